Context: an optimization exercise on an open-source flow, tuned for small area and few clock cycles. The choices shown serve that exercise and are no tape-out recipe.
Only simulation tests tie the RTL to the original design; equivalence was not proved.
Order is by start time. A run may have started before the one above it ended, and the first run may already hold edits.
Not every run is shown, and edits may drop behaviour that the tests do not exercise.
No activity file was given, so power comes from the tool's default toggle rates.

==> design/flow/design.v <==
`timescale 1ns / 1ps
`timescale 1ns / 1ps
 `timescale 1ns / 1ps
module ExploreMIPS(
    input   wire            clk,
    input   wire            rst,
    output  wire            W_instr_ram_ena,
    output  wire [3:0]      W_instr_ram_wea,
    output  wire [31:0]     W_instr_ram_w_data,
    output  wire [31:0]     W_instr_ram_addr,          
    input   wire [31:0]     W_instr_ram_r_data,        
    output  wire            W_data_ram_ena,
    output  wire [3:0]      W_data_ram_wea,            
    output  wire [31:0]     W_data_ram_w_data,         
    output  wire [31:0]     W_data_ram_addr,           
    input   wire [31:0]     W_data_ram_r_data,         
    output  wire [31:0]     W_debug_wb_pc,
    output  wire [ 3:0]     W_debug_wb_rf_wen,
    output  wire [ 4:0]     W_debug_wb_rf_wnum,
    output  wire [31:0]     W_debug_wb_rf_wdata
    );
    assign W_instr_ram_ena = ~rst;
    assign W_instr_ram_wea = 4'h0;
    assign W_instr_ram_w_data = 32'h0000_0000;
    assign W_data_ram_ena = 1'b1;
    wire [5:0]  W_op, W_func;
    wire        W_w_dst_sel;
    wire        W_w_reg_ena;
    wire        W_rt_sel;
    wire [3:0]  W_alu_sel;
    wire        W_w_mem_ena;
    wire        W_wb_sel;
    wire        W_ID_EX_mem_r;
    wire [1:0]  W_branch_sel;
    wire [1:0]  W_j_sel;
    Controller controller(
        W_op,
        W_func,
        W_w_dst_sel,
        W_w_reg_ena,
        W_branch_sel,
        W_j_sel,
        W_rt_sel,
        W_alu_sel,
        W_w_mem_ena,
        W_wb_sel
    );
    wire        PC_stall;
    wire        IF_ID_stall;
    wire        ID_EX_flush;
    wire        IF_ID_flush;
    wire [1:0]  W_EX_forwardA;
    wire [1:0]  W_EX_forwardB;
    wire [1:0]  W_ID_forwardA;
    wire [1:0]  W_ID_forwardB;
    wire [4:0]  W_ID_rs, W_ID_rt;
    wire        W_ID_mem_r;
    wire        W_ID_branch_op;
    wire        W_ID_j_op;
    wire [4:0]  W_ID_EX_rt, W_ID_EX_rs, W_ID_EX_rd;
    wire        W_EX_MEM_w_reg_ena;
    wire        W_ID_EX_w_reg_ena;
    wire [4:0]  W_EX_MEM_rd;
    wire        W_MEM_WB_w_reg_ena;
    wire [4:0]  W_MEM_WB_rd;
    wire        W_EX_MEM_mem_r;
    wire [4:0]  W_EX_MEM_rs, W_EX_MEM_rt;
    DataPath datapath(
        clk, rst,
        W_w_dst_sel,
        W_w_reg_ena,
        W_branch_sel,
        W_j_sel,
        W_rt_sel,
        W_alu_sel,
        W_w_mem_ena,
        W_wb_sel,
        PC_stall,
        IF_ID_stall,
        IF_ID_flush,
        ID_EX_flush,
        W_EX_forwardA,
        W_EX_forwardB,
        W_ID_forwardA,
        W_ID_forwardB,
        W_op,
        W_func,
        W_ID_rs,
        W_ID_rt,
        W_ID_branch_op,
        W_ID_j_op,
        W_ID_EX_mem_r,
        W_EX_MEM_mem_r,
        W_ID_EX_rt,
        W_ID_EX_rs,
        W_ID_EX_rd,
        W_EX_MEM_rt,
        W_EX_MEM_rs,
        W_ID_EX_w_reg_ena,
        W_EX_MEM_w_reg_ena,
        W_EX_MEM_rd,
        W_MEM_WB_w_reg_ena,
        W_MEM_WB_rd,
        W_instr_ram_addr,
        W_instr_ram_r_data,
        W_data_ram_wea,
        W_data_ram_w_data,
        W_data_ram_addr,
        W_data_ram_r_data,
        W_debug_wb_pc,
        W_debug_wb_rf_wen,
        W_debug_wb_rf_wnum,
        W_debug_wb_rf_wdata
    );
    Hazard hazard(
        W_ID_rs,
        W_ID_rt,
        W_ID_branch_op,
        W_ID_j_op,
        W_ID_EX_mem_r,
        W_EX_MEM_mem_r,
        W_ID_EX_rt,
        W_ID_EX_rs,
        W_ID_EX_rd,
        W_EX_MEM_rt,
        W_EX_MEM_rs,
        W_ID_EX_w_reg_ena,
        W_EX_MEM_w_reg_ena,
        W_EX_MEM_rd,
        W_MEM_WB_w_reg_ena,
        W_MEM_WB_rd,
        PC_stall,
        IF_ID_stall,
        IF_ID_flush,
        ID_EX_flush,
        W_EX_forwardA,
        W_EX_forwardB,
        W_ID_forwardA,
        W_ID_forwardB
    );
endmodule
`timescale 1ns / 1ps
 `timescale 1ns / 1ps
module Controller(
    input   wire [5:0]  W_op,
    input   wire [5:0]  W_func,
    output  reg         R_w_dst_sel,
    output  reg         R_w_reg_ena,
    output  reg  [1:0]  R_branch_sel,
    output  reg  [1:0]  R_j_sel,
    output  reg         R_rt_sel,
    output  reg  [3:0]  R_alu_sel,
    output  reg         R_w_mem_ena,
    output  reg         R_wb_sel
    );
    always @(*) begin
        case(W_op)
            6'b000_000: begin
                case (W_func)
                    6'b100_000: begin
                        R_w_dst_sel =   1'b0;
                        R_w_reg_ena =   1'b1;
                        R_branch_sel=   2'b00;
                        R_j_sel     =   2'b00;
                        R_rt_sel    =   1'b0;
                        R_alu_sel   =   4'h0;
                        R_w_mem_ena =   1'b0;
                        R_wb_sel    =   1'b0;
                    end
                    6'b100_010: begin
                        R_w_dst_sel =   1'b0;
                        R_w_reg_ena =   1'b1;
                        R_branch_sel=   2'b00;
                        R_j_sel     =   2'b00;
                        R_rt_sel    =   1'b0;
                        R_alu_sel   =   4'h1;
                        R_w_mem_ena =   1'b0;
                        R_wb_sel    =   1'b0;
                    end
                    6'b100_100: begin
                        R_w_dst_sel =   1'b0;
                        R_w_reg_ena =   1'b1;
                        R_branch_sel=   2'b00;
                        R_j_sel     =   2'b00;
                        R_rt_sel    =   1'b0;
                        R_alu_sel   =   4'h2;
                        R_w_mem_ena =   1'b0;
                        R_wb_sel    =   1'b0;
                    end 
                    6'b100_101: begin
                        R_w_dst_sel =   1'b0;
                        R_w_reg_ena =   1'b1;
                        R_branch_sel=   2'b00;
                        R_j_sel     =   2'b00;
                        R_rt_sel    =   1'b0;
                        R_alu_sel   =   4'h3;
                        R_w_mem_ena =   1'b0;
                        R_wb_sel    =   1'b0;
                    end
                    6'b101_010: begin
                        R_w_dst_sel =   1'b0;
                        R_w_reg_ena =   1'b1;
                        R_branch_sel=   2'b00;
                        R_j_sel     =   2'b00;
                        R_rt_sel    =   1'b0;
                        R_alu_sel   =   4'h4;
                        R_w_mem_ena =   1'b0;
                        R_wb_sel    =   1'b0;
                    end
                    default: begin
                        R_w_dst_sel =   1'b0;
                        R_w_reg_ena =   1'b0;
                        R_branch_sel=   2'b00;
                        R_j_sel     =   2'b00;
                        R_rt_sel    =   1'b0;
                        R_alu_sel   =   4'h0;
                        R_w_mem_ena =   1'b0;
                        R_wb_sel    =   1'b0;
                    end 
                endcase
            end
            6'b001_000: begin
                R_w_dst_sel =   1'b1;
                R_w_reg_ena =   1'b1;
                R_branch_sel=   2'b00;
                R_j_sel     =   2'b00;
                R_rt_sel    =   1'b1;
                R_alu_sel   =   4'h0;
                R_w_mem_ena =   1'b0;
                R_wb_sel    =   1'b0;
            end
            6'b100_011: begin
                R_w_dst_sel =   1'b1;
                R_w_reg_ena =   1'b1;
                R_branch_sel=   2'b00;
                R_j_sel     =   2'b00;
                R_rt_sel    =   1'b1;
                R_alu_sel   =   4'h0;
                R_w_mem_ena =   1'b0;
                R_wb_sel    =   1'b1;
            end
            6'b101_011: begin
                R_w_dst_sel =   1'b0;
                R_w_reg_ena =   1'b0;
                R_branch_sel=   2'b00;
                R_j_sel     =   2'b00;
                R_rt_sel    =   1'b1;
                R_alu_sel   =   4'h0;
                R_w_mem_ena =   1'b1;
                R_wb_sel    =   1'b0;
            end
            6'b000_100: begin
                R_w_dst_sel =   1'b0;
                R_w_reg_ena =   1'b0;
                R_branch_sel=   2'b01;
                R_j_sel     =   2'b00;
                R_rt_sel    =   1'b0;
                R_alu_sel   =   4'h0;
                R_w_mem_ena =   1'b0;
                R_wb_sel    =   1'b0;
            end
            6'b000_010: begin
                R_w_dst_sel =   1'b0;
                R_w_reg_ena =   1'b0;
                R_branch_sel=   2'b00;
                R_j_sel     =   2'b01;
                R_rt_sel    =   1'b0;
                R_alu_sel   =   4'h0;
                R_w_mem_ena =   1'b0;
                R_wb_sel    =   1'b0;
            end
            default: begin
                R_w_dst_sel =   1'b0;
                R_w_reg_ena =   1'b0;
                R_branch_sel=   2'b00;
                R_j_sel     =   2'b00;
                R_rt_sel    =   1'b0;
                R_alu_sel   =   4'h0;
                R_w_mem_ena =   1'b0;
                R_wb_sel    =   1'b0;
            end
        endcase
    end
endmodule
`timescale 1ns / 1ps
 `timescale 1ns / 1ps
module DataPath(
    input   wire clk,
    input   wire rst,
    input   wire            W_w_dst_sel,
    input   wire            W_w_reg_ena,
    input   wire [1:0]      W_branch_sel,
    input   wire [1:0]      W_j_sel,
    input   wire            W_rt_sel,
    input   wire [3:0]      W_alu_sel,
    input   wire            W_w_mem_ena,
    input   wire            W_wb_sel,
    input   wire            PC_stall,
    input   wire            IF_ID_stall,
    input   wire            IF_ID_flush,
    input   wire            ID_EX_flush,
    input   wire [1:0]      W_EX_forwardA,
    input   wire [1:0]      W_EX_forwardB,
    input   wire [1:0]      W_ID_forwardA,
    input   wire [1:0]      W_ID_forwardB,
    output  wire [5:0]      W_op,
    output  wire [5:0]      W_func,
    output  wire [4:0]      W_ID_rs,
    output  wire [4:0]      W_ID_rt,
    output  wire            W_ID_branch_op,
    output  wire            W_ID_j_op,
    output  wire            W_ID_EX_mem_r,
    output  wire            W_EX_MEM_mem_r,
    output  wire [4:0]      W_ID_EX_rt,
    output  wire [4:0]      W_ID_EX_rs,
    output  wire [4:0]      W_ID_EX_rd,
    output  wire [4:0]      W_EX_MEM_rt,
    output  wire [4:0]      W_EX_MEM_rs,
    output  wire            W_ID_EX_w_reg_ena,
    output  wire            W_EX_MEM_w_reg_ena,
    output  wire [4:0]      W_EX_MEM_rd,
    output  wire            W_MEM_WB_w_reg_ena,
    output  wire [4:0]      W_MEM_WB_rd,
    output  wire [31:0]     W_instr_ram_addr,
    input   wire [31:0]     W_instr_ram_r_data,
    output  wire [3:0]      W_data_ram_wea,
    output  wire [31:0]     W_data_ram_w_data,
    output  wire [31:0]     W_data_ram_addr,
    input   wire [31:0]     W_data_ram_r_data,
    output  wire [31:0]     W_debug_wb_pc,
    output  wire [ 3:0]     W_debug_wb_rf_wen,
    output  wire [ 4:0]     W_debug_wb_rf_wnum,
    output  wire [31:0]     W_debug_wb_rf_wdata
    );
    wire    ID_EX_stall;
    wire    EX_MEM_stall;
    wire    EX_MEM_flush;
    wire    MEM_WB_stall;
    wire    MEM_WB_flush;
    assign  ID_EX_stall = 1'b0;
    assign  EX_MEM_stall = 1'b0;
    assign  EX_MEM_flush = 1'b0;
    assign  MEM_WB_stall = 1'b0;
    assign  MEM_WB_flush = 1'b0;
    wire [32-1:0] IF_instr, IF_ID_instr;
    wire [15:0]             W_branch_imme;
    wire [25:0]             W_j_imme;
    wire [32-1:0] W_b_rs_data;
    wire [32-1:0] W_b_rt_data;
    wire [32-1:0] W_ID_rs_data, W_ID_rt_data;
    wire [32-1:0] W_IF_ID_PC, W_IF_PC;
    wire                    W_redirect;
    IF if_stage(
        clk,
        PC_stall,
        rst,
        W_branch_sel,
        W_j_sel,
        W_branch_imme,
        W_b_rs_data,
        W_b_rt_data,
        W_j_imme,
        W_ID_rs_data,
        W_IF_ID_PC,
        W_IF_PC,
        W_instr_ram_addr,
        W_redirect
    );
    assign IF_instr = W_instr_ram_r_data;
    Regs_IF_ID if_id(
        clk,
        IF_ID_stall,
        rst,
        IF_ID_flush & W_redirect,
        IF_instr,
        W_IF_PC,
        IF_ID_instr,
        W_IF_ID_PC
    );
    wire W_WB_w_reg_ena;
    wire [4:0] W_WB_w_addr;
    wire [32-1:0] W_WB_w_data;
    wire [15:0] W_ID_imme;
    wire [4:0] W_ID_rd;      
    wire W_ID_rt_sel;
    wire [3:0] W_ID_alu_sel;
    wire W_ID_w_mem_ena;
    wire W_ID_w_reg_ena;
    wire W_ID_wb_sel;
    wire W_ID_mem_r;
    ID id(
        clk,
        rst,
        IF_ID_instr,
        W_WB_w_reg_ena, W_WB_w_addr, W_WB_w_data,
        W_op, W_func,
        W_w_dst_sel, 
        W_w_reg_ena, 
        W_rt_sel, 
        W_alu_sel, 
        W_w_mem_ena, 
        W_wb_sel,
        W_ID_imme,
        W_j_imme,
        W_ID_rs, W_ID_rt, W_ID_rd,
        W_ID_rs_data, W_ID_rt_data,
        W_ID_mem_r,
        W_ID_branch_op,
        W_ID_j_op,
        W_ID_rt_sel,
        W_ID_alu_sel,
        W_ID_w_mem_ena,
        W_ID_w_reg_ena,
        W_ID_wb_sel
    );
    wire [32-1:0]  W_EX_MEM_alu_res;
    assign W_branch_imme = W_ID_imme;
    assign W_b_rs_data = 
        (W_ID_forwardA == 2'b00) ? 
        W_ID_rs_data : (W_ID_forwardA == 2'b01) ? 
        W_EX_MEM_alu_res : W_WB_w_data;
    assign W_b_rt_data = 
        (W_ID_forwardB == 2'b00) ?
        W_ID_rt_data : (W_ID_forwardB == 2'b01) ?
        W_EX_MEM_alu_res : W_WB_w_data;
    wire [15:0] W_ID_EX_imme;
    wire [32-1:0] W_ID_EX_rs_data, W_ID_EX_rt_data;
    wire W_ID_EX_rt_sel;
    wire [3:0]  W_ID_EX_alu_sel;
    wire        W_ID_EX_w_mem_ena;
    wire W_ID_EX_wb_sel;
    wire [31:0] W_ID_EX_PC;
    Regs_ID_EX id_ex(
        clk,
        ID_EX_stall,
        rst,
        ID_EX_flush,
        W_ID_imme,
        W_ID_rs, W_ID_rt, W_ID_rd,
        W_ID_rs_data, W_ID_rt_data,
        W_ID_rt_sel,
        W_ID_alu_sel,
        W_ID_w_mem_ena,
        W_ID_w_reg_ena,
        W_ID_wb_sel,
        W_ID_mem_r,
        W_IF_ID_PC,
        W_ID_EX_imme,
        W_ID_EX_rs, W_ID_EX_rt, W_ID_EX_rd,
        W_ID_EX_rs_data, W_ID_EX_rt_data,
        W_ID_EX_rt_sel,
        W_ID_EX_alu_sel,
        W_ID_EX_w_mem_ena,
        W_ID_EX_w_reg_ena,
        W_ID_EX_wb_sel,
        W_ID_EX_mem_r,
        W_ID_EX_PC
    );
    wire [32-1:0] W_EX_alu_res;
    wire [32-1:0] W_EX_rt_data;
    wire [4:0]              W_EX_rd;
    wire                    W_EX_w_mem_ena;
    wire                    W_EX_w_reg_ena;
    wire                    W_EX_wb_sel;
    EX ex(
        W_ID_EX_rs_data,
        W_ID_EX_rt_data,
        W_ID_EX_rt_sel,
        W_ID_EX_alu_sel,
        W_ID_EX_imme,
        W_EX_forwardA,
        W_EX_forwardB,
        W_EX_MEM_alu_res,
        W_WB_w_data,
        W_ID_EX_rd,
        W_ID_EX_w_mem_ena,
        W_ID_EX_w_reg_ena,
        W_ID_EX_wb_sel,
        W_EX_alu_res,
        W_EX_rt_data,
        W_EX_rd,
        W_EX_w_mem_ena,
        W_EX_w_reg_ena,
        W_EX_wb_sel
    );
    wire [32-1:0] W_EX_MEM_rt_data;
    wire                    W_EX_MEM_w_mem_ena;
    wire                    W_EX_MEM_wb_sel;
    wire [31:0] W_EX_MEM_PC;
    Regs_EX_MEM ex_mem(
        clk,
        EX_MEM_stall,
        rst,
        EX_MEM_flush,
        W_EX_alu_res,
        W_EX_rt_data,
        W_EX_rd,
        W_EX_w_mem_ena,
        W_EX_w_reg_ena,
        W_EX_wb_sel,
        W_ID_EX_mem_r,
        W_ID_EX_rs,
        W_ID_EX_rt,
        W_ID_EX_PC,
        W_EX_MEM_alu_res,
        W_EX_MEM_rt_data,
        W_EX_MEM_rd,
        W_EX_MEM_w_mem_ena,
        W_EX_MEM_w_reg_ena,
        W_EX_MEM_wb_sel,
        W_EX_MEM_mem_r,
        W_EX_MEM_rs,
        W_EX_MEM_rt,
        W_EX_MEM_PC
    );
    wire [32-1:0] W_MEM_mem_data;
    wire [32-1:0] W_MEM_alu_res;
    wire [4:0]              W_MEM_rd;
    wire                    W_MEM_w_reg_ena;
    wire                    W_MEM_wb_sel;
    MEM mem(
        clk,
        W_EX_MEM_alu_res,
        W_EX_MEM_rd,
        W_EX_MEM_w_reg_ena,
        W_EX_MEM_wb_sel,
        W_MEM_mem_data,
        W_MEM_alu_res,
        W_MEM_rd,
        W_MEM_w_reg_ena,
        W_MEM_wb_sel,
        W_data_ram_r_data
    );
    assign W_data_ram_wea       = {4{W_EX_MEM_w_mem_ena}};
    assign W_data_ram_addr      = W_EX_MEM_alu_res;
    assign W_data_ram_w_data    = W_EX_MEM_rt_data;
    wire [32-1:0] W_MEM_WB_mem_data;
    wire [32-1:0] W_MEM_WB_alu_res;
    wire                    W_MEM_WB_wb_sel;
    wire [31:0] W_WB_PC;
    Regs_MEM_WB mem_wb(
        clk,
        MEM_WB_stall,
        rst,
        MEM_WB_flush,
        W_MEM_mem_data,
        W_MEM_alu_res,
        W_MEM_rd,
        W_MEM_w_reg_ena,
        W_MEM_wb_sel,
        W_EX_MEM_PC,
        W_MEM_WB_mem_data,
        W_MEM_WB_alu_res,
        W_MEM_WB_rd,
        W_MEM_WB_w_reg_ena,
        W_MEM_WB_wb_sel,
        W_WB_PC
    );
    WB wb(
        W_MEM_WB_alu_res,
        W_MEM_WB_mem_data,
        W_MEM_WB_wb_sel,
        W_MEM_WB_rd,
        W_MEM_WB_w_reg_ena,
        W_WB_w_addr,
        W_WB_w_reg_ena,
        W_WB_w_data
    );
    assign W_debug_wb_pc        = W_WB_PC;
    assign W_debug_wb_rf_wen    = {4{W_WB_w_reg_ena}};
    assign W_debug_wb_rf_wnum   = W_WB_w_addr;
    assign W_debug_wb_rf_wdata  = W_WB_w_data;
endmodule
`timescale 1ns / 1ps
module Hazard(
    input   wire [4:0]  W_ID_rs,
    input   wire [4:0]  W_ID_rt,
    input   wire        W_ID_branch_op,
    input   wire        W_ID_j_op,
    input   wire        W_ID_EX_mem_r,
    input   wire        W_EX_MEM_mem_r,
    input   wire [4:0]  W_ID_EX_rt,
    input   wire [4:0]  W_ID_EX_rs,
    input   wire [4:0]  W_ID_EX_rd,
    input   wire [4:0]  W_EX_MEM_rt,
    input   wire [4:0]  W_EX_MEM_rs,
    input   wire        W_ID_EX_w_reg_ena,
    input   wire        W_EX_MEM_w_reg_ena,
    input   wire [4:0]  W_EX_MEM_rd,
    input   wire        W_MEM_WB_w_reg_ena,
    input   wire [4:0]  W_MEM_WB_rd,
    output  reg         PC_stall,
    output  reg         IF_ID_stall,
    output  reg         IF_ID_flush,
    output  reg         ID_EX_flush,
    output  reg [1:0]   W_EX_forwardA,
    output  reg [1:0]   W_EX_forwardB,
    output  reg [1:0]   W_ID_forwardA,
    output  reg [1:0]   W_ID_forwardB
    );
    always @(*) begin
        W_EX_forwardA = 2'b00;
        if (W_EX_MEM_w_reg_ena && (W_EX_MEM_rd != 5'h00) && (W_EX_MEM_rd == W_ID_EX_rs)) begin
            W_EX_forwardA = 2'b01;
        end else if (W_MEM_WB_w_reg_ena && (W_MEM_WB_rd != 5'h00) && (W_MEM_WB_rd == W_ID_EX_rs)) begin
            W_EX_forwardA = 2'b10;
        end
    end
    always @(*) begin
        W_EX_forwardB = 2'b00;
        if (W_EX_MEM_w_reg_ena && (W_EX_MEM_rd != 5'h00) && (W_EX_MEM_rd == W_ID_EX_rt)) begin
            W_EX_forwardB =  2'b01;
        end else if (W_MEM_WB_w_reg_ena && (W_MEM_WB_rd != 5'h00) && (W_MEM_WB_rd == W_ID_EX_rt)) begin
            W_EX_forwardB = 2'b10;
        end
    end
    always @(*) begin
        W_ID_forwardA = 2'b00;
        if (W_EX_MEM_w_reg_ena && (W_EX_MEM_rd != 5'h00) && (W_EX_MEM_rd == W_ID_rs)) begin
            W_ID_forwardA = 2'b01;
        end else if (W_MEM_WB_w_reg_ena && (W_MEM_WB_rd != 5'h00) && (W_MEM_WB_rd == W_ID_rs)) begin
            W_ID_forwardA = 2'b10;
        end
    end
    always @(*) begin
        W_ID_forwardB = 2'b00;
        if (W_EX_MEM_w_reg_ena && (W_EX_MEM_rd != 5'h00) && (W_EX_MEM_rd == W_ID_rt)) begin
            W_ID_forwardB = 2'b01;
        end else if (W_MEM_WB_w_reg_ena && (W_MEM_WB_rd != 5'h00) && (W_MEM_WB_rd == W_ID_rt)) begin
            W_ID_forwardB = 2'b10;
        end
    end
    always @(*) begin
        if (W_ID_j_op) begin
            PC_stall    = 1'b0;
            IF_ID_stall = 1'b0;
            IF_ID_flush = 1'b1;
            ID_EX_flush = 1'b0;
        end else if (W_ID_branch_op) begin
            if (W_ID_EX_mem_r && ((W_ID_EX_rt == W_ID_rs) || (W_ID_EX_rt == W_ID_rt))) begin
                PC_stall    = 1'b1;
                IF_ID_stall = 1'b1;
                IF_ID_flush = 1'b0;
                ID_EX_flush = 1'b1;
            end else if (W_EX_MEM_mem_r && ((W_EX_MEM_rt == W_ID_rs) || (W_EX_MEM_rt == W_ID_rt))) begin
                PC_stall    = 1'b1;
                IF_ID_stall = 1'b1;
                IF_ID_flush = 1'b0;
                ID_EX_flush = 1'b1;
            end else if (W_ID_EX_w_reg_ena && ((W_ID_EX_rd != 5'h00) && ((W_ID_EX_rd == W_ID_rs) || (W_ID_EX_rd == W_ID_rt)))) begin
                PC_stall    = 1'b1;
                IF_ID_stall = 1'b1;
                IF_ID_flush = 1'b0;
                ID_EX_flush = 1'b1;
            end else begin
                PC_stall    = 1'b0;
                IF_ID_stall = 1'b0;
                IF_ID_flush = 1'b1;
                ID_EX_flush = 1'b0;
            end
        end else begin
            if (W_ID_EX_mem_r && ((W_ID_EX_rt == W_ID_rs) || (W_ID_EX_rt == W_ID_rt))) begin
                PC_stall    = 1'b1;
                IF_ID_stall = 1'b1;
                IF_ID_flush = 1'b0;
                ID_EX_flush = 1'b1;
            end else begin
                PC_stall    = 1'b0;
                IF_ID_stall = 1'b0;
                IF_ID_flush = 1'b0;
                ID_EX_flush = 1'b0;
            end
        end
    end
endmodule
`timescale 1ns / 1ps
 `timescale 1ns / 1ps
module IF(
    input   wire                    clk,
    input   wire                    en,
    input   wire                    rst,
    input   wire [1:0]              W_branch_sel,
    input   wire [1:0]              W_j_sel,
    input   wire [15:0]             W_branch_imme,
    input   wire [32-1:0] W_b_rs_data,
    input   wire [32-1:0] W_b_rt_data,
    input   wire [25:0]             W_j_imme,
    input   wire [32-1:0] W_ID_rs_data,
    input   wire [32-1:0] W_ID_PC,
    output  wire [32-1:0] W_IF_PC,
    output  wire [32-1:0] W_instr_ram_addr,
    output  wire                    W_redirect
    );
    wire [32-1:0] W_next_pc, W_pc;
    reg  [1:0] W_pc_sel;
    always @(*) begin
        if (W_j_sel == 2'b00) begin
            case (W_branch_sel)
                2'b00: begin
                    W_pc_sel = 2'b00;
                end 
                2'b01: begin
                    if (W_b_rs_data == W_b_rt_data)
                        W_pc_sel = 2'b01;
                    else
                        W_pc_sel = 2'b00;
                end
                2'b10: begin
                    if (W_b_rs_data != W_b_rt_data)
                        W_pc_sel = 2'b01;
                    else
                        W_pc_sel = 2'b00;
                end
                default: begin
                    W_pc_sel = 2'b00;
                end
            endcase
        end else begin
            case (W_j_sel)
                2'b00: begin
                    W_pc_sel = 2'b00;
                end 
                2'b01: begin
                    W_pc_sel = 2'b10;
                end
                2'b10: begin
                    W_pc_sel = 2'b11;
                end
                2'b11: begin
                    W_pc_sel = 2'b10;
                end
                default: begin
                    W_pc_sel = 2'b00;
                end
            endcase
        end
    end
    PC pc(
        .clk(clk),
        .en(~en),
        .rst(rst),
        .W_next_pc(W_next_pc),
        .W_pc(W_pc)
    );
    NextPC next_pc(
        .W_pc(W_pc),
        .W_pc_sel(W_pc_sel),
        .W_branch_imme(W_branch_imme),
        .W_j_imme(W_j_imme),
        .W_ID_rs_data(W_ID_rs_data),
        .W_ID_PC(W_ID_PC),
        .W_next_pc(W_next_pc)
    );
    assign W_instr_ram_addr = en ? W_pc : W_next_pc;
    assign W_redirect = (W_pc_sel != 2'b00);
    assign W_IF_PC = W_next_pc;
endmodule
`timescale 1ns / 1ps
 `timescale 1ns / 1ps
module NextPC(
    input   wire [32-1:0] W_pc,
    input   wire [1:0]              W_pc_sel,
    input   wire [15:0]             W_branch_imme,
    input   wire [25:0]             W_j_imme,
    input   wire [32-1:0] W_ID_rs_data,
    input   wire [32-1:0] W_ID_PC,
    output  reg  [32-1:0] W_next_pc
    );
    wire [32-1:0] W_pc_add4;
    assign W_pc_add4 = W_pc + 32'h4;
    always @(*) begin
        case (W_pc_sel)
            2'b00: begin
                W_next_pc   = W_pc_add4;
            end
            2'b01: begin
                W_next_pc   = W_ID_PC + {{14{W_branch_imme[15]}}, {W_branch_imme[15:0]}, 2'b00};
            end
            2'b10: begin
                W_next_pc   = {4'b0000, W_j_imme, 2'b00};
            end
            2'b11: begin
                W_next_pc   = W_ID_rs_data;
            end
            default: begin
                W_next_pc   = 32'h0000_0000;
            end
        endcase
    end
endmodule
`timescale 1ns / 1ps
 `timescale 1ns / 1ps
module PC(
    input   wire        clk,
    input   wire        en,
    input   wire        rst,
    input   wire [31:0] W_next_pc,
    output  reg  [31:0] W_pc
    );
    always @(posedge clk, posedge rst) begin
        if (rst) begin
            W_pc <= 32'hffff_fffc;
        end else if (en) begin
            W_pc <= W_next_pc;
        end
    end
endmodule
`timescale 1ns / 1ps
 `timescale 1ns / 1ps
module ID(
    input   wire                        clk,
    input   wire                        rst,
    input   wire [32-1:0]     W_IF_instr,
    input   wire                        W_WB_w_reg_ena,
    input   wire [4:0]                  W_WB_w_addr,
    input   wire [32-1:0]     W_WB_w_data,
    output  wire [5:0]                  W_op,
    output  wire [5:0]                  W_func,
    input   wire                        W_w_dst_sel,     
    input   wire                        W_w_reg_ena,
    input   wire                        W_rt_sel,
    input   wire [3:0]                  W_alu_sel,
    input   wire                        W_w_mem_ena,
    input   wire                        W_wb_sel,
    output  wire [15:0]                 W_ID_imme,
    output  wire [25:0]                 W_j_imme,
    output  wire [4:0]                  W_ID_rs,
    output  wire [4:0]                  W_ID_rt,
    output  wire [4:0]                  W_ID_rd,
    output  wire [32-1:0]     W_ID_rs_data,
    output  wire [32-1:0]     W_ID_rt_data,
    output  wire                        W_ID_mem_r,
    output  wire                        W_ID_branch_op,
    output  wire                        W_ID_j_op,
    output  wire                        W_ID_rt_sel,
    output  wire [3:0]                  W_ID_alu_sel,
    output  wire [3:0]                  W_ID_w_mem_ena,
    output  wire                        W_ID_w_reg_ena,
    output  wire                        W_ID_wb_sel
    );
    wire [4:0] W_rs, W_rt, W_rd, W_shamt;
    wire [15:0] W_imme;
    assign W_op     =   W_IF_instr[31:26];
    assign W_rs     =   W_IF_instr[25:21];
    assign W_rt     =   W_IF_instr[20:16];
    assign W_rd     =   W_IF_instr[15:11];
    assign W_shamt  =   W_IF_instr[10:6];          
    assign W_func   =   W_IF_instr[5:0];
    assign W_imme   =   W_IF_instr[15:0];
    assign W_j_imme =   W_IF_instr[25:0];         
    assign W_ID_mem_r       = (W_op == 6'b100_011);
    assign W_ID_branch_op   = (W_op == 6'b000_100);
    assign W_ID_j_op        = (W_op == 6'b000_010);
    wire [4:0] W_w_addr;
    wire [32-1:0] W_rs_data, W_rt_data;
    assign W_w_addr = (W_w_dst_sel == 1'b0) ? W_rd : W_rt;
    RegFile regfile(
        .clk(clk),
        .rst(rst),
        .W_r_rs_addr(W_rs),
        .W_r_rt_addr(W_rt),
        .W_w_ena(W_WB_w_reg_ena),
        .W_w_addr(W_WB_w_addr),
        .W_w_data(W_WB_w_data),
        .R_r_rs_data(W_rs_data),
        .R_r_rt_data(W_rt_data)
    );
    assign W_ID_imme        = W_imme;
    assign W_ID_rs          = W_rs;
    assign W_ID_rt          = W_rt;
    assign W_ID_rd          = W_w_addr;
    assign W_ID_rs_data     = W_rs_data;
    assign W_ID_rt_data     = W_rt_data;
    assign W_ID_w_reg_ena   = W_w_reg_ena;
    assign W_ID_rt_sel      = W_rt_sel;
    assign W_ID_alu_sel     = W_alu_sel;
    assign W_ID_w_mem_ena   = W_w_mem_ena;
    assign W_ID_wb_sel      = W_wb_sel;
endmodule
`timescale 1ns / 1ps
 `timescale 1ns / 1ps
module RegFile(
    input   wire        clk,
    input   wire        rst,
    input   wire [4:0]  W_r_rs_addr,
    input   wire [4:0]  W_r_rt_addr,
    input   wire        W_w_ena,
    input   wire [4:0]  W_w_addr,
    input   wire [31:0] W_w_data,
    output  reg  [31:0] R_r_rs_data,
    output  reg  [31:0] R_r_rt_data
    );
    reg [31:0] regfile[31:0];
    always @(*) begin
        if (rst || W_r_rs_addr == 5'h00) begin
            R_r_rs_data = {32{1'b0}};
        end else if (W_w_ena && W_w_addr == W_r_rs_addr) begin
            R_r_rs_data = W_w_data;
        end else begin
            R_r_rs_data = regfile[W_r_rs_addr];
        end
    end
        always @(*) begin
        if (rst || W_r_rt_addr == 5'h00) begin
            R_r_rt_data = {32{1'b0}};
        end else if (W_w_ena && W_w_addr == W_r_rt_addr) begin
            R_r_rt_data = W_w_data;
        end else begin
            R_r_rt_data = regfile[W_r_rt_addr];
        end
    end
    always @(posedge clk) begin
        if (W_w_ena && W_w_addr != 5'h00) begin
            regfile[W_w_addr] <= W_w_data;
        end
    end
endmodule
`timescale 1ns / 1ps
 `timescale 1ns / 1ps
module EX(
    input wire  [32-1:0]  W_ID_rs_data,
    input wire  [32-1:0]  W_ID_rt_data,
    input wire                      W_ID_rt_sel,
    input wire  [3:0]               W_ID_alu_sel,
    input wire  [15:0]              W_ID_imme,
    input wire  [1:0]               W_forwardA,
    input wire  [1:0]               W_forwardB,
    input wire  [32-1:0]  W_EX_MEM_alu_res,
    input wire  [32-1:0]  W_WB_wb_data,
    input wire  [4:0]               W_ID_rd,
    input wire                      W_ID_w_mem_ena,
    input wire                      W_ID_w_reg_ena,
    input wire                      W_ID_wb_sel,
    output wire [32-1:0]  W_EX_alu_res,
    output wire [32-1:0]  W_EX_rt_data,
    output wire [4:0]               W_EX_rd,
    output wire                     W_EX_w_mem_ena,
    output wire                     W_EX_w_reg_ena,
    output wire                     W_EX_wb_sel
    );
    reg [32-1:0] W_a, W_b;
    wire [32-1:0] W_alu_res, W_a_src, W_b_src;
    always @(*) begin
        case (W_forwardA)
            2'b00: W_a = W_ID_rs_data;
            2'b01: W_a = W_EX_MEM_alu_res;
            2'b10: W_a = W_WB_wb_data;
            default: W_a = {32{1'b0}};
        endcase
    end
    always @(*) begin
        case (W_forwardB)
            2'b00: W_b = W_ID_rt_data;
            2'b01: W_b = W_EX_MEM_alu_res;
            2'b10: W_b = W_WB_wb_data;
            default: W_b = {32{1'b0}};
        endcase
    end
    assign W_a_src = W_a;
    assign W_b_src = (W_ID_rt_sel == 1'b0) ? W_b : {{16{W_ID_imme[15]}}, W_ID_imme};
    ALU alu(
        .W_a(W_a_src),
        .W_b(W_b_src),
        .W_op_sel(W_ID_alu_sel),
        .R_alu_res(W_alu_res)
    );
    assign W_EX_alu_res     = W_alu_res;
    assign W_EX_rt_data     = W_b;
    assign W_EX_rd          = W_ID_rd;
    assign W_EX_w_mem_ena   = W_ID_w_mem_ena;
    assign W_EX_w_reg_ena   = W_ID_w_reg_ena;
    assign W_EX_wb_sel      = W_ID_wb_sel;
endmodule
`timescale 1ns / 1ps
 `timescale 1ns / 1ps
module ALU(
    input   wire [32-1:0] W_a,
    input   wire [32-1:0] W_b,
    input   wire [3:0]              W_op_sel,
    output  reg  [32-1:0] R_alu_res
    );
    always @(*) begin
       case(W_op_sel)
       4'h0: R_alu_res = W_a + W_b;
       4'h1: R_alu_res = W_a - W_b;
       4'h2: R_alu_res = W_a & W_b;
       4'h3 : R_alu_res = W_a | W_b;
       4'h4 : R_alu_res = (W_a < W_b) ? {{31{1'b0}}, 1'b1} : {{31{1'b0}}, 1'b0};
       default: R_alu_res = {(32-1){1'b0}};
       endcase 
    end
endmodule
`timescale 1ns / 1ps
 `timescale 1ns / 1ps
module MEM(
    input   wire                    clk,
    input   wire [32-1:0] W_EX_alu_res,
    input   wire [4:0]              W_EX_rd,
    input   wire                    W_EX_w_reg_ena,
    input   wire                    W_EX_wb_sel,
    output  wire [32-1:0] W_MEM_mem_data,
    output  wire [32-1:0] W_MEM_alu_res,
    output  wire [4:0]              W_MEM_rd,
    output  wire                    W_MEM_w_reg_ena,
    output  wire                    W_MEM_wb_sel,
    input   wire [32-1:0] W_data_ram_r_data
    );
    assign W_MEM_alu_res    = W_EX_alu_res;
    assign W_MEM_mem_data   = W_data_ram_r_data;
    assign W_MEM_rd         = W_EX_rd;
    assign W_MEM_w_reg_ena  = W_EX_w_reg_ena;
    assign W_MEM_wb_sel     = W_EX_wb_sel;
endmodule
`timescale 1ns / 1ps
 `timescale 1ns / 1ps
module WB(
    input   wire [32-1:0] W_MEM_alu_res,
    input   wire [32-1:0] W_MEM_mem_data,
    input   wire                    W_MEM_wb_sel,
    input   wire [4:0]              W_MEM_rd,
    input   wire                    W_MEM_w_reg_ena,
    output  wire [4:0]              W_WB_addr,
    output  wire                    W_WB_w_reg_ena,
    output  wire [32-1:0] W_WB_wb_data
    );
    assign W_WB_addr = W_MEM_rd;
    assign W_WB_w_reg_ena = W_MEM_w_reg_ena;
    assign W_WB_wb_data = 
            {32{~W_MEM_wb_sel}} & W_MEM_alu_res | 
            {32{W_MEM_wb_sel}} & W_MEM_mem_data;
endmodule
`timescale 1ns / 1ps
module FlopEnRC #(parameter WIDTH = 32)(
    input wire clk,
    input wire en,
    input wire rst,
    input wire clear,
    input wire [WIDTH-1:0] in,
    output reg [WIDTH-1:0] out
    );
    always @(posedge clk, posedge rst) begin
        if (rst) begin
            out <= {WIDTH{1'b0}};
        end else if (clear) begin
            out <= {WIDTH{1'b0}};
        end else if (en) begin
            out <= in;
        end
    end
endmodule
`timescale 1ns / 1ps
 `timescale 1ns / 1ps
module Regs_IF_ID(
    input wire clk,
    input wire en,
    input wire rst,
    input wire clear,
    input wire [32-1:0] W_IF_instr_i,
    input wire [32-1:0] W_IF_PC_i,
    output wire [32-1:0] W_IF_instr_o,
    output wire [32-1:0] W_IF_PC_o
    );
    FlopEnRC #(32) flop_instr(
        .clk(clk),
        .en(~en),
        .rst(rst),
        .clear(clear),
        .in(W_IF_instr_i),
        .out(W_IF_instr_o)
    );
    FlopEnRC #(32) flop_pc(
        .clk(clk),
        .en(~en),
        .rst(rst),
        .clear(clear),
        .in(W_IF_PC_i),
        .out(W_IF_PC_o)
    );
endmodule
`timescale 1ns / 1ps
 `timescale 1ns / 1ps
module Regs_ID_EX(
    input wire clk, en, rst, clear,
    input wire [15:0]               W_ID_imme_i,
    input wire [4:0]                W_ID_rs_i,
    input wire [4:0]                W_ID_rt_i,
    input wire [4:0]                W_ID_rd_i,
    input wire [32-1:0]   W_ID_rs_data_i,
    input wire [32-1:0]   W_ID_rt_data_i,
    input wire                      W_ID_rt_sel_i,
    input wire [3:0]                W_ID_alu_sel_i,
    input wire                      W_ID_w_mem_ena_i,
    input wire                      W_ID_w_reg_ena_i,
    input wire                      W_ID_wb_sel_i,
    input wire                      W_ID_mem_r_i,
    input wire [31:0]               W_ID_PC_i,
    output wire [15:0]              W_ID_imme_o,
    output wire [4:0]               W_ID_rs_o,
    output wire [4:0]               W_ID_rt_o,
    output wire [4:0]               W_ID_rd_o,
    output wire [32-1:0]  W_ID_rs_data_o,
    output wire [32-1:0]  W_ID_rt_data_o,
    output wire                     W_ID_rt_sel_o,
    output wire [3:0]               W_ID_alu_sel_o,
    output wire                     W_ID_w_mem_ena_o,
    output wire                     W_ID_w_reg_ena_o,
    output wire                     W_ID_wb_sel_o,
    output wire                     W_ID_mem_r_o,
    output wire [31:0]              W_ID_PC_o
    );
    FlopEnRC #(32) flop_pc(
        .clk(clk),
        .en(~en),
        .rst(rst),
        .clear(clear),
        .in(W_ID_PC_i),
        .out(W_ID_PC_o)
    );
    FlopEnRC #(16) flop_imme(
        .clk(clk),
        .en(~en),
        .rst(rst),
        .clear(clear),
        .in(W_ID_imme_i),
        .out(W_ID_imme_o)
    );
    FlopEnRC #(5) flop_rs(
        .clk(clk),
        .en(~en),
        .rst(rst),
        .clear(clear),
        .in(W_ID_rs_i),
        .out(W_ID_rs_o)
    );
    FlopEnRC #(5) flop_rt(
        .clk(clk),
        .en(~en),
        .rst(rst),
        .clear(clear),
        .in(W_ID_rt_i),
        .out(W_ID_rt_o)
    );
    FlopEnRC #(5) flop_rd(
        .clk(clk),
        .en(~en),
        .rst(rst),
        .clear(clear),
        .in(W_ID_rd_i),
        .out(W_ID_rd_o)
    );
    FlopEnRC #(32) flop_rs_data(
        .clk(clk),
        .en(~en),
        .rst(rst),
        .clear(clear),
        .in(W_ID_rs_data_i),
        .out(W_ID_rs_data_o)
    );
    FlopEnRC #(32) flop_rt_data(
        .clk(clk),
        .en(~en),
        .rst(rst),
        .clear(clear),
        .in(W_ID_rt_data_i),
        .out(W_ID_rt_data_o)
    );
    FlopEnRC #(1) flop_rt_sel(
        .clk(clk),
        .en(~en),
        .rst(rst),
        .clear(clear),
        .in(W_ID_rt_sel_i),
        .out(W_ID_rt_sel_o)
    );
    FlopEnRC #(4) flop_alu_sel(
        .clk(clk),
        .en(~en),
        .rst(rst),
        .clear(clear),
        .in(W_ID_alu_sel_i),
        .out(W_ID_alu_sel_o)
    );
    FlopEnRC #(1) flop_w_mem_ena_sel(
        .clk(clk),
        .en(~en),
        .rst(rst),
        .clear(clear),
        .in(W_ID_w_mem_ena_i),
        .out(W_ID_w_mem_ena_o)
    );
    FlopEnRC #(1) flop_w_reg_ena(
        .clk(clk),
        .en(~en),
        .rst(rst),
        .clear(clear),
        .in(W_ID_w_reg_ena_i),
        .out(W_ID_w_reg_ena_o)
    );
    FlopEnRC #(1) flop_wb_sel(
        .clk(clk),
        .en(~en),
        .rst(rst),
        .clear(clear),
        .in(W_ID_wb_sel_i),
        .out(W_ID_wb_sel_o)
    );
    FlopEnRC #(1) flop_id_mem_r(
        .clk(clk),
        .en(~en),
        .rst(rst),
        .clear(clear),
        .in(W_ID_mem_r_i),
        .out(W_ID_mem_r_o)
    );
endmodule
`timescale 1ns / 1ps
 `timescale 1ns / 1ps
module Regs_EX_MEM(
    input wire clk, en, rst, clear,
    input wire [32-1:0]   W_EX_alu_res_i,
    input wire [32-1:0]   W_EX_rt_data_i,
    input wire [4:0]                W_EX_rd_i,
    input wire                      W_EX_w_mem_ena_i,
    input wire                      W_EX_w_reg_ena_i,
    input wire                      W_EX_wb_sel_i,
    input wire                      W_EX_mem_r_i,
    input wire [4:0]                W_EX_rs_i,
    input wire [4:0]                W_EX_rt_i,
    input wire [31:0]               W_EX_PC_i,
    output wire [32-1:0]  W_EX_alu_res_o,
    output wire [32-1:0]  W_EX_rt_data_o,
    output wire [4:0]               W_EX_rd_o,
    output wire                     W_EX_w_mem_ena_o,
    output wire                     W_EX_w_reg_ena_o,
    output wire                     W_EX_wb_sel_o,
    output wire                     W_EX_mem_r_o,
    output wire [4:0]               W_EX_rs_o,
    output wire [4:0]               W_EX_rt_o,
    output wire [31:0]              W_EX_PC_o
    );
    FlopEnRC #(32) flop_pc(
        .clk(clk),
        .en(~en),
        .rst(rst),
        .clear(clear),
        .in(W_EX_PC_i),
        .out(W_EX_PC_o)
    );
    FlopEnRC #(1) flop_mem_r(
        .clk(clk),
        .en(~en),
        .rst(rst),
        .clear(clear),
        .in(W_EX_mem_r_i),
        .out(W_EX_mem_r_o)
    );
    FlopEnRC #(5) flop_rs(
        .clk(clk),
        .en(~en),
        .rst(rst),
        .clear(clear),
        .in(W_EX_rs_i),
        .out(W_EX_rs_o)
    );
    FlopEnRC #(5) flop_rt(
        .clk(clk),
        .en(~en),
        .rst(rst),
        .clear(clear),
        .in(W_EX_rt_i),
        .out(W_EX_rt_o)
    );
    FlopEnRC #(32) flop_alu_res(
        .clk(clk),
        .en(~en),
        .rst(rst),
        .clear(clear),
        .in(W_EX_alu_res_i),
        .out(W_EX_alu_res_o)
    );
    FlopEnRC #(32) flop_rt_data(
        .clk(clk),
        .en(~en),
        .rst(rst),
        .clear(clear),
        .in(W_EX_rt_data_i),
        .out(W_EX_rt_data_o)
    );
    FlopEnRC #(5) flop_rd(
        .clk(clk),
        .en(~en),
        .rst(rst),
        .clear(clear),
        .in(W_EX_rd_i),
        .out(W_EX_rd_o)
    );
    FlopEnRC #(1) flop_w_mem_ena(
        .clk(clk),
        .en(~en),
        .rst(rst),
        .clear(clear),
        .in(W_EX_w_mem_ena_i),
        .out(W_EX_w_mem_ena_o)
    );
    FlopEnRC #(1) flop_w_reg_ena(
        .clk(clk),
        .en(~en),
        .rst(rst),
        .clear(clear),
        .in(W_EX_w_reg_ena_i),
        .out(W_EX_w_reg_ena_o)
    );
    FlopEnRC #(1) flop_wb_sel(
        .clk(clk),
        .en(~en),
        .rst(rst),
        .clear(clear),
        .in(W_EX_wb_sel_i),
        .out(W_EX_wb_sel_o)
    );
endmodule
`timescale 1ns / 1ps
 `timescale 1ns / 1ps
module Regs_MEM_WB(
    input   wire clk, en, rst, clear,
    input  wire [32-1:0]  W_MEM_mem_data_i,
    input  wire [32-1:0]  W_MEM_alu_res_i,
    input  wire [4:0]               W_MEM_rd_i,
    input  wire                     W_MEM_w_reg_ena_i,
    input  wire                     W_MEM_wb_sel_i,
    input  wire [31:0]              W_MEM_PC_i,
    output  wire [32-1:0] W_MEM_mem_data_o,
    output  wire [32-1:0] W_MEM_alu_res_o,
    output  wire [4:0]              W_MEM_rd_o,
    output  wire                    W_MEM_w_reg_ena_o,
    output  wire                    W_MEM_wb_sel_o,
    output wire [31:0]              W_MEM_PC_o
    );
    FlopEnRC #(32) flop_pc(
        .clk(clk),
        .en(~en),
        .rst(rst),
        .clear(clear),
        .in(W_MEM_PC_i),
        .out(W_MEM_PC_o)
    );
    FlopEnRC #(32) flop_mem_data(
        .clk(clk),
        .en(~en),
        .rst(rst),
        .clear(clear),
        .in(W_MEM_mem_data_i),
        .out(W_MEM_mem_data_o)
    );
    FlopEnRC #(32) flop_alu_res(
        .clk(clk),
        .en(~en),
        .rst(rst),
        .clear(clear),
        .in(W_MEM_alu_res_i),
        .out(W_MEM_alu_res_o)
    );
    FlopEnRC #(1) flop_w_reg_ena(
        .clk(clk),
        .en(~en),
        .rst(rst),
        .clear(clear),
        .in(W_MEM_w_reg_ena_i),
        .out(W_MEM_w_reg_ena_o)
    );
    FlopEnRC #(5) flop_rd(
        .clk(clk),
        .en(~en),
        .rst(rst),
        .clear(clear),
        .in(W_MEM_rd_i),
        .out(W_MEM_rd_o)
    );
    FlopEnRC #(1) flop_wb_sel(
        .clk(clk),
        .en(~en),
        .rst(rst),
        .clear(clear),
        .in(W_MEM_wb_sel_i),
        .out(W_MEM_wb_sel_o)
    );
endmodule
==> design/flow/run.sh <==
#!/bin/bash
# synth_recipe.tcl (not shown) runs the flow's synth.tcl, then flattens the netlist and writes it again
# the make line also repeats each setting of config.mk as NAME=value (left out here)
make -C /OpenROAD-flow-scripts/flow DESIGN_CONFIG=/design/flow/config.mk WORK_HOME=/design/flow/orfs CLKGATE_MAP_FILE= SYNTH_SCRIPT=/design/flow/synth_recipe.tcl finish
==> design/flow/config.mk <==
export PLATFORM = sky130hd
export DESIGN_NAME = ExploreMIPS
export DESIGN_NICKNAME = ExploreMIPS
export VERILOG_FILES = /design/flow/design.v
export SDC_FILE = /design/flow/constraint.sdc
export NUM_CORES = 4
export LEC_CHECK = 0
export CAP_MARGIN = 20
export CORE_MARGIN = 2
export CORE_UTILIZATION = 40
export PLACE_DENSITY = 0.6
export SLEW_MARGIN = 20
==> design/flow/constraint.sdc <==
create_clock -name core_clock -period 11.0 [get_ports {clk}]
set_input_delay 2.2000 -clock core_clock [delete_from_list [all_inputs] [get_ports {clk}]]
set_output_delay 2.2000 -clock core_clock [all_outputs]
set_load 0.01 [all_outputs]
==> flow_metrics.env, run 1 <==
export IMPL_slew_viol_final=0
export IMPL_syn_area_per_cell_um2=14.3
export IMPL_min_period_over_period_pct=89.9
export IMPL_place_ws_ns=1.46
export IMPL_rows=156
export IMPL_setup_viol=0
export IMPL_crit_type="flop to output port"
export IMPL_yosysUniqueCellTypes=95
export IMPL_cpPeakStageDelay_ns=1.02
export IMPL_dieArea_mm2=0.185
export IMPL_viasPerCell=6.19
export IMPL_clkLatencyLatePin_ns=0.84
export IMPL_rsz0062_at_grt="no"
export IMPL_grt_overflow=0
export IMPL_drt_first_pass_iters=6
export IMPL_synth_simple_area_share_pct=6.16
export IMPL_grt_use_total_pct=26.7
export IMPL_critPathSlowestCell="clkinv_1"
export IMPL_grt_start_max_net_pins=94
export IMPL_clkTransAtPathRegs_ns=0.06
export IMPL_ys_seq_area_share_pct=57.7
export IMPL_area_growth_syn_to_layout_pct=14.8
export IMPL_cts_htree_levels=4
export IMPL_post_cts_setup_buffers=0
export IMPL_grt_first_pass_wirelength_mm=354
export IMPL_finalNetCount=5524
export IMPL_syn_inst=5078
export IMPL_die_h_um=430
export IMPL_status="no timing/DRC/antenna violations"
export IMPL_synth_compound_area_share_pct=9.79
export IMPL_grt_pass1_vias=47483
export IMPL_start_kind="flop"
export IMPL_synth_flop_cell="edfxtp_1"
export IMPL_holdWs_ns=0.330
export IMPL_min_period_ns=9.89
export IMPL_portBuffers=239
export IMPL_core_area_mm2=0.180
export IMPL_antenna_found_initial=10
export IMPL_clock_skew_ns=0.0641
export IMPL_hold_path_class="flop to flop"
export IMPL_ys_warn_count=14
export IMPL_dr_first_iter_drc_count=6471
export IMPL_met1_usage_pct=36.5
export IMPL_ys_ff_latch=1466
export IMPL_start_util_pct=40.2
export IMPL_cpMostUsedCell="mux2_2"
export IMPL_die_w_um=430
export IMPL_arrival_ns=7.69
export IMPL_p_total_w=0.0163
export IMPL_io_pins=277
export IMPL_max_freq_mhz=101
export IMPL_cts_resized=0
export IMPL_drcViolationCount=0
export IMPL_top_usage_layer="met2"
export IMPL_crit_path_end_kind="output port"
export IMPL_synth_xor_area_share_pct=2.13
export IMPL_cts_buffers=160
export IMPL_leakage_nw=29.5
export IMPL_synthAdderAreaFrac_pct=2.27
export IMPL_max_cap_violations=0
export IMPL_drtAntennaViolNets=0
export IMPL_wire_per_inst_um=31.9
export IMPL_cts_buffer_depth=3
export IMPL_cp_max_fo=56
export IMPL_max_slew_margin_pct=17.9
export IMPL_syn_cell_area_mm2=0.0725
export IMPL_met2_usage_pct=42.0
export IMPL_clock_root_buffer="clkbuf_16"
export IMPL_cts_tree="built"
export IMPL_hold_viol_final=0
export IMPL_wl_mm=250
export IMPL_synth_top_family_by_area="multiplexers"
export IMPL_vias=48498
export IMPL_grt_met3_usage_pct=6.19
export IMPL_cts_sinks=1466
export IMPL_crit_required_ns=8.80
export IMPL_cp_cell_sequence="clkinv_1 > buf_4 > nand2_1 > nand3_1 > a41oi_1 > o221ai_1 > xor2_1 > nor4_1 > nand4_1 > nor4_4 > and3_4 > mux2_2 > mux2_2 > clkdlybuf4s50_1"
export IMPL_dp_hpwl_mm=160
export IMPL_drive_gt1_share_pct=19.6
export IMPL_p_per_area_mw_per_mm2=195
export IMPL_globalplace_congestion=0.911
export IMPL_synth_mux_area_share_pct=18.1
export IMPL_ir_worst_vdd_mv=0.165
export IMPL_worst_slew_pin_slew_ns=1.22
export IMPL_finalWorstSetupSlack_ns=1.11
export IMPL_postCtsHoldBufs=0
export IMPL_synth_edf_count=1024
export IMPL_final_cells=7835
export IMPL_async_flop_share_pct=30.2
export IMPL_placedCellCount=7535
critical path: cells and delay by family (launching register included):
family	cells	cell delay (ns)
and+or+nand+nor	6	2.07
xor gates and xnor gates	1	0.19
buffers and inverters	3	2.03
muxes	2	0.71
DFF	1	0.83
AOI/OAI and AO/OA	2	0.96
through the flow:
stage	area (µm²)	utilization [%]	setup TNS, ns
2_1_floorplan	72900	-	-95.88
3_3_place_gp	77900	43.2	0
3_5_place_dp	77900	43.2	0
4_1_cts	83200	46.2	0
5_1_grt	83300	46.2	0
6_report	83300	46.2	0
logic make-up after synthesis:
logic type,after synthesis
buffers and inverters,548
DFF,1466
xor gates and xnor gates,176
AOI/OAI and AO/OA,1054
other,2
muxes,744
adders and majority gates,130
and+or+nand+nor,958
layer usage:
layer  share of wire (%)  vias to the layer above
met2                  46                     2712
met4                 3.6                        4
li1                    -                    20222
met3                  10                      476
met1                  40                    25084
met5               0.010                        -
power breakdown:
group / switching, W / internal [W] / total (W)
combinational: 0.00219 / 0.00136 / 0.00356
clock: 0.00231 / 0.00318 / 0.00549
sequential: 0.000434 / 0.00677 / 0.00720
total: 0.00494 / 0.0113 / 0.0163
path summary, 6_finish.rpt:
kind / from / endpoint / slack [ns] / cells after the start
max in group asynchronous: rst / datapath.if_id.flop_instr.out[17]$_DFFE_PP0P_ / 5.74 / 6
max: datapath.if_id.flop_instr.out[23]$_DFFE_PP0P_ / W_instr_ram_addr[31] / 1.11 / 14
min reg2reg: datapath.id_ex.flop_pc.out[3]$_DFF_PP0_ / datapath.ex_mem.flop_pc.out[3]$_DFF_PP0_ / 0.33 / 0
max reg2reg: datapath.mem_wb.flop_rd.out[3]$_DFF_PP0_ / datapath.ex_mem.flop_alu_res.out[30]$_DFF_PP0_ / 2.86 / 21
min: datapath.id_ex.flop_pc.out[3]$_DFF_PP0_ / datapath.ex_mem.flop_pc.out[3]$_DFF_PP0_ / 0.33 / 0
min in group asynchronous: rst / datapath.id_ex.flop_rs_data.out[0]$_DFF_PP0_ / 1.68 / 2
cells in the final DEF, fill, tap and decap left out, types with 20 or more instances in the layout:
cell type	n
o221ai_1	67
clkbuf_16	163
dfstp_2	30
a22oi_1	60
mux2i_1	246
o31ai_1	25
and2_1	67
nand3_1	46
a22o_1	70
xnor2_1	120
clkdlybuf4s50_1	239
edfxtp_1	1024
a211oi_1	48
mux4_2	442
inv_1	138
mux2_2	52
or3_1	24
a21o_1	29
o21a_1	20
conb_1	69
nand2b_1	23
dfrtp_1	400
a21oi_1	230
nand4_1	23
clkbuf_1	32
ha_1	127
nor2_4	33
o22ai_1	73
o21ai_0	223
nor3_1	63
nand2_1	300
clkinv_1	27
clkinv_2	25
xor2_1	56
buf_4	177
nor2_1	260
area by class of cell:
type	count	area, µm²
well taps	2370	2970
clock inverters	87	986
inverters	142	537
multi-input cells	3131	28600
fillers	15739	97100
flip-flops and latches	1466	41900
repair buffers	427	3930
clock buffers	208	4380
diodes	4	10.0
cell usage after synthesis (30+ instances only):
master / number / share of area [%]
a211oi_1: 49 / 0.51
a21oi_1: 230 / 1.6
a22o_1: 70 / 0.85
a22oi_1: 60 / 0.62
and2_1: 70 / 0.60
buf_2: 69 / 0.48
buf_4: 88 / 0.91
clkbuf_1: 185 / 0.96
dfrtp_1: 412 / 14
dfstp_2: 30 / 1.1
edfxtp_1: 1024 / 42
ha_1: 127 / 2.2
inv_1: 139 / 0.72
mux2_2: 52 / 0.81
mux2i_1: 246 / 3.4
mux4_2: 442 / 14
nand2_1: 301 / 1.6
nand3_1: 46 / 0.32
nor2_1: 294 / 1.5
nor3_1: 64 / 0.44
o21ai_0: 225 / 1.6
o221ai_1: 67 / 0.81
o22ai_1: 73 / 0.63
xnor2_1: 120 / 1.4
xor2_1: 56 / 0.68
state kept, by name, indices dropped and copies added (netlist names), 3 cells and up:
signal / flops
datapath.if_stage.pc.W_pc: 32
datapath.if_id.flop_instr.out: 32
datapath.ex_mem.flop_rt.out: 5
datapath.id_ex.flop_rt_data.out: 32
datapath.ex_mem.flop_pc.out: 32
datapath.id_ex.flop_rt.out: 5
datapath.if_id.flop_pc.out: 32
datapath.id_ex.flop_rs_data.out: 32
datapath.ex_mem.flop_rd.out: 5
datapath.id_ex.flop_alu_sel.out: 3
datapath.ex_mem.flop_alu_res.out: 32
datapath.ex_mem.flop_rt_data.out: 32
datapath.mem_wb.flop_mem_data.out: 32
datapath.mem_wb.flop_rd.out: 5
datapath.id_ex.flop_imme.out: 16
datapath.id.regfile.regfile: 1024
datapath.mem_wb.flop_alu_res.out: 32
datapath.id_ex.flop_rs.out: 5
datapath.id_ex.flop_rd.out: 5
datapath.mem_wb.flop_pc.out: 32
datapath.id_ex.flop_pc.out: 32
Testbench counts, summed over its fixed seeds: cycles 9,922.
==> run 2, diff against run 1 <==
==> design/flow/design.v (replaced) <==
`timescale 1ns / 1ps
`timescale 1ns / 1ps
 `timescale 1ns / 1ps
module ExploreMIPS(
    input   wire            clk,
    input   wire            rst,
    output  wire            W_instr_ram_ena,
    output  wire [3:0]      W_instr_ram_wea,
    output  wire [31:0]     W_instr_ram_w_data,
    output  wire [31:0]     W_instr_ram_addr,
    input   wire [31:0]     W_instr_ram_r_data,
    output  wire            W_data_ram_ena,
    output  wire [3:0]      W_data_ram_wea,
    output  wire [31:0]     W_data_ram_w_data,
    output  wire [31:0]     W_data_ram_addr,
    input   wire [31:0]     W_data_ram_r_data,
    output  wire [31:0]     W_debug_wb_pc,
    output  wire [ 3:0]     W_debug_wb_rf_wen,
    output  wire [ 4:0]     W_debug_wb_rf_wnum,
    output  wire [31:0]     W_debug_wb_rf_wdata
    );
    assign W_instr_ram_ena    = ~rst;
    assign W_instr_ram_wea    = 4'h0;
    assign W_instr_ram_w_data = 32'h0000_0000;
    assign W_data_ram_ena     = 1'b1;
    wire [31:0] ins = W_instr_ram_r_data;
    wire [5:0]  op  = ins[31:26];
    wire [4:0]  rs  = ins[25:21];
    wire [4:0]  rt  = ins[20:16];
    wire [4:0]  rd  = ins[15:11];
    wire [5:0]  fn  = ins[5:0];
    wire is_r    = (op == 6'b000_000);
    wire is_addi = (op == 6'b001_000);
    wire is_lw   = (op == 6'b100_011);
    wire is_sw   = (op == 6'b101_011);
    wire is_beq  = (op == 6'b000_100);
    wire is_j    = (op == 6'b000_010);
    wire r_ok    = is_r & fn[5];                 
    wire w_ena   = r_ok | is_addi | is_lw;
    wire [4:0] w_num = is_r ? rd : rt;
    reg  [31:0] rf [1:31];
    wire [31:0] a = (rs == 5'd0) ? 32'd0 : rf[rs];
    wire [31:0] b = (rt == 5'd0) ? 32'd0 : rf[rt];
    wire [31:0] imm = {{16{ins[15]}}, ins[15:0]};
    wire        sub = is_r & fn[1];              
    wire [31:0] opb = is_r ? (sub ? ~b : b) : imm;
    wire [32:0] sum = {1'b0, a} + {1'b0, opb} + {32'd0, sub};
    wire        ltu = ~sum[32];                  
    reg  [31:0] alu;
    always @(*) begin
        if (is_r & fn[2])      alu = fn[0] ? (a | b) : (a & b);
        else if (is_r & fn[3]) alu = {31'd0, ltu};
        else                   alu = sum[31:0];
    end
    wire [31:0] w_data = is_lw ? W_data_ram_r_data : alu;
    always @(posedge clk) begin
        if (w_ena && w_num != 5'd0) rf[w_num] <= w_data;
    end
    reg  [29:0] pc;                              
    wire [29:0] pc4   = pc + 30'd1;
    wire [29:0] btgt  = pc4 + imm[29:0];
    wire        taken = is_beq & (a == b);
    wire [29:0] npc   = is_j ? {4'b0000, ins[25:0]} : (taken ? btgt : pc4);
    always @(posedge clk or posedge rst) begin
        if (rst) pc <= {30{1'b1}};
        else     pc <= npc;
    end
    assign W_instr_ram_addr = {npc, 2'b00};
    assign W_data_ram_wea    = {4{is_sw}};
    assign W_data_ram_addr   = sum[31:0];
    assign W_data_ram_w_data = b;
    assign W_debug_wb_pc       = {pc4, 2'b00};
    assign W_debug_wb_rf_wen   = {4{w_ena}};
    assign W_debug_wb_rf_wnum  = w_num;
    assign W_debug_wb_rf_wdata = w_data;
endmodule
==> flow_metrics.env, run 2 <==
export IMPL_start_kind="primary input"
export IMPL_fin_tns_setup_ns=0
export IMPL_die_w_um=373
export IMPL_syn_area_per_cell_um2=15.0
export IMPL_max_freq_mhz=94.1
export IMPL_fin_area_mm2=0.0628
export IMPL_clock_skew_ns=0.0449
export IMPL_post_cts_setup_buffers=0
export IMPL_slew_viol_final=0
export IMPL_die_h_um=373
export IMPL_min_period_over_period_pct=96.6
export IMPL_rsz0062_at_grt="no"
export IMPL_regMostFlops="rf"
export IMPL_reg_largest_list="rf: 992 flops, pc: 30 flops"
export IMPL_synth_area_leaders="edfxtp_1, mux4_2, mux2i_1"
export IMPL_r2r_slack_ns=4.85
export IMPL_dr_first_iter_drc_count=4861
export IMPL_min_period_ns=10.62
export IMPL_synth_top_area_cell="edfxtp_1"
export IMPL_ir_worst_vdd_mv=0.128
export IMPL_grt_pass1_vias=35237
export IMPL_cts_sinks=1022
export IMPL_ys_warn_count=1
export IMPL_drcViolationCount=0
export IMPL_arrival_ns=8.42
export IMPL_portBuffers=235
export IMPL_grt_first_pass_wirelength_mm=261
export IMPL_core_area_mm2=0.135
export IMPL_syn_cell_area_mm2=0.0544
export IMPL_p_per_area_mw_per_mm2=172
export IMPL_cts_buffer_depth=3
export IMPL_synth_commonest_cells="edfxtp_1, mux4_2, mux2i_1"
export IMPL_status="no timing/DRC/antenna violations"
export IMPL_clock_root_buffer="clkbuf_16"
export IMPL_crit_path_end_kind="output port"
export IMPL_grt_start_max_net_pins=100
export IMPL_yosysUniqueCellTypes=75
export IMPL_viasPerCell=6.36
export IMPL_timing_rr_start="rf[23][0]$_DFFE_PP_"
export IMPL_synth_most_common_cell="edfxtp_1"
export IMPL_wire_per_inst_um=32.4
export IMPL_synth_top_area_share_pct=54.8
export IMPL_mostFrequentLayoutCells="edfxtp_1, mux4_2, mux2i_1"
export IMPL_startpoint="W_instr_ram_r_data[16]"
export IMPL_wl_mm=186
export IMPL_crit_type="primary input to output port"
export IMPL_crit_end="W_debug_wb_rf_wdata[19]"
export IMPL_rows=135
export IMPL_crit_required_ns=8.80
export IMPL_worst_slew_pin_slew_ns=1.25
export IMPL_clkTransAtPathRegs_ns=0.06
export IMPL_drt_first_pass_iters=6
export IMPL_setup_viol=0
export IMPL_postCtsHoldBufs=0
export IMPL_cts_buffers=103
export IMPL_max_slew_margin_pct=16.4
export IMPL_ys_seq_area_share_pct=56.2
export IMPL_syn_inst=3615
export IMPL_io_pins=277
export IMPL_r2r_end="rf[25][24]$_DFFE_PP_"
export IMPL_drive_gt1_share_pct=22.7
export IMPL_hold_path_class="flop to flop"
export IMPL_cts_tree="built"
export IMPL_ys_ff_latch=1022
export IMPL_async_flop_share_pct=2.94
export IMPL_nFillCells=11655
export IMPL_globalplace_congestion=0.938
export IMPL_leakage_nw=21.4
export IMPL_cts_htree_levels=3
export IMPL_placed_area_mm2=0.0595
export IMPL_start_util_pct=40.2
export IMPL_vias=36462
export IMPL_final_common_cell="edfxtp_1"
export IMPL_drtAntennaViolNets=0
export IMPL_area_growth_syn_to_layout_pct=15.5
export IMPL_reg2reg_depth=21
export IMPL_grt_overflow=0
export IMPL_finalNetCount=4069
export IMPL_hold_viol_final=0
export IMPL_synth_edf_count=992
export IMPL_max_cap_violations=0
export IMPL_dieArea_mm2=0.139
export IMPL_largest_register_ffs=992
export IMPL_antenna_found_initial=5
export IMPL_cp_max_fo=65
export IMPL_dp_hpwl_mm=115
export IMPL_grt_use_total_pct=26.2
export IMPL_clkLatencyLatePin_ns=0.73
export IMPL_synth_flop_cell="edfxtp_1"
export IMPL_holdWs_ns=0.661
==> run 2: cell count changes after synthesis, moves of 45 or more <==
| cell | previous run | this run |
|---|---|---|
| nor2_1 | 294 | 236 |
| dfrtp_1 | 412 | 0 |
| nand2_1 | 301 | 98 |
| a22oi_1 | 60 | 10 |
| and2_1 | 70 | 3 |
| mux2i_1 | 246 | 307 |
| a22o_1 | 70 | 0 |
| clkbuf_1 | 185 | 140 |
| o21ai_0 | 225 | 143 |
| nor3_1 | 64 | 16 |
==> run 2: kinds of logic (layout without fill, tap and decap cells) <==
group	count (synthesis)	after routing	share of synthesized area (%)
other	2	45	0.0138
AOI/OAI and AO/OA	684	684	7.86
xor gates and xnor gates	110	110	1.79
adders and majority gates	128	128	2.99
buffers and inverters	425	722	3.65
muxes	750	750	23.3
and+or+nand+nor	494	494	4.16
DFF	1022	1022	56.2
==> run 2: worst max-delay path, cell delays in order <==
cell and delay [ns]:
buf_8 0.25, buf_12 0.46, mux4_2 0.60, mux4_2 0.48, mux2i_1 0.28, or2_2 0.20
nor2_1 0.05, xor2_1 0.18, ha_1 0.36, a211oi_1 0.52, o21ai_1 0.23, nand3_1 0.16
nand3_1 0.12, a211oi_1 0.90, nor2_1 0.33, a22oi_1 0.29, a21oi_2 0.11, clkdlybuf4s50_1 0.55
==> run 2: metal layers <==
metal | up-vias | track usage [%] | wire length [µm]
li1 | 14980 | - | -
met1 | 18977 | 35.2 | 73300
met2 | 2161 | 41.9 | 87200
met3 | 342 | 4.94 | 17800
met4 | 2 | 10.6 | 7470
met5 | - | 0 | 10
==> run 2: what timing repair did <==
item                                   CTS  global route
resized for setup                        0             1
setup endpoints to repair                0             2
endpoints found under the hold margin    0             0
==> run 2: area by class of cell <==
cell class | count | area [µm²] | share of cell area (%)
clock inverters | 52 | 576 | 0.917
repair buffers | 416 | 3950 | 6.29
diodes | 4 | 10.0 | 0.0159
inverters | 125 | 469 | 0.747
well taps | 1781 | 2230 | 3.55
multi-input cells | 2207 | 22300 | 35.5
clock buffers | 129 | 2680 | 4.26
flip-flops and latches | 1022 | 30600 | 48.7
==> run 2: power by group <==
part	internal (W)	leakage, nW	switching (W)
registers	0.00472	9.23	0.0000342
logic	0.00101	10.6	0.00161
clock network	0.00194	1.57	0.00151
==> run 2: worst min-delay path by stage <==
| stage | slack, ns | to | startpoint | cells past startpoint |
|---|---|---|---|---|
| after floorplan | 0.74 | pc[29]$_DFF_PP1_ | pc[29]$_DFF_PP1_ | 3 |
| after global placement | 0.66 | pc[29]$_DFF_PP1_ | pc[29]$_DFF_PP1_ | 3 |
| after detailed placement | 0.67 | pc[29]$_DFF_PP1_ | pc[29]$_DFF_PP1_ | 3 |
| after CTS | 0.68 | pc[29]$_DFF_PP1_ | pc[29]$_DFF_PP1_ | 3 |
| after global routing | 0.74 | pc[29]$_DFF_PP1_ | pc[29]$_DFF_PP1_ | 3 |
| final | 0.66 | pc[29]$_DFF_PP1_ | pc[29]$_DFF_PP1_ | 3 |
==> run 2: through the flow <==
step                      cells  total power [W]  setup slack (ns)  utilization, %
after detailed placement   5550          0.00743             0.409            44.1
after global routing       5732           0.0112             0.141            46.5
after floorplan            3654          0.00624             0.730               -
after global placement     5550          0.00742             0.456            44.1
final                      5736           0.0108             0.377            46.5
after CTS                  5731           0.0109             0.356            46.5
Testbench counts for the RTL of run 2, summed over its fixed seeds: cycles 7,592.
==> run 3, diff against run 2 <==
--- a/design/flow/design.v
+++ b/design/flow/design.v
@@ -39,11 +39,19 @@
     wire w_ena   = r_ok | is_addi | is_lw;
     wire [4:0] w_num = is_r ? rd : rt;
     reg  [31:0] rf [1:31];
-    wire [31:0] a = (rs == 5'd0) ? 32'd0 : rf[rs];
-    wire [31:0] b = (rt == 5'd0) ? 32'd0 : rf[rt];
+    reg  [31:0] a, b;
+    integer i;
+    always @(*) begin
+        a = 32'd0;
+        b = 32'd0;
+        for (i = 1; i < 32; i = i + 1) begin
+            a = a | ({32{rs == i}} & rf[i]);
+            b = b | ({32{rt == i}} & rf[i]);
+        end
+    end
     wire [31:0] imm = {{16{ins[15]}}, ins[15:0]};
-    wire        sub = is_r & fn[1];              
-    wire [31:0] opb = is_r ? (sub ? ~b : b) : imm;
+    wire        sub = (is_r & fn[1]) | is_beq;   
+    wire [31:0] opb = (is_r | is_beq) ? (sub ? ~b : b) : imm;
     wire [32:0] sum = {1'b0, a} + {1'b0, opb} + {32'd0, sub};
     wire        ltu = ~sum[32];                  
     reg  [31:0] alu;
@@ -59,7 +67,7 @@
     reg  [29:0] pc;                              
     wire [29:0] pc4   = pc + 30'd1;
     wire [29:0] btgt  = pc4 + imm[29:0];
-    wire        taken = is_beq & (a == b);
+    wire        taken = is_beq & (&(a ^ opb));   
     wire [29:0] npc   = is_j ? {4'b0000, ins[25:0]} : (taken ? btgt : pc4);
     always @(posedge clk or posedge rst) begin
         if (rst) pc <= {30{1'b1}};
==> flow_metrics.env, run 3 <==
export IMPL_cts_htree_levels=3
export IMPL_finalWorstSetupSlack_ns=0.168
export IMPL_clkLatencyLatePin_ns=0.71
export IMPL_antenna_found_initial=10
export IMPL_crit_required_ns=8.80
export IMPL_ir_worst_vdd_mv=0.131
export IMPL_leakage_nw=19.6
export IMPL_die_h_um=349
export IMPL_reg_largest_list="rf: 992 flops, pc: 30 flops"
export IMPL_max_cap_violations=0
export IMPL_portBuffers=235
export IMPL_r2r_slack_ns=5.20
export IMPL_postCtsHoldBufs=0
export IMPL_crit_type="primary input to output port"
export IMPL_globalplace_congestion=0.995
export IMPL_synth_xor_area_share_pct=1.97
export IMPL_cpPeakStageDelay_ns=0.86
export IMPL_setup_viol=0
export IMPL_reg2reg_depth=20
export IMPL_dp_hpwl_mm=147
export IMPL_largest_register_ffs=992
export IMPL_syn_area_per_cell_um2=13.5
export IMPL_regMostFlops="rf"
export IMPL_grt_use_total_pct=39.3
export IMPL_critPathSlowestCell="nor2_4"
export IMPL_synth_top_area_share_pct=62.5
export IMPL_p_total_w=0.0110
export IMPL_wl_mm=248
export IMPL_start_kind="primary input"
export IMPL_slew_viol_final=0
export IMPL_fin_tns_setup_ns=0
export IMPL_rsz0062_at_grt="no"
export IMPL_cp_max_fo=15
export IMPL_syn_cell_area_mm2=0.0476
export IMPL_cp_cell_sequence="clkdlybuf4s50_1 > or2_1 > buf_4 > nor2_4 > buf_4 > a221oi_1 > nand4_1 > or3_1 > ha_1 > a21o_1 > a21o_1 > a221oi_1 > o21ai_0 > a31o_2 > or3_1 > a31oi_1 > xnor2_1 > a22oi_1 > a21oi_2 > clkdlybuf4s50_1"
export IMPL_worst_slew_pin_slew_ns=1.33
export IMPL_status="no timing/DRC/antenna violations"
export IMPL_r2r_end="rf[5][26]$_DFFE_PP_"
export IMPL_area_growth_syn_to_layout_pct=22.3
export IMPL_clock_root_buffer="clkbuf_16"
export IMPL_clock_power_share_pct=32.4
export IMPL_mostFrequentLayoutCells="edfxtp_1, a22oi_1, buf_4"
export IMPL_placedCellCount=5367
export IMPL_rows=126
export IMPL_synth_mux_area_share_pct=0.252
export IMPL_synth_top_family_by_area="compound AO/OA/AOI/OAI gates"
export IMPL_syn_inst=3521
export IMPL_grt_overflow=0
export IMPL_timing_rr_start="rf[15][0]$_DFFE_PP_"
export IMPL_final_cells=5582
export IMPL_max_slew_margin_pct=11.2
export IMPL_cts_sinks=1022
export IMPL_ys_ff_latch=1022
export IMPL_die_w_um=349
export IMPL_dr_first_iter_drc_count=10686
export IMPL_core_area_mm2=0.118
export IMPL_drive_gt1_share_pct=17.4
export IMPL_io_pins=277
export IMPL_synth_top_area_cell="edfxtp_1"
export IMPL_min_period_over_period_pct=98.5
export IMPL_synth_edf_count=992
export IMPL_cts_buffer_depth=3
export IMPL_ys_warn_count=1
export IMPL_finalNetCount=4087
export IMPL_drt_first_pass_iters=13
export IMPL_start_util_pct=40.3
export IMPL_final_common_cell="edfxtp_1"
export IMPL_switching_power_w=0.00325
export IMPL_hold_path_class="flop to flop"
export IMPL_synth_flop_cell="edfxtp_1"
export IMPL_synthAdderAreaFrac_pct=2.46
export IMPL_synth_most_common_cell="edfxtp_1"
export IMPL_drtAntennaViolNets=0
export IMPL_yosysUniqueCellTypes=69
export IMPL_startpoint="W_instr_ram_r_data[22]"
export IMPL_power_frac_comb_pct=23.7
export IMPL_viasPerCell=7.62
export IMPL_clkTransAtPathRegs_ns=0.05
export IMPL_grt_pass1_vias=38942
export IMPL_switching_share_pct=29.5
export IMPL_drcViolationCount=0
export IMPL_crit_end="W_debug_wb_rf_wdata[26]"
export IMPL_place_ws_ns=-0.00712
export IMPL_cts_tree="built"
export IMPL_cts_buffers=102
export IMPL_grt_start_max_net_pins=56
export IMPL_synth_commonest_cells="edfxtp_1, a22oi_1, nand3_1"
export IMPL_min_period_ns=10.83
export IMPL_internal_power_w=0.00777
export IMPL_grt_first_pass_wirelength_mm=329
export IMPL_dieArea_mm2=0.122
export IMPL_synth_compound_area_share_pct=20.4
export IMPL_vias=42543
export IMPL_hold_viol_final=0
export IMPL_ys_seq_area_share_pct=64.2
export IMPL_max_freq_mhz=92.3
export IMPL_synth_simple_area_share_pct=7.59
export IMPL_synth_area_leaders="edfxtp_1, a22oi_1, a221oi_1"
export IMPL_crit_path_end_kind="output port"
export IMPL_async_flop_share_pct=2.94
export IMPL_arrival_ns=8.63
export IMPL_p_per_area_mw_per_mm2=189
export IMPL_clock_skew_ns=0.0437
export IMPL_power_frac_seq_pct=43.9
export IMPL_fin_util_pct=49.4
export IMPL_wire_per_inst_um=44.5
## run 3: cell count changes after synthesis, moves of 121 or more
cell,delta
mux4_2,-410
nand3_1,+180
a22o_1,+185
a221oi_1,+168
o21ai_0,-121
a22oi_1,+546
mux2i_1,-295
## run 3: power groups by stage
stage               Combinational (W)  Clock (W)  Sequential (W)
finish                        0.00261    0.00357         0.00484
global route                  0.00273    0.00370         0.00484
CTS                           0.00252    0.00355         0.00484
detailed placement            0.00251          0         0.00492
global placement              0.00250          0         0.00492
floorplan                     0.00116          0         0.00494
## run 3: logic make-up after synthesis
kind of cell / count (synthesis)
AOI/OAI and AO/OA: 1254
DFF: 1022
and+or+nand+nor: 712
buffers and inverters: 315
xor gates and xnor gates: 107
adders and majority gates: 97
muxes: 12
other: 2
## run 3: worst min-delay path by stage
stage,from,end,slack [ns],cells after the start
CTS,pc[7]$_DFF_PP1_,pc[7]$_DFF_PP1_,0.75,3
detailed placement,pc[7]$_DFF_PP1_,pc[7]$_DFF_PP1_,0.74,3
global placement,pc[7]$_DFF_PP1_,pc[7]$_DFF_PP1_,0.73,3
finish,pc[23]$_DFF_PP1_,pc[23]$_DFF_PP1_,0.75,3
global route,pc[23]$_DFF_PP1_,pc[23]$_DFF_PP1_,0.81,3
floorplan,pc[28]$_DFF_PP1_,pc[28]$_DFF_PP1_,0.76,3
## run 3: cell type report
cell class / count / area (µm²)
antenna: 6 / 15.0
clock buffer: 121 / 2670
clock inverter: 67 / 698
fill: 10091 / 59800
inverter: 26 / 97.6
multi-input combinational: 2224 / 16600
sequential: 1022 / 30600
tap: 1536 / 1920
timing repair buffer: 580 / 5660
## run 3: metrics by stage
| step | hold slack, ns | cell area (µm²) |
|---|---|---|
| after detailed placement | 0.741 | 54600 |
| after floorplan | 0.761 | 47800 |
| after global placement | 0.728 | 54600 |
| final | 0.751 | 58300 |
| after global routing | 0.805 | 58300 |
| after CTS | 0.750 | 58000 |
## run 3: worst max-delay path, delay by kind of cell
family | cells | cell delay [ns]
buffers and inverters | 4 | 1.76
XOR/XNOR | 1 | 0.21
AO/OA/AOI/OAI | 9 | 1.99
AND/OR/NAND/NOR | 5 | 2.08
adder cells (fa/ha/maj) | 1 | 0.36
## run 3: timing repair
item                       in CTS  in global routing
setup endpoints to repair       3                 11
cloned                          0                  1
setup buffers                   2                 18
gates resized for setup         0                 25
pin swaps                       1                  7
hold endpoints to repair        0                  0
## run 3: layer usage
| metal | wire, µm | global-route usage (%) | up-vias |
|---|---|---|---|
| li1 | - | - | 15546 |
| met1 | 81400 | 48.0 | 20595 |
| met2 | 101000 | 56.5 | 4968 |
| met3 | 44600 | 18.1 | 1420 |
| met4 | 21100 | 24.0 | 14 |
| met5 | 195 | 0.520 | - |
Testbench counts for the RTL of run 3, summed over its fixed seeds: cycles 7,592.
==> run 4, diff against run 3 <==
--- a/design/flow/design.v
+++ b/design/flow/design.v
@@ -39,16 +39,19 @@
     wire w_ena   = r_ok | is_addi | is_lw;
     wire [4:0] w_num = is_r ? rd : rt;
     reg  [31:0] rf [1:31];
-    reg  [31:0] a, b;
-    integer i;
-    always @(*) begin
-        a = 32'd0;
-        b = 32'd0;
-        for (i = 1; i < 32; i = i + 1) begin
-            a = a | ({32{rs == i}} & rf[i]);
-            b = b | ({32{rt == i}} & rf[i]);
+    wire [991:0] rf_flat;
+    wire [31:1]  rs_sel, rt_sel;
+    genvar r;
+    generate
+        for (r = 1; r < 32; r = r + 1) begin : sel_
+            assign rf_flat[(r-1)*32 +: 32] = rf[r];
+            assign rs_sel[r] = (rs == r);
+            assign rt_sel[r] = (rt == r);
         end
-    end
+    endgenerate
+    wire [31:0] a, b;
+    RfReadPort read_a(.sel(rs_sel), .d(rf_flat), .q(a));
+    RfReadPort read_b(.sel(rt_sel), .d(rf_flat), .q(b));
     wire [31:0] imm = {{16{ins[15]}}, ins[15:0]};
     wire        sub = (is_r & fn[1]) | is_beq;   
     wire [31:0] opb = (is_r | is_beq) ? (sub ? ~b : b) : imm;
@@ -82,3 +85,32 @@
     assign W_debug_wb_rf_wnum  = w_num;
     assign W_debug_wb_rf_wdata = w_data;
 endmodule
+`timescale 1ns / 1ps
+module RfAoi222(
+    input  wire a1, a2, b1, b2, c1, c2,
+    output wire y
+    );
+    assign y = ~((a1 & a2) | (b1 & b2) | (c1 & c2));
+endmodule
+module RfReadPort(
+    input  wire [31:1]  sel,         
+    input  wire [991:0] d,           
+    output wire [31:0]  q
+    );
+    genvar j, g;
+    generate
+        for (j = 0; j < 32; j = j + 1) begin : bit_
+            wire [10:0] n;           
+            for (g = 0; g < 10; g = g + 1) begin : grp
+                RfAoi222 aoi(
+                    .a1(sel[3*g+1]), .a2(d[(3*g+0)*32 + j]),
+                    .b1(sel[3*g+2]), .b2(d[(3*g+1)*32 + j]),
+                    .c1(sel[3*g+3]), .c2(d[(3*g+2)*32 + j]),
+                    .y(n[g])
+                );
+            end
+            assign n[10] = ~(sel[31] & d[30*32 + j]);
+            assign q[j] = ~(&n);
+        end
+    endgenerate
+endmodule
==> design/flow/flow/run.sh (new file) <==
#!/bin/bash
set -euo pipefail
export BUFFER_PORTS_ARGS="-buffer_cell sky130_fd_sc_hd__buf_1"
export CTS_ARGS="-sink_clustering_enable -repair_clock_nets -dont_use_dummy_load -sink_clustering_size 20 -sink_clustering_max_diameter 70"
bash standard.sh > standard.log 2>&1
==> design/flow/standard.sh (new file) <==
#!/bin/bash
# synth_recipe.tcl (not shown) runs the flow's synth.tcl, then flattens the netlist and writes it again
# the make line also repeats each setting of config.mk as NAME=value (left out here)
make -C /OpenROAD-flow-scripts/flow DESIGN_CONFIG=/design/flow/config.mk WORK_HOME=/design/flow/orfs CLKGATE_MAP_FILE= SYNTH_SCRIPT=/design/flow/synth_recipe.tcl "${@:-finish}"
--- a/design/flow/config.mk
+++ b/design/flow/config.mk
@@ -10,3 +10,4 @@
 export CORE_UTILIZATION = 40
 export PLACE_DENSITY = 0.6
 export SLEW_MARGIN = 20
+export SYNTH_HIERARCHICAL = 1
removed: design/flow/run.sh
==> flow_metrics.env, run 4 <==
export IMPL_drive_gt1_share_pct=13.1
export IMPL_reg_largest_list="rf: 992 flops, pc: 30 flops"
export IMPL_die_w_um=343
export IMPL_finalNetCount=3627
export IMPL_placed_area_mm2=0.0505
export IMPL_leakage_nw=16.8
export IMPL_globalplace_congestion=0.987
export IMPL_yosysUniqueCellTypes=66
export IMPL_antenna_found_initial=7
export IMPL_regMostFlops="rf"
export IMPL_ir_worst_vdd_mv=0.171
export IMPL_drtAntennaViolNets=0
export IMPL_max_slew_margin_pct=11.0
export IMPL_clkTransAtPathRegs_ns=0.07
export IMPL_cp_cell_sequence="buf_1 > buf_4 > or3_1 > nor2_4 > buf_4 > a222oi_1 > nand2_1 > a2111o_1 > xor2_1 > o21ai_0 > ha_1 > nand4_1 > o211a_4 > o22ai_1 > a21oi_1 > xnor2_1 > a221oi_1 > nor2_2 > buf_1"
export IMPL_grt_pass1_vias=34551
export IMPL_synth_top_area_share_pct=64.9
export IMPL_ys_ff_latch=1022
export IMPL_async_flop_share_pct=2.94
export IMPL_start_kind="primary input"
export IMPL_min_period_ns=10.78
export IMPL_hold_path_class="flop to flop"
export IMPL_wire_per_inst_um=40.2
export IMPL_cts_buffer_depth=3
export IMPL_syn_area_per_cell_um2=15.0
export IMPL_largest_register_ffs=992
export IMPL_max_freq_mhz=92.7
export IMPL_max_cap_violations=0
export IMPL_io_pins=277
export IMPL_final_common_cell="edfxtp_1"
export IMPL_grt_overflow=0
export IMPL_portBuffers=235
export IMPL_syn_inst=3067
export IMPL_grt_use_total_pct=32.8
export IMPL_critPathSlowestCell="xnor2_1"
export IMPL_hold_viol_final=0
export IMPL_crit_path_end_kind="output port"
export IMPL_clock_root_buffer="clkbuf_16"
export IMPL_postCtsHoldBufs=0
export IMPL_p_per_area_mw_per_mm2=180
export IMPL_cp_max_fo=20
export IMPL_ys_seq_area_share_pct=66.6
export IMPL_clkLatencyLatePin_ns=0.68
export IMPL_cts_resized=0
export IMPL_cts_sinks=1022
export IMPL_ys_warn_count=7
export IMPL_synth_edf_count=992
export IMPL_dieArea_mm2=0.117
export IMPL_fin_util_pct=45.8
export IMPL_cts_tree="built"
export IMPL_crit_type="primary input to output port"
export IMPL_post_cts_setup_buffers=0
export IMPL_viasPerCell=7.51
export IMPL_drt_first_pass_iters=14
export IMPL_dr_first_iter_drc_count=10471
export IMPL_synth_flop_cell="edfxtp_1"
export IMPL_cpPeakStageDelay_ns=0.74
export IMPL_fin_area_mm2=0.0523
export IMPL_start_util_pct=40.3
export IMPL_vias=37633
export IMPL_synth_top_area_cell="edfxtp_1"
export IMPL_dp_hpwl_mm=127
export IMPL_synth_area_leaders="edfxtp_1, a222oi_1, nand4_1"
export IMPL_die_h_um=343
export IMPL_cts_buffers=68
export IMPL_core_area_mm2=0.114
export IMPL_syn_cell_area_mm2=0.0459
export IMPL_cts_htree_levels=3
export IMPL_synth_most_common_cell="edfxtp_1"
export IMPL_status="no timing/DRC/antenna violations"
export IMPL_synth_commonest_cells="edfxtp_1, a222oi_1, nor2_1"
export IMPL_arrival_ns=8.58
export IMPL_slew_viol_final=0
export IMPL_grt_start_max_net_pins=49
export IMPL_wl_mm=201
export IMPL_min_period_over_period_pct=98.0
export IMPL_crit_required_ns=8.80
export IMPL_grt_first_pass_wirelength_mm=268
export IMPL_area_growth_syn_to_layout_pct=13.9
export IMPL_worst_slew_pin_slew_ns=1.33
export IMPL_setup_viol=0
export IMPL_rsz0062_at_grt="no"
export IMPL_rows=124
export IMPL_fin_tns_setup_ns=0
export IMPL_clock_skew_ns=0.0987
export IMPL_drcViolationCount=0
export IMPL_mostFrequentLayoutCells="edfxtp_1, a222oi_1, buf_1"
run 4: cell count changes in the layout (fill, tap and decap cells not counted), sizes merged, moves of 94 or more:
cell / before / now
buf: 346 / 440
clkdlybuf4s50: 226 / 0
nand3: 214 / 29
a22o: 185 / 0
nand2: 52 / 169
a22oi: 556 / 1
a221oi: 189 / 26
a222oi: 65 / 640
run 4: cells by family after synthesis:
kind of cell | after synthesis | share of synthesized area (%)
AO/OA/AOI/OAI | 1016 | 19.9
XOR/XNOR | 108 | 2.06
adder cells (fa/ha/maj) | 92 | 2.41
buffers and inverters | 145 | 1.70
flip-flops | 1022 | 66.6
multiplexers | 9 | 0.204
other | 2 | 0.0164
AND/OR/NAND/NOR | 673 | 7.07
run 4: worst paths after layout:
kind | start | to | slack [ns] | cells past startpoint
worst max-delay path | W_instr_ram_r_data[20] | W_debug_wb_rf_wdata[11] | 0.22 | 19
worst min-delay path | pc[29]$_DFF_PP1_ | pc[29]$_DFF_PP1_ | 0.68 | 3
min in group asynchronous | rst | pc[7]$_DFF_PP1_ | 1.89 | 3
worst min register to register | pc[29]$_DFF_PP1_ | pc[29]$_DFF_PP1_ | 0.68 | 3
max in group asynchronous | rst | pc[20]$_DFF_PP1_ | 9.02 | 3
worst max register to register | rf[19][0]$_DFFE_PP_ | rf[7][18]$_DFFE_PP_ | 5.34 | 18
run 4: routing by layer:
| metal | up-vias | wire (µm) | track usage [%] |
|---|---|---|---|
| met3 | 679 | 33600 | 11.6 |
| met1 | 18590 | 70700 | 43.1 |
| met4 | 6 | 12400 | 17.0 |
| li1 | 14680 | - | - |
| met2 | 3678 | 84500 | 47.7 |
| met5 | - | 30 | 0.200 |
run 4: cell type report:
type | count | area [µm²]
Antenna cell | 4 | 10.0
Clock buffer | 68 | 1700
Fill cell | 10062 | 61800
Inverter | 24 | 90.1
Multi-Input combinational cell | 1939 | 15500
Sequential cell | 1022 | 30600
Tap cell | 1512 | 1890
Timing Repair Buffer | 441 | 2530
run 4: per-stage QoR:
stage               instances  power, W  setup slack, ns  hold WS [ns]
detailed placement       4937   0.00708            0.503         0.675
CTS                      5005   0.00937            0.482         0.683
global route             5007   0.00968           0.0272         0.749
global placement         4937   0.00707            0.505         0.685
finish                   5010   0.00941            0.217         0.683
floorplan                3106   0.00612         0.000206         0.741
run 4: Yosys stat by module, one instance, submodules excluded:
module | copies in the design | flip-flops and latches | area [µm²]
RfAoi222 | 640 | 0 | 10.0
RfReadPort | 2 | 0 | 915
ExploreMIPS | 1 | 1022 | 37700
run 4: critical path, delay by kind of cell:
family / cells / cell delay, ns
AO/OA/AOI/OAI: 7 / 1.70
AND/OR/NAND/NOR: 5 / 1.82
XOR/XNOR: 2 / 0.96
adder cells (fa/ha/maj): 1 / 0.42
buffers and inverters: 4 / 1.44
run 4: report_power, final:
| part | internal [W] | switching [W] | total (W) |
|---|---|---|---|
| clock network | 0.00110 | 0.00126 | 0.00236 |
| registers | 0.00479 | 0.0000316 | 0.00482 |
| logic | 0.000625 | 0.00160 | 0.00223 |
| total | 0.00652 | 0.00289 | 0.00941 |
Testbench counts for the RTL of run 4, summed over its fixed seeds: cycles 7,592.
==> run 5, diff against run 4 <==
==> design/flow/flow/run.sh (replaced) <==
#!/bin/bash
set -euo pipefail
export BUFFER_PORTS_ARGS="-buffer_cell sky130_fd_sc_hd__buf_1"
bash standard.sh > standard.log 2>&1
==> flow_metrics.env, run 5 <==
export IMPL_status="no timing/DRC/antenna violations"
export IMPL_dr_first_iter_drc_count=10125
export IMPL_fin_util_pct=47.3
export IMPL_synth_commonest_cells="edfxtp_1, a222oi_1, nor2_1"
export IMPL_clkLatencyLatePin_ns=0.74
export IMPL_drcViolationCount=0
export IMPL_synth_edf_count=992
export IMPL_syn_inst=3067
export IMPL_rows=124
export IMPL_final_common_cell="edfxtp_1"
export IMPL_worst_slew_pin_slew_ns=1.33
export IMPL_p_per_area_mw_per_mm2=197
export IMPL_r2r_slack_ns=5.24
export IMPL_viasPerCell=7.38
export IMPL_drt_first_pass_iters=17
export IMPL_crit_path_end_kind="output port"
export IMPL_power_frac_comb_pct=21.0
export IMPL_syn_area_per_cell_um2=15.0
export IMPL_grt_overflow=0
export IMPL_postCtsHoldBufs=0
export IMPL_clock_root_buffer="clkbuf_16"
export IMPL_grt_first_pass_wirelength_mm=270
export IMPL_clock_power_share_pct=33.5
export IMPL_dieArea_mm2=0.117
export IMPL_start_util_pct=40.3
export IMPL_crit_type="primary input to output port"
export IMPL_max_cap_violations=0
export IMPL_power_frac_seq_pct=45.5
export IMPL_post_cts_setup_buffers=0
export IMPL_grt_use_total_pct=32.9
export IMPL_dp_hpwl_mm=127
export IMPL_hold_viol_final=0
export IMPL_async_flop_share_pct=2.94
export IMPL_synth_flop_cell="edfxtp_1"
export IMPL_mostFrequentLayoutCells="edfxtp_1, a222oi_1, buf_1"
export IMPL_min_from="pc[29]$_DFF_PP1_"
export IMPL_largest_register_ffs=992
export IMPL_die_h_um=343
export IMPL_min_period_over_period_pct=98.6
export IMPL_ir_worst_vdd_mv=0.201
export IMPL_r2r_end="rf[12][18]$_DFFE_PP_"
export IMPL_hold_end="pc[29]$_DFF_PP1_"
export IMPL_portBuffers=235
export IMPL_wire_per_inst_um=39.2
export IMPL_crit_required_ns=8.80
export IMPL_reg2reg_depth=18
export IMPL_clock_skew_ns=0.0399
export IMPL_area_growth_syn_to_layout_pct=17.5
export IMPL_hold_path_class="flop to flop"
export IMPL_synth_top_area_share_pct=64.9
export IMPL_leakage_nw=17.6
export IMPL_switching_power_w=0.00319
export IMPL_multi_input_area_mm2=0.0155
export IMPL_switching_share_pct=30.0
export IMPL_ys_seq_area_share_pct=66.6
export IMPL_setup_viol=0
export IMPL_drive_gt1_share_pct=14.7
export IMPL_cts_buffers=105
export IMPL_die_w_um=343
export IMPL_antenna_found_initial=8
export IMPL_start_kind="primary input"
export IMPL_cpPeakStageDelay_ns=0.80
export IMPL_regMostFlops="rf"
export IMPL_cp_cell_sequence="buf_1 > nand3b_1 > nor2_4 > buf_4 > a222oi_1 > nand4_1 > a2111o_1 > xor2_1 > o21ai_0 > ha_1 > nand4_1 > o211a_4 > o22ai_1 > a21oi_1 > xnor2_1 > a221oi_1 > nor2_2 > buf_1"
export IMPL_grt_pass1_vias=35216
export IMPL_cp_max_fo=19
export IMPL_critPathSlowestCell="xnor2_1"
export IMPL_vias=37932
export IMPL_seqCellArea_mm2=0.0306
export IMPL_yosysUniqueCellTypes=66
export IMPL_cts_resized=0
export IMPL_synth_area_leaders="edfxtp_1, a222oi_1, nand4_1"
export IMPL_ys_warn_count=7
export IMPL_cts_sinks=1022
export IMPL_ys_ff_latch=1022
export IMPL_max_freq_mhz=92.2
export IMPL_syn_cell_area_mm2=0.0459
export IMPL_internal_power_w=0.00743
export IMPL_drtAntennaViolNets=0
export IMPL_nFillCells=9906
export IMPL_finalNetCount=3663
export IMPL_cts_buffer_depth=3
export IMPL_io_pins=277
export IMPL_cts_htree_levels=3
export IMPL_rsz0062_at_grt="no"
export IMPL_timing_rr_start="rf[19][0]$_DFFE_PP_"
export IMPL_holdPathStages=3
export IMPL_synth_most_common_cell="edfxtp_1"
export IMPL_fin_tns_setup_ns=0
export IMPL_synth_top_area_cell="edfxtp_1"
export IMPL_grt_start_max_net_pins=49
export IMPL_cts_tree="built"
export IMPL_max_slew_margin_pct=10.8
export IMPL_reg_largest_list="rf: 992 flops, pc: 30 flops"
export IMPL_min_period_ns=10.84
export IMPL_slew_viol_final=0
export IMPL_clkTransAtPathRegs_ns=0.06
export IMPL_globalplace_congestion=0.987
export IMPL_arrival_ns=8.64
export IMPL_core_area_mm2=0.114
export IMPL_wl_mm=201
run 5: cell counts after synthesis:
Identical to the previous run, type by type.
run 5: stage by stage:
step,cells,hold slack (ns),worst slack [ns],total power [W],cell area (µm²)
2_1_floorplan,3106,0.741,0.000206,0.00612,46100
5_1_grt,5135,0.748,0.0266,0.0109,53900
6_report,5137,0.678,0.159,0.0106,53900
3_5_place_dp,4937,0.675,0.503,0.00708,50500
4_1_cts,5134,0.683,0.467,0.0106,53900
3_3_place_gp,4937,0.685,0.505,0.00707,50500
run 5: how the worst max path moves through the flow:
stage | cells past startpoint | start | endpoint | slack [ns]
final | 18 | W_instr_ram_r_data[20] | W_debug_wb_rf_wdata[11] | 0.16
after global routing | 21 | W_instr_ram_r_data[19] | W_debug_wb_rf_wdata[18] | 0.03
after CTS | 22 | W_instr_ram_r_data[19] | W_debug_wb_rf_wdata[31] | 0.47
after detailed placement | 22 | W_instr_ram_r_data[19] | W_debug_wb_rf_wdata[31] | 0.50
after global placement | 22 | W_instr_ram_r_data[19] | W_debug_wb_rf_wdata[29] | 0.51
after floorplan | 19 | W_instr_ram_r_data[25] | W_debug_wb_rf_wdata[16] | 0.0002
run 5: Yosys stat by module (local to each module, per instance):
module       flops+latches  times used  cell area [µm²]  cells
RfReadPort               0           2              915    131
RfAoi222                 0         640             10.0      1
ExploreMIPS           1022           1            37700   2165
run 5: cell type report:
type	instances	share of cell area, %
flip-flops and latches	1022	56.7
multi-input cells	1939	28.7
clock inverters	69	1.22
repair buffers	440	4.65
diodes	3	0.0139
clock buffers	128	5.07
well taps	1512	3.51
inverters	24	0.167
run 5: worst max-delay path: cells and delay by family:
kind / cells / cell delay [ns]
simple gates: 5 / 1.93
buf+inv: 3 / 1.34
fa+ha+maj: 1 / 0.42
xor+xnor: 2 / 1.01
compound gates: 7 / 1.70
run 5: power groups by stage:
stage | Combinational, W | Sequential, W | Clock, W
3_5_place_dp | 0.00217 | 0.00491 | 0
5_1_grt | 0.00237 | 0.00483 | 0.00372
4_1_cts | 0.00218 | 0.00483 | 0.00357
3_3_place_gp | 0.00216 | 0.00491 | 0
6_report | 0.00223 | 0.00483 | 0.00356
2_1_floorplan | 0.00120 | 0.00492 | 0
run 5: logic make-up after synthesis:
group / Yosys count / share of synthesized area (%)
xor+xnor: 108 / 2.06
other cells: 2 / 0.0164
simple gates: 673 / 7.07
mux: 9 / 0.204
buf+inv: 145 / 1.70
flops: 1022 / 66.6
fa+ha+maj: 92 / 2.41
compound gates: 1016 / 19.9
run 5: per-layer routing:
metal  GRT usage, %  wire length (µm)
met1           42.8             69300
met4           18.0             13300
met5          0.120                47
met3           12.2             35000
met2           47.5             83700
==> run 6, diff against run 5 <==
--- a/design/flow/design.v
+++ b/design/flow/design.v
@@ -68,8 +68,11 @@
         if (w_ena && w_num != 5'd0) rf[w_num] <= w_data;
     end
     reg  [29:0] pc;                              
-    wire [29:0] pc4   = pc + 30'd1;
-    wire [29:0] btgt  = pc4 + imm[29:0];
+    wire [29:0] pc4;
+    AdInc30 u_inc(.x(pc), .s(pc4));
+    wire [29:0] btgt;                          
+    wire        btgt_co;
+    AdBk30 u_btgt(.x(pc), .y(imm[29:0]), .ci(1'b1), .s(btgt), .co(btgt_co));
     wire        taken = is_beq & (&(a ^ opb));   
     wire [29:0] npc   = is_j ? {4'b0000, ins[25:0]} : (taken ? btgt : pc4);
     always @(posedge clk or posedge rst) begin
@@ -114,3 +117,156 @@
         end
     endgenerate
 endmodule
+`timescale 1ns / 1ps
+module AdHa(input wire a, input wire b, output wire s, output wire c);
+    assign s = a ^ b;
+    assign c = a & b;
+endmodule
+module AdGp(input wire gh, input wire ph, input wire gl, input wire pl,
+    output wire g, output wire p);
+    assign g = gh | (ph & gl);
+    assign p = ph & pl;
+endmodule
+module AdG(input wire gh, input wire ph, input wire gl, output wire g);
+    assign g = gh | (ph & gl);
+endmodule
+module AdBk30(input wire [29:0] x, input wire [29:0] y, input wire ci,
+    output wire [29:0] s, output wire co);
+    wire [29:0] p0, g0;
+    genvar i;
+    generate for (i = 0; i < 30; i = i + 1) begin : pg
+        AdHa ha(.a(x[i]), .b(y[i]), .s(p0[i]), .c(g0[i]));
+    end endgenerate
+    wire g_c0; AdG opc(.gh(g0[0]), .ph(p0[0]), .gl(ci), .g(g_c0));
+    wire g_2; AdG op2(.gh(g0[1]), .ph(p0[1]), .gl(g_c0), .g(g_2));
+    wire g_3, p_3; AdGp op3(.gh(g0[3]), .ph(p0[3]), .gl(g0[2]), .pl(p0[2]), .g(g_3), .p(p_3));
+    wire g_4, p_4; AdGp op4(.gh(g0[5]), .ph(p0[5]), .gl(g0[4]), .pl(p0[4]), .g(g_4), .p(p_4));
+    wire g_5, p_5; AdGp op5(.gh(g0[7]), .ph(p0[7]), .gl(g0[6]), .pl(p0[6]), .g(g_5), .p(p_5));
+    wire g_6, p_6; AdGp op6(.gh(g0[9]), .ph(p0[9]), .gl(g0[8]), .pl(p0[8]), .g(g_6), .p(p_6));
+    wire g_7, p_7; AdGp op7(.gh(g0[11]), .ph(p0[11]), .gl(g0[10]), .pl(p0[10]), .g(g_7), .p(p_7));
+    wire g_8, p_8; AdGp op8(.gh(g0[13]), .ph(p0[13]), .gl(g0[12]), .pl(p0[12]), .g(g_8), .p(p_8));
+    wire g_9, p_9; AdGp op9(.gh(g0[15]), .ph(p0[15]), .gl(g0[14]), .pl(p0[14]), .g(g_9), .p(p_9));
+    wire g_10, p_10; AdGp op10(.gh(g0[17]), .ph(p0[17]), .gl(g0[16]), .pl(p0[16]), .g(g_10), .p(p_10));
+    wire g_11, p_11; AdGp op11(.gh(g0[19]), .ph(p0[19]), .gl(g0[18]), .pl(p0[18]), .g(g_11), .p(p_11));
+    wire g_12, p_12; AdGp op12(.gh(g0[21]), .ph(p0[21]), .gl(g0[20]), .pl(p0[20]), .g(g_12), .p(p_12));
+    wire g_13, p_13; AdGp op13(.gh(g0[23]), .ph(p0[23]), .gl(g0[22]), .pl(p0[22]), .g(g_13), .p(p_13));
+    wire g_14, p_14; AdGp op14(.gh(g0[25]), .ph(p0[25]), .gl(g0[24]), .pl(p0[24]), .g(g_14), .p(p_14));
+    wire g_15, p_15; AdGp op15(.gh(g0[27]), .ph(p0[27]), .gl(g0[26]), .pl(p0[26]), .g(g_15), .p(p_15));
+    wire g_16, p_16; AdGp op16(.gh(g0[29]), .ph(p0[29]), .gl(g0[28]), .pl(p0[28]), .g(g_16), .p(p_16));
+    wire g_17; AdG op17(.gh(g_3), .ph(p_3), .gl(g_2), .g(g_17));
+    wire g_18, p_18; AdGp op18(.gh(g_5), .ph(p_5), .gl(g_4), .pl(p_4), .g(g_18), .p(p_18));
+    wire g_19, p_19; AdGp op19(.gh(g_7), .ph(p_7), .gl(g_6), .pl(p_6), .g(g_19), .p(p_19));
+    wire g_20, p_20; AdGp op20(.gh(g_9), .ph(p_9), .gl(g_8), .pl(p_8), .g(g_20), .p(p_20));
+    wire g_21, p_21; AdGp op21(.gh(g_11), .ph(p_11), .gl(g_10), .pl(p_10), .g(g_21), .p(p_21));
+    wire g_22, p_22; AdGp op22(.gh(g_13), .ph(p_13), .gl(g_12), .pl(p_12), .g(g_22), .p(p_22));
+    wire g_23, p_23; AdGp op23(.gh(g_15), .ph(p_15), .gl(g_14), .pl(p_14), .g(g_23), .p(p_23));
+    wire g_24; AdG op24(.gh(g_18), .ph(p_18), .gl(g_17), .g(g_24));
+    wire g_25, p_25; AdGp op25(.gh(g_20), .ph(p_20), .gl(g_19), .pl(p_19), .g(g_25), .p(p_25));
+    wire g_26, p_26; AdGp op26(.gh(g_22), .ph(p_22), .gl(g_21), .pl(p_21), .g(g_26), .p(p_26));
+    wire g_27; AdG op27(.gh(g_25), .ph(p_25), .gl(g_24), .g(g_27));
+    wire g_28; AdG op28(.gh(g_26), .ph(p_26), .gl(g_27), .g(g_28));
+    wire g_29; AdG op29(.gh(g_19), .ph(p_19), .gl(g_24), .g(g_29));
+    wire g_30; AdG op30(.gh(g_21), .ph(p_21), .gl(g_27), .g(g_30));
+    wire g_31; AdG op31(.gh(g_23), .ph(p_23), .gl(g_28), .g(g_31));
+    wire g_32; AdG op32(.gh(g_4), .ph(p_4), .gl(g_17), .g(g_32));
+    wire g_33; AdG op33(.gh(g_6), .ph(p_6), .gl(g_24), .g(g_33));
+    wire g_34; AdG op34(.gh(g_8), .ph(p_8), .gl(g_29), .g(g_34));
+    wire g_35; AdG op35(.gh(g_10), .ph(p_10), .gl(g_27), .g(g_35));
+    wire g_36; AdG op36(.gh(g_12), .ph(p_12), .gl(g_30), .g(g_36));
+    wire g_37; AdG op37(.gh(g_14), .ph(p_14), .gl(g_28), .g(g_37));
+    wire g_38; AdG op38(.gh(g_16), .ph(p_16), .gl(g_31), .g(g_38));
+    wire g_39; AdG op39(.gh(g0[2]), .ph(p0[2]), .gl(g_2), .g(g_39));
+    wire g_40; AdG op40(.gh(g0[4]), .ph(p0[4]), .gl(g_17), .g(g_40));
+    wire g_41; AdG op41(.gh(g0[6]), .ph(p0[6]), .gl(g_32), .g(g_41));
+    wire g_42; AdG op42(.gh(g0[8]), .ph(p0[8]), .gl(g_24), .g(g_42));
+    wire g_43; AdG op43(.gh(g0[10]), .ph(p0[10]), .gl(g_33), .g(g_43));
+    wire g_44; AdG op44(.gh(g0[12]), .ph(p0[12]), .gl(g_29), .g(g_44));
+    wire g_45; AdG op45(.gh(g0[14]), .ph(p0[14]), .gl(g_34), .g(g_45));
+    wire g_46; AdG op46(.gh(g0[16]), .ph(p0[16]), .gl(g_27), .g(g_46));
+    wire g_47; AdG op47(.gh(g0[18]), .ph(p0[18]), .gl(g_35), .g(g_47));
+    wire g_48; AdG op48(.gh(g0[20]), .ph(p0[20]), .gl(g_30), .g(g_48));
+    wire g_49; AdG op49(.gh(g0[22]), .ph(p0[22]), .gl(g_36), .g(g_49));
+    wire g_50; AdG op50(.gh(g0[24]), .ph(p0[24]), .gl(g_28), .g(g_50));
+    wire g_51; AdG op51(.gh(g0[26]), .ph(p0[26]), .gl(g_37), .g(g_51));
+    wire g_52; AdG op52(.gh(g0[28]), .ph(p0[28]), .gl(g_31), .g(g_52));
+    wire [29:0] c = {g_52, g_31, g_51, g_37, g_50, g_28, g_49, g_36, g_48, g_30, g_47, g_35, g_46, g_27, g_45, g_34, g_44, g_29, g_43, g_33, g_42, g_24, g_41, g_32, g_40, g_17, g_39, g_2, g_c0, ci};
+    assign s = p0 ^ c;
+    assign co = g_38;
+endmodule
+module AdBk32(input wire [31:0] x, input wire [31:0] y, input wire ci,
+    output wire [31:0] s, output wire co);
+    wire [31:0] p0, g0;
+    genvar i;
+    generate for (i = 0; i < 32; i = i + 1) begin : pg
+        AdHa ha(.a(x[i]), .b(y[i]), .s(p0[i]), .c(g0[i]));
+    end endgenerate
+    wire g_c0; AdG opc(.gh(g0[0]), .ph(p0[0]), .gl(ci), .g(g_c0));
+    wire g_2; AdG op2(.gh(g0[1]), .ph(p0[1]), .gl(g_c0), .g(g_2));
+    wire g_3, p_3; AdGp op3(.gh(g0[3]), .ph(p0[3]), .gl(g0[2]), .pl(p0[2]), .g(g_3), .p(p_3));
+    wire g_4, p_4; AdGp op4(.gh(g0[5]), .ph(p0[5]), .gl(g0[4]), .pl(p0[4]), .g(g_4), .p(p_4));
+    wire g_5, p_5; AdGp op5(.gh(g0[7]), .ph(p0[7]), .gl(g0[6]), .pl(p0[6]), .g(g_5), .p(p_5));
+    wire g_6, p_6; AdGp op6(.gh(g0[9]), .ph(p0[9]), .gl(g0[8]), .pl(p0[8]), .g(g_6), .p(p_6));
+    wire g_7, p_7; AdGp op7(.gh(g0[11]), .ph(p0[11]), .gl(g0[10]), .pl(p0[10]), .g(g_7), .p(p_7));
+    wire g_8, p_8; AdGp op8(.gh(g0[13]), .ph(p0[13]), .gl(g0[12]), .pl(p0[12]), .g(g_8), .p(p_8));
+    wire g_9, p_9; AdGp op9(.gh(g0[15]), .ph(p0[15]), .gl(g0[14]), .pl(p0[14]), .g(g_9), .p(p_9));
+    wire g_10, p_10; AdGp op10(.gh(g0[17]), .ph(p0[17]), .gl(g0[16]), .pl(p0[16]), .g(g_10), .p(p_10));
+    wire g_11, p_11; AdGp op11(.gh(g0[19]), .ph(p0[19]), .gl(g0[18]), .pl(p0[18]), .g(g_11), .p(p_11));
+    wire g_12, p_12; AdGp op12(.gh(g0[21]), .ph(p0[21]), .gl(g0[20]), .pl(p0[20]), .g(g_12), .p(p_12));
+    wire g_13, p_13; AdGp op13(.gh(g0[23]), .ph(p0[23]), .gl(g0[22]), .pl(p0[22]), .g(g_13), .p(p_13));
+    wire g_14, p_14; AdGp op14(.gh(g0[25]), .ph(p0[25]), .gl(g0[24]), .pl(p0[24]), .g(g_14), .p(p_14));
+    wire g_15, p_15; AdGp op15(.gh(g0[27]), .ph(p0[27]), .gl(g0[26]), .pl(p0[26]), .g(g_15), .p(p_15));
+    wire g_16, p_16; AdGp op16(.gh(g0[29]), .ph(p0[29]), .gl(g0[28]), .pl(p0[28]), .g(g_16), .p(p_16));
+    wire g_17, p_17; AdGp op17(.gh(g0[31]), .ph(p0[31]), .gl(g0[30]), .pl(p0[30]), .g(g_17), .p(p_17));
+    wire g_18; AdG op18(.gh(g_3), .ph(p_3), .gl(g_2), .g(g_18));
+    wire g_19, p_19; AdGp op19(.gh(g_5), .ph(p_5), .gl(g_4), .pl(p_4), .g(g_19), .p(p_19));
+    wire g_20, p_20; AdGp op20(.gh(g_7), .ph(p_7), .gl(g_6), .pl(p_6), .g(g_20), .p(p_20));
+    wire g_21, p_21; AdGp op21(.gh(g_9), .ph(p_9), .gl(g_8), .pl(p_8), .g(g_21), .p(p_21));
+    wire g_22, p_22; AdGp op22(.gh(g_11), .ph(p_11), .gl(g_10), .pl(p_10), .g(g_22), .p(p_22));
+    wire g_23, p_23; AdGp op23(.gh(g_13), .ph(p_13), .gl(g_12), .pl(p_12), .g(g_23), .p(p_23));
+    wire g_24, p_24; AdGp op24(.gh(g_15), .ph(p_15), .gl(g_14), .pl(p_14), .g(g_24), .p(p_24));
+    wire g_25, p_25; AdGp op25(.gh(g_17), .ph(p_17), .gl(g_16), .pl(p_16), .g(g_25), .p(p_25));
+    wire g_26; AdG op26(.gh(g_19), .ph(p_19), .gl(g_18), .g(g_26));
+    wire g_27, p_27; AdGp op27(.gh(g_21), .ph(p_21), .gl(g_20), .pl(p_20), .g(g_27), .p(p_27));
+    wire g_28, p_28; AdGp op28(.gh(g_23), .ph(p_23), .gl(g_22), .pl(p_22), .g(g_28), .p(p_28));
+    wire g_29, p_29; AdGp op29(.gh(g_25), .ph(p_25), .gl(g_24), .pl(p_24), .g(g_29), .p(p_29));
+    wire g_30; AdG op30(.gh(g_27), .ph(p_27), .gl(g_26), .g(g_30));
+    wire g_31, p_31; AdGp op31(.gh(g_29), .ph(p_29), .gl(g_28), .pl(p_28), .g(g_31), .p(p_31));
+    wire g_32; AdG op32(.gh(g_31), .ph(p_31), .gl(g_30), .g(g_32));
+    wire g_33; AdG op33(.gh(g_28), .ph(p_28), .gl(g_30), .g(g_33));
+    wire g_34; AdG op34(.gh(g_20), .ph(p_20), .gl(g_26), .g(g_34));
+    wire g_35; AdG op35(.gh(g_22), .ph(p_22), .gl(g_30), .g(g_35));
+    wire g_36; AdG op36(.gh(g_24), .ph(p_24), .gl(g_33), .g(g_36));
+    wire g_37; AdG op37(.gh(g_4), .ph(p_4), .gl(g_18), .g(g_37));
+    wire g_38; AdG op38(.gh(g_6), .ph(p_6), .gl(g_26), .g(g_38));
+    wire g_39; AdG op39(.gh(g_8), .ph(p_8), .gl(g_34), .g(g_39));
+    wire g_40; AdG op40(.gh(g_10), .ph(p_10), .gl(g_30), .g(g_40));
+    wire g_41; AdG op41(.gh(g_12), .ph(p_12), .gl(g_35), .g(g_41));
+    wire g_42; AdG op42(.gh(g_14), .ph(p_14), .gl(g_33), .g(g_42));
+    wire g_43; AdG op43(.gh(g_16), .ph(p_16), .gl(g_36), .g(g_43));
+    wire g_44; AdG op44(.gh(g0[2]), .ph(p0[2]), .gl(g_2), .g(g_44));
+    wire g_45; AdG op45(.gh(g0[4]), .ph(p0[4]), .gl(g_18), .g(g_45));
+    wire g_46; AdG op46(.gh(g0[6]), .ph(p0[6]), .gl(g_37), .g(g_46));
+    wire g_47; AdG op47(.gh(g0[8]), .ph(p0[8]), .gl(g_26), .g(g_47));
+    wire g_48; AdG op48(.gh(g0[10]), .ph(p0[10]), .gl(g_38), .g(g_48));
+    wire g_49; AdG op49(.gh(g0[12]), .ph(p0[12]), .gl(g_34), .g(g_49));
+    wire g_50; AdG op50(.gh(g0[14]), .ph(p0[14]), .gl(g_39), .g(g_50));
+    wire g_51; AdG op51(.gh(g0[16]), .ph(p0[16]), .gl(g_30), .g(g_51));
+    wire g_52; AdG op52(.gh(g0[18]), .ph(p0[18]), .gl(g_40), .g(g_52));
+    wire g_53; AdG op53(.gh(g0[20]), .ph(p0[20]), .gl(g_35), .g(g_53));
+    wire g_54; AdG op54(.gh(g0[22]), .ph(p0[22]), .gl(g_41), .g(g_54));
+    wire g_55; AdG op55(.gh(g0[24]), .ph(p0[24]), .gl(g_33), .g(g_55));
+    wire g_56; AdG op56(.gh(g0[26]), .ph(p0[26]), .gl(g_42), .g(g_56));
+    wire g_57; AdG op57(.gh(g0[28]), .ph(p0[28]), .gl(g_36), .g(g_57));
+    wire g_58; AdG op58(.gh(g0[30]), .ph(p0[30]), .gl(g_43), .g(g_58));
+    wire [31:0] c = {g_58, g_43, g_57, g_36, g_56, g_42, g_55, g_33, g_54, g_41, g_53, g_35, g_52, g_40, g_51, g_30, g_50, g_39, g_49, g_34, g_48, g_38, g_47, g_26, g_46, g_37, g_45, g_18, g_44, g_2, g_c0, ci};
+    assign s = p0 ^ c;
+    assign co = g_32;
+endmodule
+module AdInc30(input wire [29:0] x, output wire [29:0] s);
+    wire [30:0] c;
+    assign c[0] = 1'b1;
+    genvar i;
+    generate for (i = 0; i < 30; i = i + 1) begin : h
+        AdHa ha(.a(x[i]), .b(c[i]), .s(s[i]), .c(c[i+1]));
+    end endgenerate
+endmodule
==> design/flow/flow/run.sh (replaced) <==
#!/bin/bash
set -euo pipefail
export BUFFER_PORTS_ARGS="-buffer_cell sky130_fd_sc_hd__buf_1"
export CTS_ARGS="-sink_clustering_enable -repair_clock_nets -dont_use_dummy_load -sink_clustering_size 20 -sink_clustering_max_diameter 70"
bash standard.sh > standard.log 2>&1
==> flow_metrics.env, run 6 <==
export IMPL_status="no timing/DRC/antenna violations"
export IMPL_viasPerCell=7.50
export IMPL_cpPeakStageDelay_ns=0.86
export IMPL_clkLatencyLatePin_ns=0.67
export IMPL_post_cts_setup_buffers=0
export IMPL_drtAntennaViolNets=0
export IMPL_fin_tns_setup_ns=0
export IMPL_max_freq_mhz=95.9
export IMPL_wire_per_inst_um=38.8
export IMPL_area_growth_syn_to_layout_pct=13.0
export IMPL_startpoint="W_instr_ram_r_data[19]"
export IMPL_clkTransAtPathRegs_ns=0.04
export IMPL_diodes=0
export IMPL_final_common_cell="edfxtp_1"
export IMPL_io_pins=277
export IMPL_cts_tree="built"
export IMPL_min_period_ns=10.43
export IMPL_core_area_mm2=0.113
export IMPL_final_cells=4858
export IMPL_holdWs_ns=0.802
export IMPL_cp_max_fo=32
export IMPL_start_util_pct=40.4
export IMPL_drcViolationCount=0
export IMPL_dieArea_mm2=0.117
export IMPL_grt_pass1_vias=34203
export IMPL_finalWorstSetupSlack_ns=0.574
export IMPL_mostFrequentLayoutCells="edfxtp_1, a222oi_1, buf_1"
export IMPL_wl_mm=188
export IMPL_cp_cell_sequence="buf_1 > nand2_1 > nor2_4 > buf_4 > a222oi_1 > nand4_1 > a2111o_1 > nand2_1 > xor2_1 > ha_1 > nor2b_1 > o21bai_2 > a211oi_2 > o41ai_4 > nor3_1 > or3_1 > xor2_1 > a221o_1 > buf_4 > buf_1"
export IMPL_reg2reg_depth=32
export IMPL_ys_warn_count=7
export IMPL_critPathSlowestCell="nor2_4"
export IMPL_min_from="pc[27]$_DFF_PP1_"
export IMPL_portBuffers=235
export IMPL_dp_hpwl_mm=117
export IMPL_worstSetupPathDepth=20
export IMPL_hold_end="pc[27]$_DFF_PP1_"
export IMPL_leakage_nw=16.9
export IMPL_cts_resized=0
export IMPL_die_h_um=341
export IMPL_syn_cell_area_mm2=0.0456
export IMPL_grt_start_max_net_pins=53
export IMPL_fin_area_mm2=0.0515
export IMPL_holdPathStages=3
export IMPL_clock_root_buffer="clkbuf_16"
export IMPL_crit_type="primary input to output port"
export IMPL_finalNetCount=3520
export IMPL_place_ws_ns=0.817
export IMPL_reg_largest_list="rf: 992 flops, pc: 30 flops"
export IMPL_worst_slew_pin_slew_ns=1.27
export IMPL_r2r_end="pc[29]$_DFF_PP1_"
export IMPL_die_w_um=341
export IMPL_drive_gt1_share_pct=12.1
export IMPL_rsz0062_at_grt="no"
export IMPL_slew_viol_final=0
export IMPL_regMostFlops="rf"
export IMPL_syn_inst=2965
export IMPL_timing_rr_start="pc[0]$_DFF_PP1_"
export IMPL_cts_buffer_depth=3
export IMPL_antenna_found_initial=7
export IMPL_start_kind="primary input"
export IMPL_hold_path_class="flop to flop"
export IMPL_setup_viol=0
export IMPL_grt_first_pass_wirelength_mm=256
export IMPL_arrival_ns=8.23
export IMPL_postCtsHoldBufs=0
export IMPL_placed_area_mm2=0.0498
export IMPL_max_cap_violations=0
export IMPL_vias=36445
export IMPL_cts_buffers=67
export IMPL_syn_area_per_cell_um2=15.4
export IMPL_crit_buf_inv=4
export IMPL_crit_required_ns=8.80
export IMPL_dr_first_iter_drc_count=9471
export IMPL_cts_htree_levels=3
export IMPL_rows=123
export IMPL_r2r_slack_ns=4.63
export IMPL_grt_overflow=0
export IMPL_globalplace_congestion=0.972
export IMPL_min_period_over_period_pct=94.8
export IMPL_crit_path_end_kind="output port"
export IMPL_max_slew_margin_pct=15.0
export IMPL_grt_use_total_pct=31.0
export IMPL_p_per_area_mw_per_mm2=180
export IMPL_largest_register_ffs=992
export IMPL_ir_worst_vdd_mv=0.190
export IMPL_hold_viol_final=0
export IMPL_cts_sinks=1022
export IMPL_placedCellCount=4791
export IMPL_clock_skew_ns=0.0916
export IMPL_drt_first_pass_iters=14
export IMPL_path_delay_family="simple AND/OR/NAND/NOR gates"
run 6: per-layer routing:
metal  vias up  global-route usage (%)  part of all wire [%]
met2      3713                    43.5                    40
met3       632                    12.4                    18
li1      14228                       -                     -
met5         -                   0.123                 0.033
met1     17866                    41.2                    35
met4         6                    16.4                   6.1
run 6: worst max-delay path by stage:
| stage | end | slack (ns) |
|---|---|---|
| floorplan | W_debug_wb_rf_wdata[16] | 0.28 |
| global placement | W_debug_wb_rf_wdata[12] | 0.89 |
| detailed placement | W_debug_wb_rf_wdata[19] | 0.82 |
| CTS | W_debug_wb_rf_wdata[19] | 0.79 |
| global route | W_debug_wb_rf_wdata[22] | 0.36 |
| finish | W_debug_wb_rf_wdata[19] | 0.57 |
run 6: final cells by class:
type | instances | area (µm²)
clock buffer | 67 | 1680
fill | 9937 | 61300
inverter | 11 | 41.3
multi-input combinational | 1853 | 15200
sequential | 1022 | 30600
tap | 1500 | 1880
timing repair buffer | 405 | 2160
run 6: where the power goes:
part	internal (W)	total, W	leakage [nW]	switching, W
logic	0.000565	0.00208	6.80	0.00151
clock network	0.00108	0.00234	0.826	0.00126
registers	0.00482	0.00485	9.23	0.0000295
run 6: tightest hold or removal path, stage by stage, from the launching register on:
cell	delay, ns
dfstp_2	0.37
ha_1	0.30
nand2_1	0.05
a21oi_1	0.07
run 6: per-stage QoR:
| step | utilization (%) | total power (W) |
|---|---|---|
| final | 45.6 | 0.00926 |
| after global placement | 44.2 | 0.00693 |
| after detailed placement | 44.2 | 0.00696 |
| after floorplan | - | 0.00606 |
| after global routing | 45.6 | 0.00954 |
| after CTS | 45.6 | 0.00923 |
Testbench counts for the RTL of run 6, summed over its fixed seeds: cycles 7,592.
==> run 7, diff against run 6 <==
==> design/flow/flow/run.sh (replaced) <==
#!/bin/bash
set -euo pipefail
export BUFFER_PORTS_ARGS="-buffer_cell sky130_fd_sc_hd__buf_1"
export CTS_ARGS="-sink_clustering_enable -repair_clock_nets -dont_use_dummy_load -sink_clustering_size 14 -sink_clustering_max_diameter 60 -sink_clustering_buffer sky130_fd_sc_hd__clkbuf_8"
bash standard.sh > standard.log 2>&1
==> flow_metrics.env, run 7 <==
export IMPL_path_delay_family="simple AND/OR/NAND/NOR gates"
export IMPL_crit_buf_inv=4
export IMPL_final_common_cell="edfxtp_1"
export IMPL_post_cts_setup_buffers=0
export IMPL_largest_register_ffs=992
export IMPL_ys_warn_count=7
export IMPL_min_period_over_period_pct=94.5
export IMPL_clkLatencyLatePin_ns=0.69
export IMPL_cts_tree="built"
export IMPL_min_period_ns=10.40
export IMPL_mostFrequentLayoutCells="edfxtp_1, a222oi_1, buf_1"
export IMPL_clock_skew_ns=0.0981
export IMPL_setup_viol=0
export IMPL_rsz0062_at_grt="no"
export IMPL_crit_end="W_debug_wb_rf_wdata[19]"
export IMPL_postCtsHoldBufs=0
export IMPL_grt_start_max_net_pins=53
export IMPL_worst_slew_pin_slew_ns=1.19
export IMPL_cts_sinks=1022
export IMPL_dp_hpwl_mm=117
export IMPL_area_growth_syn_to_layout_pct=12.4
export IMPL_cp_cell_sequence="buf_1 > nand2_1 > nor2_4 > buf_4 > a222oi_1 > nand4_1 > a2111o_1 > nand2_1 > xor2_1 > ha_1 > nor2b_1 > o21bai_2 > a211oi_2 > o41ai_4 > nor3_1 > or3_1 > xor2_1 > a221o_1 > buf_4 > buf_1"
export IMPL_finalNetCount=3546
export IMPL_wl_mm=189
export IMPL_reg_largest_list="rf: 992 flops, pc: 30 flops"
export IMPL_start_kind="primary input"
export IMPL_fin_tns_setup_ns=0
export IMPL_r2r_end="pc[29]$_DFF_PP1_"
export IMPL_status="no timing/DRC/antenna violations"
export IMPL_cts_buffers=93
export IMPL_wire_per_inst_um=38.7
export IMPL_regMostFlops="rf"
export IMPL_vias=36593
export IMPL_globalplace_congestion=0.972
export IMPL_io_pins=277
export IMPL_internal_power_w=0.00621
export IMPL_switching_power_w=0.00280
export IMPL_syn_inst=2965
export IMPL_cts_resized=0
export IMPL_switching_share_pct=31.1
export IMPL_drive_gt1_share_pct=12.8
export IMPL_syn_cell_area_mm2=0.0456
export IMPL_clock_power_share_pct=23.2
export IMPL_hold_viol_final=0
export IMPL_drtAntennaViolNets=0
export IMPL_grt_use_total_pct=31.2
export IMPL_max_freq_mhz=96.2
export IMPL_worstSetupPathDepth=20
export IMPL_max_cap_violations=0
export IMPL_arrival_ns=8.20
export IMPL_syn_area_per_cell_um2=15.4
export IMPL_cts_htree_levels=3
export IMPL_rows=123
export IMPL_viasPerCell=7.49
export IMPL_dieArea_mm2=0.117
export IMPL_portBuffers=235
export IMPL_core_area_mm2=0.113
export IMPL_drcViolationCount=0
export IMPL_grt_first_pass_wirelength_mm=258
export IMPL_cpPeakStageDelay_ns=0.87
export IMPL_power_frac_comb_pct=23.1
export IMPL_ir_worst_vdd_mv=0.184
export IMPL_cts_buffer_depth=3
export IMPL_clock_root_buffer="clkbuf_16"
export IMPL_startpoint="W_instr_ram_r_data[19]"
export IMPL_hold_path_class="flop to flop"
export IMPL_die_h_um=341
export IMPL_slew_viol_final=0
export IMPL_holdPathStages=3
export IMPL_critPathSlowestCell="nor2_4"
export IMPL_clkTransAtPathRegs_ns=0.05
export IMPL_crit_type="primary input to output port"
export IMPL_max_slew_margin_pct=20.5
export IMPL_dr_first_iter_drc_count=9620
export IMPL_antenna_found_initial=7
export IMPL_leakage_nw=16.7
export IMPL_reg2reg_depth=32
export IMPL_p_per_area_mw_per_mm2=176
export IMPL_grt_pass1_vias=34315
export IMPL_holdWs_ns=0.796
export IMPL_crit_required_ns=8.80
export IMPL_cp_max_fo=32
export IMPL_power_frac_seq_pct=53.8
export IMPL_grt_overflow=0
export IMPL_crit_path_end_kind="output port"
export IMPL_start_util_pct=40.4
export IMPL_r2r_slack_ns=4.65
export IMPL_die_w_um=341
export IMPL_timing_rr_start="pc[0]$_DFF_PP1_"
export IMPL_drt_first_pass_iters=14
[run 7: how the worst min path moves through the flow]
stage                startpoint                to  slack, ns
3_5_place_dp   pc[26]$_DFF_PP1_  pc[26]$_DFF_PP1_       0.80
6_report       pc[26]$_DFF_PP1_  pc[26]$_DFF_PP1_       0.80
5_1_grt        pc[27]$_DFF_PP1_  pc[27]$_DFF_PP1_       0.84
4_1_cts        pc[27]$_DFF_PP1_  pc[27]$_DFF_PP1_       0.80
3_3_place_gp   pc[26]$_DFF_PP1_  pc[26]$_DFF_PP1_       0.80
2_1_floorplan  pc[29]$_DFF_PP1_  pc[29]$_DFF_PP1_       0.86
[run 7: power by group through the flow]
| stage | registers (W) | logic (W) | clock network (W) |
|---|---|---|---|
| floorplan | 0.00494 | 0.00112 | 0 |
| global placement | 0.00493 | 0.00200 | 0 |
| detailed placement | 0.00493 | 0.00203 | 0 |
| CTS | 0.00484 | 0.00203 | 0.00210 |
| global route | 0.00485 | 0.00221 | 0.00223 |
| finish | 0.00485 | 0.00208 | 0.00209 |
[run 7: final cells by class]
| type | instances | area, µm² |
|---|---|---|
| fillers | 9983 | 61600 |
| flip-flops and latches | 1022 | 30600 |
| multi-input cells | 1853 | 15200 |
| repair buffers | 405 | 2160 |
| well taps | 1500 | 1880 |
| clock buffers | 93 | 1380 |
| inverters | 11 | 41.3 |
| diodes | 4 | 10.0 |
[run 7: per-stage QoR]
stage	instances	util (%)	total power (W)	worst slack [ns]	instance area (µm²)
2_1_floorplan	3006	-	0.00606	0.278	45700
6_report	4888	45.4	0.00901	0.602	51200
3_5_place_dp	4791	44.2	0.00696	0.817	49800
4_1_cts	4884	45.4	0.00897	0.801	51200
3_3_place_gp	4791	44.2	0.00693	0.894	49800
5_1_grt	4885	45.4	0.00929	0.364	51200
[run 7: tightest hold or removal path: stages (launching register included)]
cell     delay (ns)
dfstp_2        0.37
ha_1           0.29
nand2_1        0.05
a21oi_1        0.07
[run 7: layer usage]
layer	GRT usage (%)	vias up	share of wire, %
met5	1.18	-	0.11
met3	12.5	671	19
li1	-	14259	-
met4	16.3	6	6.3
met2	43.5	3728	40
met1	41.6	17929	35
==> run 8, diff against run 7 <==
==> design/flow/flow/run.sh (replaced) <==
#!/bin/bash
set -euo pipefail
export BUFFER_PORTS_ARGS="-buffer_cell sky130_fd_sc_hd__buf_1"
export CTS_ARGS="-sink_clustering_enable -repair_clock_nets -dont_use_dummy_load -sink_clustering_size 14 -sink_clustering_max_diameter 60 -buf_list sky130_fd_sc_hd__clkbuf_8"
bash standard.sh > standard.log 2>&1
==> flow_metrics.env, run 8 <==
export IMPL_switching_power_w=0.00279
export IMPL_rsz0062_at_grt="no"
export IMPL_ys_warn_count=7
export IMPL_max_slew_margin_pct=20.5
export IMPL_slew_viol_final=0
export IMPL_nFillCells=10000
export IMPL_clkLatencyLatePin_ns=0.82
export IMPL_switching_share_pct=31.2
export IMPL_reg2reg_depth=32
export IMPL_cts_htree_levels=3
export IMPL_dr_first_iter_drc_count=9970
export IMPL_area_growth_syn_to_layout_pct=12.2
export IMPL_cts_sinks=1022
export IMPL_crit_path_end_kind="output port"
export IMPL_start_util_pct=40.4
export IMPL_status="no timing/DRC/antenna violations"
export IMPL_wire_per_inst_um=38.7
export IMPL_die_w_um=341
export IMPL_dieArea_mm2=0.117
export IMPL_syn_inst=2965
export IMPL_core_area_mm2=0.113
export IMPL_p_per_area_mw_per_mm2=175
export IMPL_syn_area_per_cell_um2=15.4
export IMPL_r2r_end="pc[29]$_DFF_PP1_"
export IMPL_max_cap_violations=0
export IMPL_grt_pass1_vias=34282
export IMPL_crit_type="primary input to output port"
export IMPL_wl_mm=189
export IMPL_start_kind="primary input"
export IMPL_min_period_ns=10.43
export IMPL_cp_max_fo=32
export IMPL_mostFrequentLayoutCells="edfxtp_1, a222oi_1, buf_1"
export IMPL_drtAntennaViolNets=0
export IMPL_syn_cell_area_mm2=0.0456
export IMPL_clock_root_buffer="clkbuf_8"
export IMPL_regMostFlops="rf"
export IMPL_io_pins=277
export IMPL_post_cts_setup_buffers=0
export IMPL_r2r_slack_ns=4.63
export IMPL_worst_slew_pin_slew_ns=1.19
export IMPL_vias=36699
export IMPL_arrival_ns=8.23
export IMPL_portBuffers=235
export IMPL_globalplace_congestion=0.972
export IMPL_dp_hpwl_mm=117
export IMPL_cts_tree="built"
export IMPL_timing_rr_start="pc[0]$_DFF_PP1_"
export IMPL_fin_area_mm2=0.0511
export IMPL_grt_use_total_pct=31.2
export IMPL_cts_buffers=93
export IMPL_max_freq_mhz=95.9
export IMPL_hold_viol_final=0
export IMPL_final_common_cell="edfxtp_1"
export IMPL_cts_buffer_depth=3
export IMPL_crit_required_ns=8.80
export IMPL_drive_gt1_share_pct=12.8
export IMPL_clkTransAtPathRegs_ns=0.05
export IMPL_clock_skew_ns=0.139
export IMPL_viasPerCell=7.51
export IMPL_cts_resized=0
export IMPL_internal_power_w=0.00613
export IMPL_ir_worst_vdd_mv=0.185
export IMPL_grt_first_pass_wirelength_mm=257
export IMPL_postCtsHoldBufs=0
export IMPL_hold_path_class="flop to flop"
export IMPL_clock_power_share_pct=22.4
export IMPL_drcViolationCount=0
export IMPL_p_total_w=0.00892
export IMPL_power_frac_seq_pct=54.3
export IMPL_grt_start_max_net_pins=53
export IMPL_drt_first_pass_iters=13
export IMPL_crit_end="W_debug_wb_rf_wdata[19]"
export IMPL_setup_viol=0
export IMPL_placed_area_mm2=0.0498
export IMPL_fin_tns_setup_ns=0
export IMPL_startpoint="W_instr_ram_r_data[19]"
export IMPL_grt_overflow=0
export IMPL_min_period_over_period_pct=94.8
export IMPL_antenna_found_initial=7
export IMPL_largest_register_ffs=992
export IMPL_power_frac_comb_pct=23.3
export IMPL_rows=123
export IMPL_leakage_nw=16.7
export IMPL_reg_largest_list="rf: 992 flops, pc: 30 flops"
export IMPL_die_h_um=341
export IMPL_finalNetCount=3546
-- run 8: cell type report --
class	instances	area, µm²	share of cell area [%]
inverter	11	41.3	0.0808
timing repair buffer	405	2160	4.23
tap	1500	1880	3.67
sequential	1022	30600	59.8
clock buffer	93	1280	2.50
antenna	4	10.0	0.0196
multi-input combinational	1853	15200	29.7
-- run 8: through the flow --
stage	setup WS [ns]	util, %	hold slack [ns]	cells
CTS	0.801	45.3	0.803	4884
global placement	0.894	44.2	0.795	4791
global route	0.365	45.3	0.843	4885
floorplan	0.278	-	0.862	3006
finish	0.574	45.3	0.796	4888
detailed placement	0.817	44.2	0.796	4791
-- run 8: how the worst min path moves through the flow --
stage                                start               end  slack [ns]  cells past startpoint
after detailed placement  pc[26]$_DFF_PP1_  pc[26]$_DFF_PP1_        0.80                      3
final                     pc[26]$_DFF_PP1_  pc[26]$_DFF_PP1_        0.80                      3
after CTS                 pc[27]$_DFF_PP1_  pc[27]$_DFF_PP1_        0.80                      3
after floorplan           pc[29]$_DFF_PP1_  pc[29]$_DFF_PP1_        0.86                      4
after global placement    pc[26]$_DFF_PP1_  pc[26]$_DFF_PP1_        0.80                      3
after global routing      pc[27]$_DFF_PP1_  pc[27]$_DFF_PP1_        0.84                      3
-- run 8: routing by layer --
| layer | GRT usage, % | up-vias | wire [µm] |
|---|---|---|---|
| met5 | 1.18 | - | 235 |
| met4 | 16.8 | 10 | 12100 |
| met3 | 12.3 | 700 | 34200 |
| met2 | 43.2 | 3747 | 75700 |
| met1 | 41.6 | 17979 | 66900 |
| li1 | - | 14263 | - |
-- run 8: critical path, cell delays in order --
cell and delay, ns:
buf_1 0.38, nand2_1 0.55, nor2_4 0.87, buf_4 0.45, a222oi_1 0.16, nand4_1 0.22
a2111o_1 0.27, nand2_1 0.09, xor2_1 0.26, ha_1 0.29, nor2b_1 0.17, o21bai_2 0.25
a211oi_2 0.15, o41ai_4 0.39, nor3_1 0.09, or3_1 0.34, xor2_1 0.39, a221o_1 0.22
buf_4 0.28, buf_1 0.19
-- run 8: power by group through the flow --
stage          Clock, W  Sequential, W  Combinational, W
3_5_place_dp          0        0.00493           0.00203
6_report        0.00199        0.00485           0.00208
3_3_place_gp          0        0.00493           0.00200
2_1_floorplan         0        0.00494           0.00112
5_1_grt         0.00214        0.00485           0.00221
4_1_cts         0.00201        0.00484           0.00203

-- static timing again, ports no longer ideal --
How much do the figures lean on ideal ports? The routed layouts below were timed once more, with nothing changed but the port constraints.
Step 1, drivers: a clkbuf_16 drives clk and a buf_2 each remaining input, both assumed.
Step 2, shift: input delay + t, output delay - t, t = (earliest + latest rising clock arrival at the registers) / 2. This alone moves slack from input paths to output paths.
Three values: ideal ports, drivers, drivers and shift; two values: the first two.
| run | t, ns | slack for setup (ns) | hold slack, ns | worst setup path at the end | cell pins on the clock port's net |
|---|---|---|---|---|---|
| run 1 | 0.887 | 1.110 / 1.028 / 1.297 | 0.330 / 0.330 / 0.330 | input to output | 1 |
| run 2 | 0.788 | 0.377 / 0.304 / 0.304 | 0.661 / 0.661 / 0.661 | input to output | 1 |
| run 3 | 0.758 | 0.168 / 0.145 / 0.145 | 0.751 / 0.751 / 0.751 | input to output | 1 |
| run 4 | 0.708 | 0.217 / 0.188 / 0.188 | 0.683 / 0.683 / 0.683 | input to output | 1 |
| run 5 | 0.794 | 0.159 / 0.122 / 0.122 | 0.678 / 0.678 / 0.678 | input to output | 1 |
| run 6 | 0.694 | 0.574 / 0.536 / 0.536 | 0.802 / 0.802 / 0.802 | input to output | 1 |
| run 7 | 0.712 | 0.602 / 0.564 / 0.564 | 0.796 / 0.796 / 0.796 | input to output | 1 |
| run 8 | 0.827 | 0.574 / 0.536 / 0.536 | 0.796 / 0.796 / 0.796 | input to output | 1 |
After both steps every run listed still meets setup and hold. The setup slack of run 2, which loses most, moves by -0.073 ns with the drivers and by -0.073 ns with both steps.
